What follows belongs to an exercise in optimizing a design on an open flow for small area, a short achievable clock period and few clock cycles; a production flow would make more cautious choices.
At most, simulation tests tie the RTL to the original design; equivalence was not proved.
Runs are listed by start time; runs that overlapped did not see each other's results, and the first one shown may already differ from the original design.
The series may have gaps, and a smaller design here may also do less where the tests do not look.
Function not checked in runs 2 to 7, 9 and 10: the RTL went through the layout flow alone.
No activity file was given, so power comes from the tool's default toggle rates.

==> flow/design.v <==
module microprocessor(
					input [7:0]data_in,
					input Enter,
					input Reset,
					input Clock,
					input testStart,
					input prog_we,
					input [4:0]prog_addr,
					output [7:0]dataOut,
					output Halt,
					output in_wait);
reg [7:0] mem [0:31];
reg [4:0] pc;		 
reg [7:0] ir;		 
reg       iv;		 
reg [7:0] a;
wire [2:0] op = ir[7:5];
wire [4:0] ad = ir[4:0];
wire [7:0] d  = mem[ad];	 
wire [7:0] f  = mem[pc];	 
wire op_ld  = iv & (op == 3'd0);
wire op_st  = iv & (op == 3'd1);
wire op_ari = iv & (op[2:1] == 2'b01);
wire op_in  = iv & (op == 3'd4);
wire op_hlt = iv & (op == 3'd7);
wire taken  = iv & ((op == 3'd5 & a == 8'd0) | (op == 3'd6 & ~a[7]));
wire hold   = op_hlt | (op_in & ~Enter);
wire [7:0] sum = a + (d ^ {8{op[0]}}) + {7'd0, op[0]};
assign dataOut = a;
assign Halt    = op_hlt;
assign in_wait = op_in;
always @(posedge Clock or posedge Reset)
	if (Reset) begin
		pc <= 5'd0;
		iv <= 1'b0;
		a  <= 8'd0;
	end else if (!hold) begin
		iv <= 1'b1;
		pc <= (taken ? ad : pc) + 5'd1;
		if (op_ld)
			a <= d;
		else if (op_ari)
			a <= sum;
		else if (op_in)
			a <= data_in;
	end
always @(posedge Clock)
	if (!hold)
		ir <= taken ? d : ((op_st & ad == pc) ? a : f);
function [7:0] boot;
	input [4:0] n;
	case (n)
	5'd0:  boot = 8'h80; 5'd1:  boot = 8'h3E; 5'd2:  boot = 8'h80; 5'd3:  boot = 8'h3F;
	5'd4:  boot = 8'h1E; 5'd5:  boot = 8'h7F; 5'd6:  boot = 8'hB0; 5'd7:  boot = 8'hCC;
	5'd8:  boot = 8'h1F; 5'd9:  boot = 8'h7E; 5'd10: boot = 8'h3F; 5'd11: boot = 8'hC4;
	5'd12: boot = 8'h1E; 5'd13: boot = 8'h7F; 5'd14: boot = 8'h3E; 5'd15: boot = 8'hC4;
	5'd16: boot = 8'h1E; default: boot = 8'hFF;
	endcase
endfunction
wire [7:0] wd = prog_we ? data_in : a;
integer i;
always @(posedge Clock)
	for (i = 0; i < 32; i = i + 1)
		if ((prog_we & prog_addr == i) | (op_st & ad == i))
			mem[i] <= wd;
		else if (testStart & i < 18)
			mem[i] <= boot(i);
endmodule
==> flow/run.sh <==
#!/bin/bash
# synth_recipe.tcl (not shown) runs the flow's synth.tcl, then flattens the netlist and writes it again
# the make line also repeats each setting of config.mk as NAME=value (left out here)
make -C /OpenROAD-flow-scripts/flow DESIGN_CONFIG=/design/flow/config.mk WORK_HOME=/design/flow/orfs CLKGATE_MAP_FILE= SYNTH_SCRIPT=/design/flow/synth_recipe.tcl finish
==> flow/config.mk <==
export PLATFORM = sky130hd
export DESIGN_NAME = microprocessor
export DESIGN_NICKNAME = microprocessor
export VERILOG_FILES = /design/flow/design.v
export SDC_FILE = /design/flow/constraint.sdc
export NUM_CORES = 4
export LEC_CHECK = 0
export CAP_MARGIN = 20
export CORE_MARGIN = 2
export CORE_UTILIZATION = 40
export SLEW_MARGIN = 20
==> flow/constraint.sdc <==
create_clock -name core_clock -period 7.0 [get_ports {Clock}]
set_input_delay 1.4000 -clock core_clock [delete_from_list [all_inputs] [get_ports {Clock}]]
set_output_delay 1.4000 -clock core_clock [all_outputs]
set_load 0.01 [all_outputs]
==> results.py, run 1 <==
metrics = {
    "cts": {
        "postCtsSetupRepairBufs": 0,
        "cts_made_buffers": 31,
        "clock_sinks": 278,
        "cts_tree": "yes",
        "ctsLongestPathBuffers": 3,
        "insertion_delay_ns": 0.59,
        "clk_pin_slew_ns": 0.06,
        "ctsResizeCount": 0,
        "cts_htree_levels": 1,
        "cts-root-buf": "clkbuf_16",
        "postCtsHoldBufs": 0,
    },
    "floorplan": {
        "die_w_um": 194,
        "core_um2": 35600,
        "initial_utilization_pct": 40.5,
        "die_area_um2": 37600,
        "die-height_um": 194,
        "num_rows": 69,
        "io_pins": 28,
    },
    "setup_path": {
        "cpMostUsedCell": "a21oi_1",
        "cp_data_arrival_time_ns": 5.58,
        "cp.required_ns": 7.50,
        "ff2ff_setup_slack_ns": 1.92,
        "endpoint_kind": "flip-flop",
        "cp_slowest_cell": "edfxtp_1",
        "worst_path_largest_cell_delay_ns": 0.92,
        "crit_fanout": 27,
        "cp_cell_sequence": "or3b_1 -> nor2_1 -> a22oi_1 -> nand4_1 -> nor2_1 -> a21oi_1 -> xor2_1 -> fa_1 -> a21o_1 -> a21oi_1 -> o21bai_1 -> a21oi_1 -> xnor2_1 -> nand2_1 -> a21oi_1 -> a21oi_1 -> o21ai_0",
        "start_kind": "flip-flop",
        "critPathKind": "flip-flop to flip-flop",
    },
    "timing": {
        "setup-tns-final_ns": 0,
        "finalCriticalPeriod_ns": 5.08,
        "fmax_mhz": 197,
        "slew_viol_final": 0,
        "period_share_pct": 72.5,
        "max_slew.worst_pin.slew_ns": 1.16,
        "skew_ns": 0.0252,
        "rsz0062_at_grt": "false",
        "relSlewSlack_pct": 22.5,
        "hold_viol": 0,
        "finalSetupViolCount": 0,
    },
    "job": {
        "max_cap_violations": 0,
    },
    "synthesis": {
        "async_reset_ff_share_pct": 5.04,
        "avgSynthCellArea_um2": 10.9,
        "synth_cell_type_count": 79,
        "netlist_area_um2": 14400,
        "ys_ff_latch": 278,
        "synth_edf_count": 264,
        "syn_inst": 1322,
        "synth_flop_cell": "edfxtp_1",
        "ys_seq_area_share_pct": 57.4,
        "syn-num-nets": 1349,
        "synth-warning-count": 2,
    },
    "power_and_ir_drop": {
        "p_leak_nw": 5.80,
        "irDropWorstVdd_v": 0.000369,
        "p_per_area_nw_per_um2": 441,
        "p_total_mw": 7.37,
    },
    "grt": {
        "grt_antenna_before_repair": 3,
        "track_usage_pct": 41.9,
        "grt_pass1_wl_um": 107000,
        "grt_max_degree": 43,
        "grt_pass1_vias": 12600,
        "grt_overflow": 0,
    },
    "place": {
        "place_area_um2": 15600,
        "port_buffers": 27,
        "place_congestion": 1.10,
        "hpwl_um": 61600,
    },
    "layout": {
        "final_layout_size_suffix_gt1_share_pct": 12.6,
        "finalInstanceArea_um2": 16700,
        "area_growth_pct": 16.0,
        "nets": 1429,
        "final_core_util_pct": 47.0,
    },
    "detailed_routing": {
        "first_pass_iters": 6,
        "wl_per_cell_um": 42.4,
        "drt_iter0_drc": 2182,
        "routed_wl_um": 80000,
        "via_per_inst": 7.03,
        "vias": 13300,
        "drtAntennaViolNets": 0,
        "drc": 0,
    },
    "worst_hold_path": {
        "hp-class": "flip-flop to flip-flop",
    },
    "outcome": {
        "outcome": "finished clean",
    },
}
## worst max-delay path: cells and delay by family, from the launching register on
family                   cells  cell delay (ns)
flip-flops                   1             0.92
adder cells (fa/ha/maj)      1             0.44
AND/OR/NAND/NOR              5             1.53
XOR/XNOR                     2             0.32
AO/OA/AOI/OAI                9             1.75
## state kept, by name, summed over array words and instances, names as in the netlist
signal / count
iv: 1
a: 8
pc: 5
ir: 8
mem: 256
## through the flow
step	cells	setup slack [ns]	hold WS, ns
5_1_grt	1888	1.68	0.672
3_3_place_gp	1830	2.07	0.631
4_1_cts	1887	2.08	0.632
2_1_floorplan	1322	3.42	0.592
6_report	1888	1.92	0.642
3_5_place_dp	1830	2.12	0.617
## cell usage after synthesis (5+ instances only)
cell / instances / area, um2
a21oi_1: 50 / 250
a222oi_1: 5 / 50.1
a22o_1: 11 / 96.3
a22oi_1: 213 / 1600
a32oi_1: 5 / 43.8
and2_1: 5 / 31.3
and3_1: 21 / 131
buf_1: 7 / 26.3
buf_2: 13 / 65.1
clkbuf_1: 30 / 113
dfrtp_1: 14 / 350
edfxtp_1: 264 / 7930
ha_1: 8 / 100
inv_1: 32 / 120
mux2_2: 5 / 56.3
mux2i_1: 21 / 210
nand2_1: 195 / 732
nand2b_1: 27 / 169
nand3_1: 22 / 110
nand3b_1: 8 / 60.1
nand4_1: 21 / 131
nor2_1: 152 / 571
nor2b_1: 7 / 43.8
nor3_1: 17 / 85.1
nor4_1: 17 / 106
o21ai_0: 30 / 150
or2_2: 9 / 56.3
or3_1: 6 / 37.5
xnor2_1: 8 / 70.1
xor2_1: 8 / 70.1
## layer usage
metal,part of all wire [%],wire (um),GRT usage (%)
met1,37,29500,53.3
met2,43,34700,63.2
met3,11,8830,10.1
met4,8.7,6960,28.8
met5,0.015,12,0
## logic make-up (layout without fill, tap and decap cells)
logic type | Yosys count | after routing | share of synthesized area, %
fa+ha+maj | 9 | 9 | 0.833
xor+xnor | 17 | 17 | 1.16
flops | 278 | 278 | 57.4
buf+inv | 88 | 192 | 2.64
mux | 26 | 26 | 1.85
simple gates | 537 | 537 | 17.6
compound gates | 366 | 366 | 18.5
other cells | 1 | 2 | 0.0260
## path summary, 6_finish.rpt
kind                       startpoint    end  cells after the start
max in group asynchronous       Reset  pc[0]                      2
setup reg to reg                ir[2]   a[6]                     17
hold / removal                   a[6]   a[6]                      2
hold reg to reg                  a[6]   a[6]                      2
min in group asynchronous       Reset     iv                      2
setup / recovery                ir[2]   a[6]                     17
## cells in the final DEF (no fill, tap or decap), drive strengths merged, types with 33 or more instances in the layout
cell and count:
a21oi 50, a22oi 213, buf 76, clkbuf 33
edfxtp 264, inv 35, nand2 196, nor2 159
o21ai 34
## cell type report
class                      instances  area [um2]
antenna                            1        2.50
clock buffer                      33         783
clock inverter                    24         308
fill                            3372       18900
inverter                          32         120
multi-input combinational        956        5810
sequential                       278        8280
tap                              461         577
timing repair buffer             103         841
## report_power, final
part / internal (mW) / switching [mW]
clock: 1.04 / 0.723
sequential: 2.01 / 0.323
combinational: 1.12 / 2.15
Testbench counts, summed over its fixed seeds: cycles 48,868.
==> run 2: changes to the inputs <==
--- a/flow/design.v
+++ b/flow/design.v
@@ -19,32 +19,37 @@
 wire [7:0] d  = mem[ad];	 
 wire [7:0] f  = mem[pc];	 
-wire op_ld  = iv & (op == 3'd0);
-wire op_st  = iv & (op == 3'd1);
-wire op_ari = iv & (op[2:1] == 2'b01);
-wire op_in  = iv & (op == 3'd4);
-wire op_hlt = iv & (op == 3'd7);
-wire taken  = iv & ((op == 3'd5 & a == 8'd0) | (op == 3'd6 & ~a[7]));
-wire hold   = op_hlt | (op_in & ~Enter);
+wire op_ld  = (op == 3'd0);
+wire op_st  = (op == 3'd1) & ~Reset;
+wire op_ari = (op[2:1] == 2'b01);
+wire op_in  = (op == 3'd4);
+wire op_hlt = (op == 3'd7);
+wire taken  = (op == 3'd5 & a == 8'd0) | (op == 3'd6 & ~a[7]);
+wire hold   = op_hlt | (op_in & ~(Enter & iv));
 wire [7:0] sum = a + (d ^ {8{op[0]}}) + {7'd0, op[0]};
 assign dataOut = a;
-assign Halt    = op_hlt;
-assign in_wait = op_in;
+assign Halt    = iv & op_hlt;
+assign in_wait = iv & op_in;
 always @(posedge Clock or posedge Reset)
 	if (Reset) begin
-		pc <= 5'd0;
+		pc <= 5'd1;
 		iv <= 1'b0;
 		a  <= 8'd0;
-	end else if (!hold) begin
+	end else begin
 		iv <= 1'b1;
-		pc <= (taken ? ad : pc) + 5'd1;
-		if (op_ld)
-			a <= d;
-		else if (op_ari)
-			a <= sum;
-		else if (op_in)
-			a <= data_in;
+		if (!hold) begin
+			pc <= (taken ? ad : pc) + 5'd1;
+			if (op_ld)
+				a <= d;
+			else if (op_ari)
+				a <= sum;
+			else if (op_in)
+				a <= data_in;
+		end
 	end
+wire [7:0] m0 = (prog_we & prog_addr == 5'd0) ? data_in : (testStart ? 8'h80 : mem[0]);
 always @(posedge Clock)
-	if (!hold)
+	if (Reset)
+		ir <= m0;
+	else if (!hold)
 		ir <= taken ? d : ((op_st & ad == pc) ? a : f);
 function [7:0] boot;
--- a/flow/config.mk
+++ b/flow/config.mk
@@ -9,3 +9,4 @@
 export CORE_MARGIN = 2
 export CORE_UTILIZATION = 40
+export SETUP_SLACK_MARGIN = 4.0
 export SLEW_MARGIN = 20
==> run 2 against run 1 <==
Against the previous run:
- cell area increased by 18%
- synthesized area increased by 4.4%
- still clean
- worst hold slack got worse by 0.063 ns
- critical path depth increased by 3
- non-clock buffer count increased by 120
- global-route usage decreased by 0.79 points
- clock skew decreased by 0.0012 ns
==> results.py, run 2 <==
metrics = {
    "outcome": {
        "outcome": "finished clean",
    },
    "detailed_routing": {
        "vias": 15200,
        "wl_per_cell_um": 37.9,
        "drc": 0,
        "drtAntennaViolNets": 0,
        "routed_wl_um": 80900,
        "first_pass_iters": 9,
        "via_per_inst": 7.10,
        "drt_iter0_drc": 2503,
    },
    "synthesis": {
        "netlist_top_cells_area": "edfxtp_1 (51%), nand3_1 (7.5%), a22oi_1 (4.5%)",
        "synth_flop_cell": "edfxtp_1",
        "synth_top_area_cell": "edfxtp_1",
        "syn_inst": 1485,
        "yosysMostFrequentCell": "edfxtp_1",
        "avgSynthCellArea_um2": 10.1,
        "netlist_area_um2": 15000,
        "synth-warning-count": 2,
        "ys_ff_latch": 278,
        "synth_cell_type_count": 82,
        "ys_top_cells_by_count": "edfxtp_1 (256), nand3_1 (224), nand2_1 (170)",
        "synth_top_area_share_pct": 51.1,
        "async_reset_ff_share_pct": 5.04,
        "ys_seq_area_share_pct": 54.5,
        "syn-num-nets": 1512,
        "synth_edf_count": 256,
    },
    "timing": {
        "finalCriticalPeriod_ns": 4.21,
        "skew_ns": 0.0240,
        "hold_viol": 0,
        "worst_slack_ns": 2.79,
        "finalSetupViolCount": 0,
        "max_slew.worst_pin.slew_ns": 1.03,
        "relSlewSlack_pct": 30.7,
        "slew_viol_final": 0,
        "period_share_pct": 60.1,
        "setup-tns-final_ns": 0,
        "rsz0062_at_grt": "true",
        "fmax_mhz": 238,
    },
    "setup_path": {
        "crit_fanout": 5,
        "worst_path_largest_cell_delay_ns": 0.43,
        "critPathKind": "flip-flop to flip-flop",
        "cpMostUsedCell": "a21oi_1",
        "start_kind": "flip-flop",
        "cp_cell_sequence": "buf_6 -> buf_6 -> buf_12 -> and3_4 -> buf_4 -> and3_4 -> a2111oi_4 -> nand4_1 -> o22a_2 -> mux2_4 -> fa_2 -> a21o_1 -> a21oi_2 -> o21bai_1 -> a21oi_1 -> xnor2_1 -> nand2_1 -> a21oi_1 -> a21oi_1 -> o21ai_1",
        "cp_data_arrival_time_ns": 4.68,
        "cp_slowest_cell": "a2111oi_4",
        "cp.required_ns": 7.47,
        "crit_family": "compound AO/OA/AOI/OAI gates",
        "endpoint_kind": "flip-flop",
        "path_buf_inv": 4,
    },
    "floorplan": {
        "die_w_um": 198,
        "die_area_um2": 39200,
        "initial_utilization_pct": 40.3,
        "num_rows": 71,
        "core_um2": 37300,
        "die-height_um": 198,
        "io_pins": 28,
    },
    "cts": {
        "clk_pin_slew_ns": 0.06,
        "ctsLongestPathBuffers": 3,
        "postCtsHoldBufs": 0,
        "cts_made_buffers": 34,
        "clock_sinks": 278,
        "cts_tree": "yes",
        "cts-root-buf": "clkbuf_16",
        "cts_htree_levels": 2,
        "insertion_delay_ns": 0.56,
    },
    "power_and_ir_drop": {
        "p_per_area_nw_per_um2": 466,
        "irDropWorstVdd_v": 0.000208,
        "p_leak_nw": 6.68,
    },
    "layout": {
        "stdcell_count": 2133,
        "nets": 1663,
        "final_common_cell": "edfxtp_1",
        "largest_reg_flops": 256,
        "regMostFlops": "mem",
        "diodes": 0,
        "area_growth_pct": 30.7,
        "final_layout_size_suffix_gt1_share_pct": 27.5,
        "nFillCells": 3366,
        "finalInstanceArea_um2": 19700,
        "final_cell_mix": "edfxtp_1 (256), nand3_1 (217), nand2_1 (151)",
        "reg_top3": "mem x256, a x8, ir x8",
    },
    "place": {
        "place_congestion": 1.09,
        "dpl.cell_count": 1921,
        "hpwl_um": 54900,
        "dp_slack_ns": 1.85,
        "port_buffers": 27,
        "place_area_um2": 16000,
    },
    "grt": {
        "grt_antenna_before_repair": 0,
        "grt_overflow": 0,
        "track_usage_pct": 41.1,
        "grt_max_degree": 55,
        "grt_pass1_wl_um": 110000,
        "grt_pass1_vias": 14200,
    },
    "job": {
        "max_cap_violations": 0,
    },
    "worst_hold_path": {
        "hp-class": "flip-flop to flip-flop",
    },
}
-- run 2: cell count changes after synthesis, moves of 17 or more --
cell,previous run,this run
a22oi_1,213,91
clkbuf_1,30,75
nand2_1,195,170
nand2b_1,27,10
nand3_1,22,224
nand4_1,21,73
nor2_1,152,116
-- run 2: final cells by class --
class / count / area, um2 / area share, %
timing repair buffer: 223 / 2240 / 11.4
inverter: 23 / 93.8 / 0.477
clock buffer: 39 / 891 / 4.53
tap: 474 / 593 / 3.02
clock inverter: 20 / 219 / 1.11
sequential: 278 / 8210 / 41.8
multi-input combinational: 1075 / 7410 / 37.7
timing repair inverter: 1 / 7.51 / 0.0382
-- run 2: worst min-delay path, stage by stage (launching register included) --
cell and delay, ns:
dfxtp_1 0.35, a21oi_1 0.14, a21oi_1 0.04
-- run 2: worst paths after layout --
check	slack [ns]	startpoint	endpoint	cells after the start
min	0.58	mem[0][4]	mem[0][4]	2
max in group asynchronous	5.22	Reset	pc[4]	2
max reg2reg	2.79	ir[0]	a[6]	20
min reg2reg	0.58	mem[0][4]	mem[0][4]	2
max	2.79	ir[0]	a[6]	20
min in group asynchronous	1.27	Reset	iv	2
-- run 2: routing by layer --
layer	track usage [%]	wire [um]	up-vias	part of all wire (%)
li1	-	-	6028	-
met1	49.4	27800	7331	34
met2	62.5	35000	1337	43
met3	10.7	9330	458	12
met4	33.0	8710	0	11
met5	0	0	-	0
-- run 2: metrics by stage --
step / hold WS, ns / power, mW / util (%)
6_report: 0.579 / 9.17 / 52.7
5_1_grt: 0.601 / 9.41 / 52.7
4_1_cts: 0.575 / 8.51 / 50.3
3_5_place_dp: 0.563 / 5.82 / 43.0
3_3_place_gp: 0.578 / 5.83 / 43.0
2_1_floorplan: 0.510 / 4.52 / -
-- run 2: kinds of logic (layout without fill, tap and decap cells) --
logic type | Yosys count | count (layout) | synth area share (%)
compound gates | 284 | 284 | 13.6
xor+xnor | 18 | 18 | 1.05
fa+ha+maj | 9 | 9 | 0.798
buf+inv | 133 | 306 | 3.79
flops | 278 | 278 | 54.5
mux | 23 | 23 | 1.57
other cells | 1 | 1 | 0.0249
simple gates | 739 | 740 | 24.7
-- run 2: power breakdown --
part / switching, mW / total (mW) / internal [mW]
registers: 0.131 / 2.13 / 2.00
logic: 3.21 / 5.24 / 2.02
clock network: 0.738 / 1.81 / 1.07
-- run 2: repair_timing --
action,in CTS,in global routing
gates resized for setup,194,72
cloned,6,3
setup endpoints to repair,444,221
pin swaps,45,28
hold endpoints to repair,0,0
buffers inserted,78,66
==> run 3: changes to the inputs <==
--- a/flow/config.mk
+++ b/flow/config.mk
@@ -9,4 +9,3 @@
 export CORE_MARGIN = 2
 export CORE_UTILIZATION = 40
-export SETUP_SLACK_MARGIN = 4.0
 export SLEW_MARGIN = 20
==> run 3 against run 2 <==
Against the previous run:
- first-iteration DRC count decreased by 8.2%
- worst hold slack got worse by 0.016 ns
- via count decreased by 6.7%
- setup slack got worse by 1.4 ns
- sequential cell count unchanged
- largest cell class unchanged
- utilization decreased by 7.0 points
- largest power group unchanged
==> results.py, run 3 <==
metrics = {
    "outcome": {
        "outcome": "finished clean",
    },
    "power_and_ir_drop": {
        "p_per_area_nw_per_um2": 447,
        "p_switching_mw": 3.53,
        "irDropWorstVdd_v": 0.000225,
        "internal_power_mw": 4.10,
        "p_leak_nw": 5.66,
        "p_comb_share_pct": 48.4,
        "power.share.sequential_pct": 29.7,
        "pwr-share-clk_pct": 21.9,
        "switching_share_pct": 46.2,
    },
    "detailed_routing": {
        "drc": 0,
        "drtAntennaViolNets": 0,
        "first_pass_iters": 6,
        "routed_wl_um": 78900,
        "wl_per_cell_um": 39.4,
        "via_per_inst": 7.07,
        "drt_iter0_drc": 2297,
        "vias": 14100,
    },
    "timing": {
        "slew_viol_final": 0,
        "setup-tns-final_ns": 0,
        "finalCriticalPeriod_ns": 5.58,
        "max_slew.worst_pin.slew_ns": 1.18,
        "fmax_mhz": 179,
        "rsz0062_at_grt": "false",
        "relSlewSlack_pct": 20.5,
        "skew_ns": 0.0182,
        "period_share_pct": 79.8,
        "finalSetupViolCount": 0,
        "hold_viol": 0,
    },
    "setup_path": {
        "ff2ff_setup_slack_ns": 1.42,
        "cp_data_arrival_time_ns": 6.05,
        "crit_fanout": 25,
        "cp.required_ns": 7.47,
        "r2r-start": "ir[3]",
        "critPathKind": "flip-flop to flip-flop",
        "r2r_cells": 15,
        "critical_path.reg2reg.endpoint": "a[7]",
        "endpoint_kind": "flip-flop",
        "start_kind": "flip-flop",
    },
    "layout": {
        "regMostFlops": "mem",
        "final_common_cell": "edfxtp_1",
        "final_layout_size_suffix_gt1_share_pct": 10.7,
        "nets": 1531,
        "diodes": 0,
        "reg_top3": "mem x256, a x8, ir x8",
        "final_cell_mix": "edfxtp_1 (256), nand3_1 (224), nand2_1 (169)",
        "final_core_util_pct": 45.7,
        "largest_reg_flops": 256,
        "area_growth_pct": 13.4,
    },
    "grt": {
        "grt_antenna_before_repair": 0,
        "grt_pass1_vias": 13400,
        "grt_overflow": 0,
        "grt_pass1_wl_um": 108000,
        "track_usage_pct": 40.3,
        "grt_max_degree": 65,
    },
    "synthesis": {
        "ys_ff_latch": 278,
        "syn-num-nets": 1512,
        "synth_top_area_cell": "edfxtp_1",
        "ys_seq_area_share_pct": 54.5,
        "synth-warning-count": 2,
        "synth_mux_area_share_pct": 1.57,
        "synth_compound_area_share_pct": 13.6,
        "synth_cell_type_count": 82,
        "synth_edf_count": 256,
        "netlist_area_um2": 15000,
        "ys_top_cells_by_count": "edfxtp_1 (256), nand3_1 (224), nand2_1 (170)",
        "synth_fa_ha_area_share_pct": 0.798,
        "synth_top_family_by_area": "simple AND/OR/NAND/NOR gates",
        "synth_top_area_share_pct": 51.1,
        "yosysMostFrequentCell": "edfxtp_1",
        "synth_xor_area_share_pct": 1.05,
        "synth_flop_cell": "edfxtp_1",
        "syn_inst": 1485,
        "synth-simple-area-share_pct": 24.7,
        "avgSynthCellArea_um2": 10.1,
        "netlist_top_cells_area": "edfxtp_1 (51%), nand3_1 (7.5%), a22oi_1 (4.5%)",
        "async_reset_ff_share_pct": 5.04,
    },
    "worst_hold_path": {
        "holdPathEnd": "mem[0][4]",
        "hp-class": "flip-flop to flip-flop",
        "min_from": "mem[0][4]",
        "holdPathStages": 2,
    },
    "cts": {
        "cts_tree": "yes",
        "postCtsSetupRepairBufs": 0,
        "cts-root-buf": "clkbuf_16",
        "clock_sinks": 278,
        "cts_made_buffers": 31,
        "clk_pin_slew_ns": 0.07,
        "ctsLongestPathBuffers": 3,
        "postCtsHoldBufs": 0,
        "ctsResizeCount": 0,
        "insertion_delay_ns": 0.60,
        "cts_htree_levels": 1,
    },
    "floorplan": {
        "core_um2": 37300,
        "die_w_um": 198,
        "io_pins": 28,
        "initial_utilization_pct": 40.3,
        "num_rows": 71,
        "die-height_um": 198,
        "die_area_um2": 39200,
    },
    "place": {
        "place_congestion": 1.02,
        "port_buffers": 27,
        "hpwl_um": 57500,
    },
    "job": {
        "max_cap_violations": 0,
    },
}
run 3: cell counts after synthesis:
Identical to the previous run, type by type.
run 3: cell type report:
| class | instances | area, um2 |
|---|---|---|
| clock buffers | 34 | 787 |
| clock inverters | 21 | 226 |
| inverters | 23 | 86.3 |
| flip-flops and latches | 278 | 8200 |
| multi-input cells | 1074 | 6380 |
| repair buffers | 96 | 788 |
| fillers | 3543 | 20200 |
| well taps | 474 | 593 |
run 3: per-stage QoR:
step / hold WS [ns] / power [mW] / instances / worst slack (ns) / area (um2)
3_3_place_gp: 0.533 / 5.83 / 1945 / 1.67 / 16000
3_5_place_dp: 0.537 / 5.80 / 1945 / 1.71 / 16000
2_1_floorplan: 0.510 / 4.44 / 1485 / 3.36 / 15000
6_report: 0.563 / 7.62 / 2000 / 1.42 / 17100
5_1_grt: 0.569 / 7.89 / 2000 / 1.23 / 17100
4_1_cts: 0.549 / 7.47 / 2000 / 1.68 / 17100
run 3: power groups by stage:
stage / combinational (mW) / sequential [mW] / clock [mW]
after floorplan: 2.34 / 2.10 / 0
after global placement: 3.54 / 2.29 / 0
after global routing: 3.87 / 2.28 / 1.74
final: 3.69 / 2.27 / 1.67
after detailed placement: 3.51 / 2.29 / 0
after CTS: 3.53 / 2.26 / 1.68
run 3: worst max path at each step:
stage / start / to / slack [ns] / depth (start not counted)
detailed placement: ir[3] / a[7] / 1.71 / 15
floorplan: ir[2] / a[6] / 3.36 / 19
finish: ir[3] / a[7] / 1.42 / 15
CTS: ir[3] / a[7] / 1.68 / 15
global placement: ir[3] / a[7] / 1.67 / 15
global route: ir[3] / a[7] / 1.23 / 15
run 3: cell families (layout without fill, tap and decap cells):
logic type / count (synthesis) / in the layout
multiplexers: 23 / 23
flip-flops: 278 / 278
XOR/XNOR: 18 / 18
buffers and inverters: 133 / 174
AND/OR/NAND/NOR: 739 / 739
other: 1 / 1
adder cells (fa/ha/maj): 9 / 9
AO/OA/AOI/OAI: 284 / 284
run 3: critical path: stages (launching register included):
cell and delay [ns]:
edfxtp_1 0.97, nand2b_1 0.43, nor2_1 0.09, buf_4 0.22, a222oi_1 0.60, nand3_1 0.16, nor4_1 0.97, nor2_1 0.27
xor2_1 0.22, ha_1 0.35, a21oi_1 0.23, o21bai_1 0.10, a21oi_1 0.22, o21ai_1 0.10, a21o_1 0.18, a221o_1 0.31
run 3: routing by layer:
metal	share of wire, %	vias up	wire [um]	global-route usage [%]
met4	9.7	0	7650	31.2
met1	37	6974	28800	50.3
met5	0	-	0	0
li1	-	5745	-	-
met3	9.6	327	7560	7.24
met2	44	1094	34900	62.3
==> run 4: changes to the inputs <==
==> flow/design.v (replaced) <==
module microprocessor(
					input [7:0]data_in,
					input Enter,
					input Reset,
					input Clock,
					input testStart,
					input prog_we,
					input [4:0]prog_addr,
					output [7:0]dataOut,
					output Halt,
					output in_wait);
reg [7:0]  mem [0:31];
reg [31:0] pco;		 
reg [2:0]  op;		 
reg [31:0] ado;		 
reg        iv;		 
reg        m0_stale;	 
reg [7:0]  a;
reg [7:0] d;		 
reg [7:0] f;		 
reg       fwd;		 
integer k;
always @(*) begin
	d = 8'd0;
	f = 8'd0;
	fwd = 1'b0;
	for (k = 0; k < 32; k = k + 1) begin
		d = d | (mem[k] & {8{ado[k]}});
		f = f | (mem[k] & {8{pco[k]}});
		fwd = fwd | (ado[k] & pco[k]);
	end
end
wire op_ld  = (op == 3'd0);
wire op_st  = (op == 3'd1);
wire op_ari = (op[2:1] == 2'b01);
wire op_in  = (op == 3'd4);
wire op_hlt = (op == 3'd7);
wire taken  = (op == 3'd5 & a == 8'd0) | (op == 3'd6 & ~a[7]);
wire hold   = op_hlt | (op_in & ~(Enter & iv));
wire run    = ~Reset & ~m0_stale;		 
wire step   = run & ~hold;
wire store  = run & op_st;
wire [7:0] x = a ^ {8{op[0]}};
wire [7:0] g0 = x & d;
wire [7:0] p0 = x ^ d;
wire [7:0] g1, p1, g2, p2, g3;
genvar j;
generate
	for (j = 0; j < 8; j = j + 1) begin : pre
		if (j >= 1) begin
			assign g1[j] = g0[j] | (p0[j] & g0[j-1]);
			assign p1[j] = p0[j] & p0[j-1];
		end else begin
			assign g1[j] = g0[j];
			assign p1[j] = p0[j];
		end
		if (j >= 2) begin
			assign g2[j] = g1[j] | (p1[j] & g1[j-2]);
			assign p2[j] = p1[j] & p1[j-2];
		end else begin
			assign g2[j] = g1[j];
			assign p2[j] = p1[j];
		end
		if (j >= 4)
			assign g3[j] = g2[j] | (p2[j] & g2[j-4]);
		else
			assign g3[j] = g2[j];
	end
endgenerate
wire [7:0] carry = {g3[6:0], 1'b0};
wire [7:0] sum = p0 ^ carry ^ {8{op[0]}};
assign dataOut = a;
assign Halt    = iv & op_hlt;
assign in_wait = iv & op_in;
always @(posedge Clock or posedge Reset)
	if (Reset) begin
		iv <= 1'b0;
		a  <= 8'd0;
	end else begin
		iv <= 1'b1;
		if (step) begin
			if (op_ld)
				a <= d;
			else if (op_ari)
				a <= sum;
			else if (op_in)
				a <= data_in;
		end
	end
wire [7:0] ir_next = ~run ? mem[0] : (taken ? d : (op_st & fwd ? a : f));
always @(posedge Clock) begin
	m0_stale <= Reset & (testStart | (prog_we & prog_addr == 5'd0));
	if (Reset)
		pco <= 32'd2;
	else if (step)
		pco <= taken ? {ado[30:0], ado[31]} : {pco[30:0], pco[31]};
	if (~run | ~hold) begin
		op  <= ir_next[7:5];
		ado <= 32'd1 << ir_next[4:0];
	end
end
function [7:0] boot;
	input [4:0] n;
	case (n)
	5'd0:  boot = 8'h80; 5'd1:  boot = 8'h3E; 5'd2:  boot = 8'h80; 5'd3:  boot = 8'h3F;
	5'd4:  boot = 8'h1E; 5'd5:  boot = 8'h7F; 5'd6:  boot = 8'hB0; 5'd7:  boot = 8'hCC;
	5'd8:  boot = 8'h1F; 5'd9:  boot = 8'h7E; 5'd10: boot = 8'h3F; 5'd11: boot = 8'hC4;
	5'd12: boot = 8'h1E; 5'd13: boot = 8'h7F; 5'd14: boot = 8'h3E; 5'd15: boot = 8'hC4;
	5'd16: boot = 8'h1E; default: boot = 8'hFF;
	endcase
endfunction
wire [7:0] wd = prog_we ? data_in : a;
integer i;
always @(posedge Clock)
	for (i = 0; i < 32; i = i + 1)
		if ((prog_we & prog_addr == i) | (store & ado[i]))
			mem[i] <= wd;
		else if (testStart & i < 18)
			mem[i] <= boot(i);
endmodule
==> run 4 against run 3 <==
Against the previous run:
- sequential power up 22%
- critical path depth down 3
- non-clock buffer count down 7
- highest routed layer unchanged
- largest cell class unchanged
- synthesized cell count down 6.8%
- still clean on timing, DRC and antenna
==> results.py, run 4 <==
metrics = {
    "power_and_ir_drop": {
        "pwr-share-clk_pct": 28.1,
        "p_leak_nw": 5.75,
        "internal_power_mw": 4.28,
        "p_comb_share_pct": 33.1,
        "power.share.sequential_pct": 38.8,
        "switching_share_pct": 39.8,
        "p_switching_mw": 2.83,
        "p_total_mw": 7.12,
        "p_per_area_nw_per_um2": 389,
        "irDropWorstVdd_v": 0.000310,
    },
    "cts": {
        "postCtsHoldBufs": 0,
        "clock_sinks": 333,
        "ctsResizeCount": 0,
        "cts-root-buf": "clkbuf_16",
        "cts_tree": "yes",
        "cts_made_buffers": 38,
        "insertion_delay_ns": 0.58,
        "ctsLongestPathBuffers": 3,
        "postCtsSetupRepairBufs": 0,
        "clk_pin_slew_ns": 0.06,
        "cts_htree_levels": 2,
    },
    "detailed_routing": {
        "vias": 14200,
        "drc": 0,
        "wl_per_cell_um": 40.9,
        "routed_wl_um": 79900,
        "via_per_inst": 7.27,
        "drt_iter0_drc": 3031,
        "first_pass_iters": 9,
        "drtAntennaViolNets": 0,
    },
    "setup_path": {
        "endpoint_kind": "flip-flop",
        "cp.required_ns": 7.46,
        "start_kind": "flip-flop",
        "critPathKind": "flip-flop to flip-flop",
        "crit_fanout": 11,
        "cp_data_arrival_time_ns": 4.60,
        "ff2ff_setup_slack_ns": 2.87,
    },
    "synthesis": {
        "synth_top_area_cell": "edfxtp_1",
        "syn-num-nets": 1409,
        "ys_ff_latch": 333,
        "netlist_top_cells_area": "edfxtp_1 (54%), a22oi_1 (12%), dfxtp_1 (4.1%)",
        "synth_edf_count": 291,
        "ys_seq_area_share_pct": 59.8,
        "async_reset_ff_share_pct": 2.70,
        "synth_cell_type_count": 63,
        "synth_top_area_share_pct": 54.3,
        "netlist_area_um2": 16100,
        "ys_top_cells_by_count": "edfxtp_1 (291), a22oi_1 (260), nand2_1 (128)",
        "synth-warning-count": 2,
        "syn_inst": 1384,
        "yosysMostFrequentCell": "edfxtp_1",
        "synth_flop_cell": "edfxtp_1",
        "avgSynthCellArea_um2": 11.6,
    },
    "worst_hold_path": {
        "hp-class": "flip-flop to flip-flop",
    },
    "grt": {
        "grt_overflow": 0,
        "grt_pass1_wl_um": 108000,
        "track_usage_pct": 38.3,
        "grt_max_degree": 68,
        "grt_pass1_vias": 13300,
        "grt_antenna_before_repair": 1,
    },
    "timing": {
        "relSlewSlack_pct": 16.8,
        "finalCriticalPeriod_ns": 4.13,
        "max_slew.worst_pin.slew_ns": 1.25,
        "hold_viol": 0,
        "period_share_pct": 59.0,
        "setup-tns-final_ns": 0,
        "skew_ns": 0.0306,
        "finalSetupViolCount": 0,
        "slew_viol_final": 0,
        "rsz0062_at_grt": "false",
        "fmax_mhz": 242,
    },
    "outcome": {
        "outcome": "finished clean",
    },
    "floorplan": {
        "core_um2": 39700,
        "die_area_um2": 41900,
        "initial_utilization_pct": 40.5,
        "die_w_um": 205,
        "die-height_um": 205,
        "num_rows": 73,
        "io_pins": 28,
    },
    "layout": {
        "area_growth_pct": 13.4,
        "nets": 1421,
        "reg_top3": "mem x256, ado x32, pco x32",
        "nFillCells": 3637,
        "largest_reg_flops": 256,
        "final_cell_mix": "edfxtp_1 (291), a22oi_1 (260), nand2_1 (128)",
        "final_layout_size_suffix_gt1_share_pct": 11.1,
        "regArea_um2": 9620,
        "regMostFlops": "mem",
        "multi_input_area_um2": 5980,
        "final_common_cell": "edfxtp_1",
    },
    "place": {
        "hpwl_um": 52400,
        "port_buffers": 27,
        "place_congestion": 1.08,
    },
    "job": {
        "max_cap_violations": 0,
    },
}
[run 4: changes by cell type after synthesis, moves of 21 or more]
cell,previous run,this run
nand2_1,170,128
nor4_1,11,37
mux2i_1,18,43
nand3_1,224,45
nor2_1,116,95
dfxtp_1,8,33
a22oi_1,91,260
nand4_1,73,51
and3_1,32,0
a21oi_1,43,9
edfxtp_1,256,291
[run 4: power groups by stage]
stage	Clock (mW)	Sequential (mW)	Combinational (mW)
5_1_grt	2.07	2.74	2.45
4_1_cts	1.99	2.72	2.22
3_3_place_gp	0	2.77	2.21
2_1_floorplan	0	2.49	1.46
3_5_place_dp	0	2.76	2.21
6_report	2.00	2.76	2.35
[run 4: path summary, 6_finish.rpt]
kind / startpoint / to / cells after the start
setup / recovery: ado[26] / a[7] / 12
hold / removal: mem[0][7] / op[2] / 2
setup reg to reg: ado[26] / a[7] / 12
hold reg to reg: mem[0][7] / op[2] / 2
max in group asynchronous: Reset / a[2] / 3
min in group asynchronous: Reset / a[4] / 3
[run 4: cell type report]
| type | count | area share [%] |
|---|---|---|
| antenna | 4 | 0.0548 |
| clock buffer | 44 | 5.50 |
| clock inverter | 22 | 1.08 |
| inverter | 15 | 0.308 |
| multi-input combinational | 919 | 32.8 |
| sequential | 333 | 52.7 |
| tap | 525 | 3.60 |
| timing repair buffer | 89 | 4.03 |
[run 4: worst max-delay path, stage by stage, from the launching register on]
cell,delay [ns]
edfxtp_1,0.83
a22oi_1,0.43
nand4_1,0.15
nor2_1,0.37
nand2_1,0.20
ha_1,0.33
a21o_1,0.17
a21oi_1,0.23
inv_1,0.10
o211a_2,0.29
or4b_4,0.53
a311oi_2,0.29
nor3b_2,0.07
[run 4: layer usage]
metal  vias to the layer above  track usage [%]  wire length, um
met5                         -                0                0
met4                         0             27.3             7100
met3                       423             15.4            12100
met2                      1378             53.0            32500
met1                      6876             48.4            28200
li1                       5512                -                -
[run 4: logic make-up after synthesis]
logic type,Yosys count,synth area share [%]
XOR/XNOR,15,0.816
AO/OA/AOI/OAI,422,19.4
adder cells (fa/ha/maj),8,0.660
other,1,0.0233
flip-flops,333,59.8
buffers and inverters,132,3.60
AND/OR/NAND/NOR,430,13.1
multiplexers,43,2.67
[run 4: per-stage QoR]
| stage | hold slack, ns | setup slack, ns | utilization (%) | instances | instance area, um2 |
|---|---|---|---|---|---|
| 6_report | 0.657 | 2.87 | 46.0 | 1951 | 18300 |
| 5_1_grt | 0.690 | 2.74 | 46.0 | 1947 | 18300 |
| 4_1_cts | 0.649 | 2.90 | 45.9 | 1947 | 18200 |
| 3_5_place_dp | 0.629 | 2.27 | 42.9 | 1881 | 17000 |
| 3_3_place_gp | 0.616 | 2.31 | 42.9 | 1881 | 17000 |
| 2_1_floorplan | 0.547 | 3.58 | - | 1384 | 16100 |
==> run 5: changes to the inputs <==
--- a/flow/config.mk
+++ b/flow/config.mk
@@ -9,3 +9,4 @@
 export CORE_MARGIN = 2
 export CORE_UTILIZATION = 40
+export SETUP_SLACK_MARGIN = 3.0
 export SLEW_MARGIN = 20
==> run 5 against run 4 <==
Against the previous run:
- utilization increased by 0.88 points
- largest power group unchanged
- count of clock-buffer cells in the layout did not move
- final cell count rose by 1.7%
- total power is 1.5% higher
- global-route usage barely moved
- die area did not move
- register-to-register slack gained 0.25 ns
- clock power hardly changed
- non-clock buffer count is 33 higher
- clock skew is 0.0031 ns lower
- critical path depth is 3 lower
- via count up 1.5%
==> results.py, run 5 <==
metrics = {
    "cts": {
        "postCtsHoldBufs": 0,
        "clk_pin_slew_ns": 0.06,
        "insertion_delay_ns": 0.58,
        "ctsLongestPathBuffers": 3,
        "cts_made_buffers": 38,
        "cts_tree": "yes",
        "clock_sinks": 333,
        "cts_htree_levels": 2,
        "cts-root-buf": "clkbuf_16",
    },
    "layout": {
        "final_common_cell": "edfxtp_1",
        "stdcell_count": 1984,
        "final_layout_size_suffix_gt1_share_pct": 13.4,
        "area_growth_pct": 15.6,
        "regArea_um2": 9620,
        "nFillCells": 3606,
        "finalInstanceArea_um2": 18600,
        "largest_reg_flops": 256,
        "nets": 1455,
        "final_cell_mix": "edfxtp_1 (291), a22oi_1 (259), nand2_1 (128)",
        "multi_input_area_um2": 6000,
        "final_core_util_pct": 46.9,
        "regMostFlops": "mem",
        "reg_top3": "mem x256, ado x32, pco x32",
    },
    "synthesis": {
        "synth-warning-count": 2,
        "ys_ff_latch": 333,
        "avgSynthCellArea_um2": 11.6,
        "ys_seq_area_share_pct": 59.8,
        "syn_inst": 1384,
        "synth_cell_type_count": 63,
        "ys_top_cells_by_count": "edfxtp_1 (291), a22oi_1 (260), nand2_1 (128)",
        "synth_top_area_cell": "edfxtp_1",
        "syn-num-nets": 1409,
        "synth_edf_count": 291,
        "netlist_top_cells_area": "edfxtp_1 (54%), a22oi_1 (12%), dfxtp_1 (4.1%)",
        "async_reset_ff_share_pct": 2.70,
        "synth_flop_cell": "edfxtp_1",
        "netlist_area_um2": 16100,
        "yosysMostFrequentCell": "edfxtp_1",
        "synth_top_area_share_pct": 54.3,
    },
    "timing": {
        "setup-tns-final_ns": 0,
        "fmax_mhz": 258,
        "skew_ns": 0.0275,
        "max_slew.worst_pin.slew_ns": 1.28,
        "relSlewSlack_pct": 14.3,
        "rsz0062_at_grt": "false",
        "period_share_pct": 55.4,
        "finalCriticalPeriod_ns": 3.88,
        "finalSetupViolCount": 0,
        "hold_viol": 0,
        "worst_slack_ns": 3.12,
        "timing.hold.ws_ns": 0.649,
        "slew_viol_final": 0,
    },
    "power_and_ir_drop": {
        "p_total_mw": 7.22,
        "irDropWorstVdd_v": 0.000257,
        "p_per_area_nw_per_um2": 388,
        "p_leak_nw": 5.95,
    },
    "setup_path": {
        "critPathKind": "flip-flop to flip-flop",
        "cp_data_arrival_time_ns": 4.34,
        "cp.required_ns": 7.46,
        "crit_fanout": 12,
        "start_kind": "flip-flop",
        "endpoint_kind": "flip-flop",
    },
    "grt": {
        "track_usage_pct": 38.3,
        "grt_overflow": 0,
        "grt_pass1_wl_um": 108000,
        "grt_pass1_vias": 13300,
        "grt_antenna_before_repair": 2,
        "grt_max_degree": 68,
        "grt_use_met3_pct": 15.4,
        "busiest_layer": "met2",
        "met2_usage_pct": 53.0,
        "use_met1_pct": 48.4,
    },
    "place": {
        "dpl.cell_count": 1881,
        "place_congestion": 1.08,
        "hpwl_um": 52400,
        "dp_slack_ns": 2.27,
        "place_area_um2": 17000,
        "port_buffers": 27,
    },
    "floorplan": {
        "initial_utilization_pct": 40.5,
        "die_area_um2": 41900,
        "core_um2": 39700,
        "die-height_um": 205,
        "die_w_um": 205,
        "io_pins": 28,
        "num_rows": 73,
    },
    "detailed_routing": {
        "drt_iter0_drc": 3181,
        "vias": 14400,
        "wl_per_cell_um": 40.5,
        "drc": 0,
        "first_pass_iters": 7,
        "drtAntennaViolNets": 0,
        "via_per_inst": 7.26,
        "routed_wl_um": 80400,
    },
    "outcome": {
        "outcome": "finished clean",
    },
    "job": {
        "max_cap_violations": 0,
    },
    "worst_hold_path": {
        "hp-class": "flip-flop to flip-flop",
    },
}
## run 5: cell counts after synthesis
No cell type changed its count.
## run 5: what timing repair did
| item | 4_1_cts | 5_1_grt |
|---|---|---|
| setup endpoints to repair | 2 | 50 |
| setup buffers | 0 | 33 |
| gates cloned | 0 | 1 |
| pin swaps | 0 | 1 |
| gates resized for setup | 1 | 3 |
## run 5: path summary, 6_finish.rpt
kind	startpoint	to	slack [ns]	depth (start not counted)
hold / removal	mem[0][7]	op[2]	0.65	2
setup reg to reg	ado[0]	a[7]	3.12	9
max in group asynchronous	Reset	a[2]	5.18	3
hold reg to reg	mem[0][7]	op[2]	0.65	2
setup / recovery	ado[0]	a[7]	3.12	9
min in group asynchronous	Reset	a[4]	1.46	3
## run 5: area by class of cell
class	instances	share of cell area [%]
clock buffers	44	5.40
inverters	15	0.302
multi-input cells	920	32.2
clock inverters	22	1.06
repair buffers	122	5.75
diodes	3	0.0403
flip-flops and latches	333	51.7
well taps	525	3.53
## run 5: power breakdown
part / internal, mW / switching (mW) / leakage, nW / total [mW]
registers: 2.37 / 0.256 / 3.00 / 2.62
logic: 0.862 / 1.75 / 2.36 / 2.61
clock network: 1.14 / 0.851 / 0.587 / 1.99
total: 4.37 / 2.85 / 5.95 / 7.22
## run 5: per-layer routing
metal,routed length (um),share of wire [%]
met1,27900,35
met2,32300,40
met3,12600,16
met4,7600,9.5
met5,0,0
## run 5: cell families after synthesis
group	after synthesis	synth area share, %
AOI/OAI and AO/OA	422	19.4
xor gates and xnor gates	15	0.816
adders and majority gates	8	0.660
buffers and inverters	132	3.60
DFF	333	59.8
muxes	43	2.67
other	1	0.0233
and+or+nand+nor	430	13.1
## run 5: critical path, stage by stage (launching register included)
cell and delay [ns]:
edfxtp_1 0.78, a22o_1 0.38, a221oi_1 0.24, nand3_1 0.12
or4_1 0.66, ha_1 0.44, a31o_2 0.26, or4b_4 0.50
a311oi_2 0.29, nor3b_2 0.07
==> run 6: changes to the inputs <==
--- a/flow/design.v
+++ b/flow/design.v
@@ -13,4 +13,5 @@
 reg [31:0] pco;		 
 reg [2:0]  op;		 
+reg        f_ld, f_st, f_ari, f_in, f_hlt, f_jz, f_jp;	 
 reg [31:0] ado;		 
 reg        iv;		 
@@ -31,14 +32,8 @@
 	end
 end
-wire op_ld  = (op == 3'd0);
-wire op_st  = (op == 3'd1);
-wire op_ari = (op[2:1] == 2'b01);
-wire op_in  = (op == 3'd4);
-wire op_hlt = (op == 3'd7);
-wire taken  = (op == 3'd5 & a == 8'd0) | (op == 3'd6 & ~a[7]);
-wire hold   = op_hlt | (op_in & ~(Enter & iv));
+wire taken  = (f_jz & a == 8'd0) | (f_jp & ~a[7]);
+wire hold   = f_hlt | (f_in & ~(Enter & iv));
 wire run    = ~Reset & ~m0_stale;		 
 wire step   = run & ~hold;
-wire store  = run & op_st;
 wire [7:0] x = a ^ {8{op[0]}};
 wire [7:0] g0 = x & d;
@@ -71,6 +66,6 @@
 wire [7:0] sum = p0 ^ carry ^ {8{op[0]}};
 assign dataOut = a;
-assign Halt    = iv & op_hlt;
-assign in_wait = iv & op_in;
+assign Halt    = iv & f_hlt;
+assign in_wait = iv & f_in;
 always @(posedge Clock or posedge Reset)
 	if (Reset) begin
@@ -80,13 +75,13 @@
 		iv <= 1'b1;
 		if (step) begin
-			if (op_ld)
+			if (f_ld)
 				a <= d;
-			else if (op_ari)
+			else if (f_ari)
 				a <= sum;
-			else if (op_in)
+			else if (f_in)
 				a <= data_in;
 		end
 	end
-wire [7:0] ir_next = ~run ? mem[0] : (taken ? d : (op_st & fwd ? a : f));
+wire [7:0] ir_next = ~run ? mem[0] : (taken ? d : (f_st & fwd ? a : f));
 always @(posedge Clock) begin
 	m0_stale <= Reset & (testStart | (prog_we & prog_addr == 5'd0));
@@ -97,4 +92,11 @@
 	if (~run | ~hold) begin
 		op  <= ir_next[7:5];
+		f_ld  <= ir_next[7:5] == 3'd0;
+		f_st  <= ir_next[7:5] == 3'd1;
+		f_ari <= ir_next[7:6] == 2'b01;
+		f_in  <= ir_next[7:5] == 3'd4;
+		f_jz  <= ir_next[7:5] == 3'd5;
+		f_jp  <= ir_next[7:5] == 3'd6;
+		f_hlt <= ir_next[7:5] == 3'd7;
 		ado <= 32'd1 << ir_next[4:0];
 	end
@@ -114,5 +116,5 @@
 always @(posedge Clock)
 	for (i = 0; i < 32; i = i + 1)
-		if ((prog_we & prog_addr == i) | (store & ado[i]))
+		if ((prog_we & prog_addr == i) | (f_st & ado[i] & run))
 			mem[i] <= wd;
 		else if (testStart & i < 18)
--- a/flow/config.mk
+++ b/flow/config.mk
@@ -9,4 +9,4 @@
 export CORE_MARGIN = 2
 export CORE_UTILIZATION = 40
-export SETUP_SLACK_MARGIN = 3.0
+export SETUP_SLACK_MARGIN = 3.5
 export SLEW_MARGIN = 20
==> run 6 against run 5 <==
Against the previous run:
- final cell count is 1.5% lower
- die area down 1.1%
- clock skew is 0.013 ns lower
- synthesized cell count decreased by 2.7%
- sequential share of layout area up 0.75 points
==> results.py, run 6 <==
metrics = {
    "synthesis": {
        "synth-warning-count": 2,
        "ys_top_cells_by_count": "edfxtp_1 (296), a22oi_1 (285), nor2_1 (114)",
        "syn-num-nets": 1371,
        "synth_top_area_cell": "edfxtp_1",
        "synth_top_area_share_pct": 55.8,
        "yosysMostFrequentCell": "edfxtp_1",
        "ys_seq_area_share_pct": 61.4,
        "synth_edf_count": 296,
        "async_reset_ff_share_pct": 2.66,
        "syn_inst": 1346,
        "ys_ff_latch": 338,
        "avgSynthCellArea_um2": 11.8,
        "synth_flop_cell": "edfxtp_1",
        "netlist_area_um2": 15900,
        "netlist_top_cells_area": "edfxtp_1 (56%), a22oi_1 (13%), dfxtp_1 (4.1%)",
        "synth_cell_type_count": 51,
    },
    "layout": {
        "stdcell_count": 1955,
        "final_layout_size_suffix_gt1_share_pct": 14.6,
        "reg_top3": "mem x256, ado x32, pco x32",
        "final_cell_mix": "edfxtp_1 (296), a22oi_1 (278), nand2_1 (113)",
        "regArea_um2": 9770,
        "multi_input_area_um2": 5790,
        "final_common_cell": "edfxtp_1",
        "regMostFlops": "mem",
        "nets": 1424,
        "nFillCells": 3532,
        "finalInstanceArea_um2": 18600,
        "final_core_util_pct": 47.1,
        "largest_reg_flops": 256,
        "area_growth_pct": 17.1,
    },
    "timing": {
        "rsz0062_at_grt": "true",
        "finalCriticalPeriod_ns": 3.59,
        "setup-tns-final_ns": 0,
        "worst_slack_ns": 3.41,
        "hold_viol": 0,
        "period_share_pct": 51.3,
        "fmax_mhz": 278,
        "max_slew.worst_pin.slew_ns": 1.16,
        "skew_ns": 0.0141,
        "finalSetupViolCount": 0,
        "relSlewSlack_pct": 21.7,
        "slew_viol_final": 0,
        "timing.hold.ws_ns": 0.657,
    },
    "detailed_routing": {
        "first_pass_iters": 7,
        "vias": 14000,
        "wl_per_cell_um": 40.8,
        "drtAntennaViolNets": 0,
        "drt_iter0_drc": 2706,
        "via_per_inst": 7.17,
        "routed_wl_um": 79700,
        "drc": 0,
    },
    "setup_path": {
        "cp.required_ns": 7.30,
        "cp_cell_sequence": "a22oi_1 -> nand4_1 -> nor4_1 -> a21oi_1 -> a222oi_1 -> buf_4 -> nand2b_1 -> nor2_1",
        "cp_slowest_cell": "nor4_1",
        "crit_fanout": 11,
        "endpoint_kind": "flip-flop",
        "cp_data_arrival_time_ns": 3.89,
        "critPathKind": "flip-flop to flip-flop",
        "crit_family": "simple AND/OR/NAND/NOR gates",
        "worst_path_largest_cell_delay_ns": 0.73,
        "path_buf_inv": 1,
        "start_kind": "flip-flop",
    },
    "floorplan": {
        "num_rows": 73,
        "core_um2": 39500,
        "die_w_um": 204,
        "die_area_um2": 41400,
        "io_pins": 28,
        "die-height_um": 204,
        "initial_utilization_pct": 40.3,
    },
    "outcome": {
        "outcome": "finished clean",
    },
    "grt": {
        "met2_usage_pct": 53.7,
        "busiest_layer": "met2",
        "track_usage_pct": 38.7,
        "grt_max_degree": 63,
        "grt_overflow": 0,
        "grt_pass1_wl_um": 108000,
        "grt_use_met3_pct": 18.0,
        "grt_antenna_before_repair": 1,
        "use_met1_pct": 48.5,
        "grt_pass1_vias": 13100,
    },
    "cts": {
        "postCtsHoldBufs": 0,
        "cts-root-buf": "clkbuf_16",
        "cts_htree_levels": 2,
        "clk_pin_slew_ns": 0.06,
        "insertion_delay_ns": 0.57,
        "ctsLongestPathBuffers": 3,
        "cts_made_buffers": 38,
        "cts_tree": "yes",
        "clock_sinks": 338,
    },
    "place": {
        "place_area_um2": 16800,
        "dpl.cell_count": 1847,
        "place_congestion": 1.09,
        "dp_slack_ns": 2.36,
        "port_buffers": 27,
        "hpwl_um": 53600,
    },
    "power_and_ir_drop": {
        "p_total_mw": 8.06,
        "p_per_area_nw_per_um2": 432,
        "irDropWorstVdd_v": 0.000242,
        "p_leak_nw": 5.89,
    },
    "job": {
        "max_cap_violations": 0,
    },
    "worst_hold_path": {
        "hp-class": "flip-flop to flip-flop",
    },
}
run 6: cell types whose count changed in the layout (fill, tap and decap cells not counted), sizes merged, moves of 11 or more:
cell / previous run / this run
a22o: 31 / 18
a22oi: 264 / 287
nand2: 128 / 113
nand3: 45 / 34
nand4: 52 / 69
nor2: 96 / 114
nor4: 37 / 14
run 6: tightest hold or removal path, delay by kind of cell (launching register included):
family	cells	cell delay, ns
DFF	1	0.48
AOI/OAI and AO/OA	1	0.06
and+or+nand+nor	1	0.08
run 6: layer usage:
metal | wire length (um) | vias up
li1 | - | 5407
met1 | 28300 | 6825
met2 | 31800 | 1372
met3 | 12800 | 419
met4 | 6710 | 4
met5 | 118 | -
run 6: timing repair:
| action | 4_1_cts | 5_1_grt |
|---|---|---|
| gates resized for setup | 12 | 45 |
| pin swaps | 6 | 7 |
| setup endpoints to repair | 296 | 115 |
| setup buffers | 33 | 4 |
run 6: where the power goes:
part           total, mW  internal, mW  switching [mW]  leakage (nW)
logic               3.17          1.09            2.08          2.23
registers           2.87          2.50           0.370          3.07
clock network       2.02          1.15           0.869         0.590
run 6: logic make-up (layout without fill, tap and decap cells):
kind of cell             after synthesis  after routing  synth area share (%)
buffers and inverters                126            209                  3.52
other                                  1              2                0.0236
XOR/XNOR                              18             18                 0.990
AND/OR/NAND/NOR                      414            414                  12.5
multiplexers                          44             44                  2.78
flip-flops                           338            338                  61.4
adder cells (fa/ha/maj)                7              7                 0.597
AO/OA/AOI/OAI                        398            398                  18.2
run 6: area by class of cell:
type | count | area share (%)
tap | 525 | 3.52
multi-input combinational | 882 | 31.1
sequential | 338 | 52.4
clock inverter | 24 | 1.03
timing repair buffer | 121 | 5.96
inverter | 18 | 0.362
clock buffer | 46 | 5.60
antenna | 1 | 0.0134
run 6: worst paths after layout:
path                       slack (ns)  endpoint   start  depth (start not counted)
max                              3.41   ado[27]  pco[3]                          8
min                              0.66      a[5]    a[5]                          2
max reg2reg                      3.41   ado[27]  pco[3]                          8
min reg2reg                      0.66      a[5]    a[5]                          2
max in group asynchronous        5.35        iv   Reset                          2
min in group asynchronous        1.35      a[3]   Reset                          2
==> run 7: changes to the inputs <==
--- a/flow/config.mk
+++ b/flow/config.mk
@@ -9,4 +9,4 @@
 export CORE_MARGIN = 2
 export CORE_UTILIZATION = 40
-export SETUP_SLACK_MARGIN = 3.5
+export SETUP_SLACK_MARGIN = 4.5
 export SLEW_MARGIN = 20
==> run 7 against run 6 <==
Against the previous run:
- clock skew grew 0.013 ns
- total power grew 16%
- via count grew 7.3%
- highest routed layer unchanged
- setup slack gained 0.034 ns
- still clean
- register-to-register slack gained 0.03 ns
- sequential cell count is the same
- combinational power grew 37%
- critical endpoint is now a[7]
- largest cell class unchanged
==> results.py, run 7 <==
metrics = {
    "layout": {
        "final_layout_size_suffix_gt1_share_pct": 31.6,
        "stdcell_count": 2096,
        "reg_top3": "mem x256, ado x32, pco x32",
        "finalInstanceArea_um2": 21100,
        "nets": 1564,
        "area_growth_pct": 32.8,
        "regMostFlops": "mem",
        "multi_input_area_um2": 6730,
        "final_common_cell": "edfxtp_1",
        "nFillCells": 3293,
        "final_cell_mix": "edfxtp_1 (296), a22oi_1 (247), buf_4 (144)",
        "largest_reg_flops": 256,
        "regArea_um2": 9790,
    },
    "setup_path": {
        "cp_slowest_cell": "or4_4",
        "cp_data_arrival_time_ns": 4.04,
        "start_kind": "flip-flop",
        "worst_path_largest_cell_delay_ns": 0.63,
        "path_buf_inv": 1,
        "endpoint_kind": "flip-flop",
        "cp_cell_sequence": "buf_6 -> a22oi_2 -> nand4_1 -> or4_4 -> ha_4 -> a21o_1 -> a21o_1 -> nor2b_4 -> o311a_1 -> or3_1 -> a311oi_1",
        "cpMostUsedCell": "a21o_1",
        "crit_family": "simple AND/OR/NAND/NOR gates",
        "crit_fanout": 12,
        "cp.required_ns": 7.48,
        "critPathKind": "flip-flop to flip-flop",
    },
    "place": {
        "dpl.cell_count": 1858,
        "port_buffers": 27,
        "hpwl_um": 58400,
        "place_area_um2": 17500,
        "place_congestion": 1.07,
    },
    "grt": {
        "grt_pass1_vias": 13900,
        "track_usage_pct": 44.0,
        "grt_overflow": 0,
        "grt_max_degree": 63,
        "grt_antenna_before_repair": 4,
        "grt_pass1_wl_um": 121000,
    },
    "job": {
        "max_cap_violations": 0,
    },
    "cts": {
        "clk_pin_slew_ns": 0.06,
        "cts_tree": "yes",
        "postCtsHoldBufs": 0,
        "clock_sinks": 338,
        "cts-root-buf": "clkbuf_16",
        "cts_htree_levels": 2,
        "cts_made_buffers": 40,
        "insertion_delay_ns": 0.59,
        "ctsLongestPathBuffers": 3,
    },
    "synthesis": {
        "async_reset_ff_share_pct": 2.66,
        "ys_ff_latch": 338,
        "ys_top_cells_by_count": "edfxtp_1 (296), a22oi_1 (285), nor2_1 (114)",
        "synth-warning-count": 2,
        "synth_top_area_cell": "edfxtp_1",
        "ys_seq_area_share_pct": 61.4,
        "netlist_top_cells_area": "edfxtp_1 (56%), a22oi_1 (13%), dfxtp_1 (4.1%)",
        "syn_inst": 1346,
        "syn-num-nets": 1371,
        "yosysMostFrequentCell": "edfxtp_1",
        "synth_flop_cell": "edfxtp_1",
        "netlist_area_um2": 15900,
        "avgSynthCellArea_um2": 11.8,
        "synth_edf_count": 296,
        "synth_cell_type_count": 51,
        "synth_top_area_share_pct": 55.8,
    },
    "detailed_routing": {
        "vias": 15000,
        "drc": 0,
        "routed_wl_um": 91300,
        "wl_per_cell_um": 43.6,
        "drtAntennaViolNets": 0,
        "first_pass_iters": 9,
        "via_per_inst": 7.18,
        "drt_iter0_drc": 3120,
    },
    "timing": {
        "setup-tns-final_ns": 0,
        "max_slew.worst_pin.slew_ns": 1.05,
        "slew_viol_final": 0,
        "finalCriticalPeriod_ns": 3.56,
        "period_share_pct": 50.8,
        "relSlewSlack_pct": 29.3,
        "fmax_mhz": 281,
        "hold_viol": 0,
        "finalSetupViolCount": 0,
        "skew_ns": 0.0273,
        "rsz0062_at_grt": "true",
    },
    "outcome": {
        "outcome": "finished clean",
    },
    "power_and_ir_drop": {
        "p_leak_nw": 7.14,
        "irDropWorstVdd_v": 0.000306,
        "p_per_area_nw_per_um2": 441,
    },
    "floorplan": {
        "num_rows": 73,
        "initial_utilization_pct": 40.3,
        "die_area_um2": 41400,
        "die_w_um": 204,
        "io_pins": 28,
        "die-height_um": 204,
        "core_um2": 39500,
    },
    "worst_hold_path": {
        "hp-class": "flip-flop to flip-flop",
    },
}
## run 7: cell counts after synthesis
Identical to the previous run, type by type.
## run 7: where the power goes
group,switching (mW),internal [mW],total [mW]
logic,2.63,1.70,4.33
clock network,0.909,1.22,2.13
registers,0.353,2.50,2.86
total,3.89,5.43,9.32
## run 7: layer usage
layer  wire length, um  part of all wire (%)  global-route usage, %
met5                18                 0.020                  0.357
met4              7840                   8.6                   30.3
met3             15100                    17                   17.8
met2             36200                    40                   60.0
met1             32100                    35                   56.8
## run 7: kinds of logic after synthesis
kind of cell,share of synthesized area (%)
other,0.0236
adder cells (fa/ha/maj),0.597
buffers and inverters,3.52
XOR/XNOR,0.990
flip-flops,61.4
AND/OR/NAND/NOR,12.5
AO/OA/AOI/OAI,18.2
multiplexers,2.78
## run 7: per-stage QoR
step / hold slack [ns] / setup WS [ns] / power [mW] / util (%)
after floorplan: 0.585 / 3.96 / 4.49 / -
after global placement: 0.646 / 2.97 / 5.82 / 44.3
after detailed placement: 0.674 / 2.96 / 5.81 / 44.3
after CTS: 0.695 / 3.58 / 8.80 / 52.6
after global routing: 0.728 / 3.45 / 9.42 / 53.4
final: 0.709 / 3.44 / 9.32 / 53.5
## run 7: cell type report
| cell class | count | area share, % |
|---|---|---|
| inverters | 18 | 0.456 |
| clock buffers | 44 | 4.91 |
| multi-input cells | 887 | 31.8 |
| diodes | 3 | 0.0355 |
| clock inverters | 27 | 1.21 |
| well taps | 525 | 3.11 |
| repair buffers | 254 | 12.2 |
| flip-flops and latches | 338 | 46.3 |
## run 7: final timing paths
| check | from | end | slack (ns) | cells after the start |
|---|---|---|---|---|
| setup / recovery | ado[6] | a[7] | 3.44 | 11 |
| hold / removal | pco[3] | pco[3] | 0.71 | 3 |
| setup reg to reg | ado[6] | a[7] | 3.44 | 11 |
| min in group asynchronous | Reset | a[7] | 0.84 | 2 |
| max in group asynchronous | Reset | iv | 5.41 | 3 |
| hold reg to reg | pco[3] | pco[3] | 0.71 | 3 |
## run 7: worst register-to-register path: stages, from the launching register on
cell,delay (ns)
edfxtp_1,0.38
buf_6,0.19
a22oi_2,0.20
nand4_1,0.29
or4_4,0.63
ha_4,0.28
a21o_1,0.17
a21o_1,0.21
nor2b_4,0.16
o311a_1,0.35
or3_1,0.34
a311oi_1,0.26
## run 7: what timing repair did
action                     in CTS  in global routing
resized for setup             235                 47
setup endpoints to repair     619                243
pin swaps                      56                 19
cloned                          5                  1
buffers inserted              144                 14
==> run 8: changes to the inputs <==
--- a/flow/design.v
+++ b/flow/design.v
@@ -18,4 +18,6 @@
 reg        m0_stale;	 
 reg [7:0]  a;
+reg [7:0]  a_o;		 
+reg        halt_o, wait_o;	 
 reg [7:0] d;		 
 reg [7:0] f;		 
@@ -65,23 +67,34 @@
 wire [7:0] carry = {g3[6:0], 1'b0};
 wire [7:0] sum = p0 ^ carry ^ {8{op[0]}};
-assign dataOut = a;
-assign Halt    = iv & f_hlt;
-assign in_wait = iv & f_in;
+assign dataOut = a_o;
+assign Halt    = halt_o;
+assign in_wait = wait_o;
+wire [7:0] a_next = f_ld ? d : (f_ari ? sum : data_in);
+wire       a_load = step & (f_ld | f_ari | f_in);
+wire [7:0] ir_next = ~run ? mem[0] : (taken ? d : (f_st & fwd ? a : f));
+wire       ir_load = ~run | ~hold;
 always @(posedge Clock or posedge Reset)
 	if (Reset) begin
-		iv <= 1'b0;
-		a  <= 8'd0;
+		iv     <= 1'b0;
+		a_o    <= 8'd0;
+		halt_o <= 1'b0;
+		wait_o <= 1'b0;
 	end else begin
 		iv <= 1'b1;
-		if (step) begin
-			if (f_ld)
-				a <= d;
-			else if (f_ari)
-				a <= sum;
-			else if (f_in)
-				a <= data_in;
+		if (a_load)
+			a_o <= a_next;
+		if (ir_load) begin
+			halt_o <= ir_next[7:5] == 3'd7;
+			wait_o <= ir_next[7:5] == 3'd4;
+		end else begin
+			halt_o <= f_hlt;
+			wait_o <= f_in;
 		end
 	end
-wire [7:0] ir_next = ~run ? mem[0] : (taken ? d : (f_st & fwd ? a : f));
+always @(posedge Clock)
+	if (Reset)
+		a <= 8'd0;
+	else if (a_load)
+		a <= a_next;
 always @(posedge Clock) begin
 	m0_stale <= Reset & (testStart | (prog_we & prog_addr == 5'd0));
@@ -90,5 +103,5 @@
 	else if (step)
 		pco <= taken ? {ado[30:0], ado[31]} : {pco[30:0], pco[31]};
-	if (~run | ~hold) begin
+	if (ir_load) begin
 		op  <= ir_next[7:5];
 		f_ld  <= ir_next[7:5] == 3'd0;
--- a/flow/config.mk
+++ b/flow/config.mk
@@ -8,5 +8,7 @@
 export CAP_MARGIN = 20
 export CORE_MARGIN = 2
-export CORE_UTILIZATION = 40
-export SETUP_SLACK_MARGIN = 4.5
+export CORE_UTILIZATION = 45
+export CTS_CLUSTER_DIAMETER = 100
+export CTS_CLUSTER_SIZE = 20
+export SETUP_SLACK_MARGIN = 4.0
 export SLEW_MARGIN = 20
==> run 8 against run 7 <==
Against the previous run:
- still clean on timing, DRC and antenna
- non-clock buffer count shrank 81
- via count shrank 0.15%
- global-route usage grew 1.5 points
- critical path type unchanged
- largest power group unchanged
==> results.py, run 8 <==
metrics = {
    "cts": {
        "ctsLongestPathBuffers": 3,
        "clk_pin_slew_ns": 0.10,
        "clock_sinks": 348,
        "cts_htree_levels": 1,
        "cts_tree": "yes",
        "postCtsHoldBufs": 0,
        "cts-root-buf": "clkbuf_16",
        "cts_made_buffers": 21,
        "insertion_delay_ns": 0.57,
    },
    "grt": {
        "grt_overflow": 0,
        "track_usage_pct": 45.5,
        "grt_antenna_before_repair": 2,
        "grt_pass1_vias": 13800,
        "grt_max_degree": 64,
        "grt_pass1_wl_um": 117000,
    },
    "synthesis": {
        "syn_inst": 1416,
        "syn-num-nets": 1441,
        "ys_top_cells_by_count": "edfxtp_1 (294), a22oi_1 (210), nor2_1 (141)",
        "netlist_top_cells_area": "edfxtp_1 (54%), a22oi_1 (9.6%), dfxtp_1 (5.2%)",
        "async_reset_ff_share_pct": 3.16,
        "synth_edf_count": 294,
        "ys_ff_latch": 348,
        "netlist_area_um2": 16500,
        "avgSynthCellArea_um2": 11.6,
        "synth-warning-count": 2,
        "ys_seq_area_share_pct": 60.5,
        "yosysMostFrequentCell": "edfxtp_1",
        "synth_top_area_share_pct": 53.6,
        "synth_top_area_cell": "edfxtp_1",
        "synth_cell_type_count": 59,
        "synth_flop_cell": "edfxtp_1",
    },
    "power_and_ir_drop": {
        "power.share.sequential_pct": 34.5,
        "p_leak_nw": 6.45,
        "internal_power_mw": 4.66,
        "p_switching_mw": 3.61,
        "p_per_area_nw_per_um2": 416,
        "p_comb_share_pct": 49.5,
        "switching_share_pct": 43.7,
        "irDropWorstVdd_v": 0.000222,
        "p_total_mw": 8.28,
        "pwr-share-clk_pct": 16.0,
    },
    "timing": {
        "slew_viol_final": 0,
        "finalSetupViolCount": 0,
        "max_slew.worst_pin.slew_ns": 1.16,
        "relSlewSlack_pct": 22.1,
        "period_share_pct": 48.3,
        "finalCriticalPeriod_ns": 3.38,
        "worst_slack_ns": 3.62,
        "fmax_mhz": 296,
        "skew_ns": 0.0248,
        "hold_viol": 0,
        "setup-tns-final_ns": 0,
        "rsz0062_at_grt": "true",
    },
    "detailed_routing": {
        "drc": 0,
        "via_per_inst": 7.57,
        "vias": 15000,
        "drtAntennaViolNets": 0,
        "first_pass_iters": 9,
        "routed_wl_um": 87600,
        "wl_per_cell_um": 44.1,
        "drt_iter0_drc": 2897,
    },
    "layout": {
        "final_cell_mix": "edfxtp_1 (294), a22oi_1 (197), nand2_1 (115)",
        "nFillCells": 3072,
        "finalInstanceArea_um2": 19900,
        "final_layout_size_suffix_gt1_share_pct": 23.3,
        "reg_top3": "mem x256, ado x32, pco x32",
        "final_common_cell": "edfxtp_1",
        "regArea_um2": 9970,
        "nets": 1526,
        "largest_reg_flops": 256,
        "regMostFlops": "mem",
        "area_growth_pct": 20.9,
        "multi_input_area_um2": 7040,
    },
    "place": {
        "place_area_um2": 17500,
        "dp_slack_ns": 2.19,
        "hpwl_um": 59100,
        "place_congestion": 1.08,
        "port_buffers": 27,
    },
    "job": {
        "max_cap_violations": 0,
    },
    "outcome": {
        "outcome": "finished clean",
    },
    "floorplan": {
        "core_um2": 36300,
        "die_area_um2": 38200,
        "num_rows": 70,
        "die-height_um": 195,
        "die_w_um": 195,
        "io_pins": 28,
        "initial_utilization_pct": 45.3,
    },
    "setup_path": {
        "endpoint_kind": "flip-flop",
        "cp_data_arrival_time_ns": 3.84,
        "critPathKind": "flip-flop to flip-flop",
        "crit_fanout": 5,
        "cp.required_ns": 7.46,
        "start_kind": "flip-flop",
        "ff2ff_setup_slack_ns": 3.62,
    },
    "worst_hold_path": {
        "hp-class": "flip-flop to flip-flop",
    },
}
[run 8: cell count changes after synthesis, moves of 18 or more]
cell / change
a22oi_1: -75
a221oi_1: +35
a22o_1: +29
clkbuf_1: +29
nor2_1: +27
buf_2: -18
[run 8: timing repair]
item	CTS	global route
pin swaps	36	40
cloned	1	0
resized for setup	151	106
setup buffers	53	25
endpoints found under the setup margin	640	110
[run 8: final timing paths]
kind | start | end | cells after the start
min in group asynchronous | Reset | a_o[4] | 2
max reg2reg | ado[6] | a[6] | 11
max in group asynchronous | Reset | halt_o | 3
max | ado[6] | a[6] | 11
min reg2reg | a_o[3] | a_o[3] | 2
min | a_o[3] | a_o[3] | 2
[run 8: metrics by stage]
stage | hold slack (ns) | cells | util [%]
after floorplan | 0.453 | 1416 | -
after global placement | 0.477 | 1867 | 48.2
after detailed placement | 0.486 | 1867 | 48.2
after CTS | 0.509 | 1958 | 53.0
after global routing | 0.532 | 1984 | 54.8
final | 0.502 | 1984 | 54.8
[run 8: cell families (layout without fill, tap and decap cells)]
family	Yosys count	count (layout)	share of synthesized area, %
and+or+nand+nor	447	447	12.9
AOI/OAI and AO/OA	418	419	19.3
DFF	348	348	60.5
buffers and inverters	131	229	3.06
muxes	45	45	2.75
xor gates and xnor gates	19	19	1.01
adders and majority gates	7	7	0.532
other	1	2	0.0228
[run 8: critical path, stage by stage, from the launching register on]
cell	delay, ns
edfxtp_1	0.43
buf_12	0.18
a22o_1	0.23
a221oi_2	0.30
nand3_2	0.24
or4_4	0.60
ha_4	0.19
or3_4	0.35
a221o_1	0.29
nand2_2	0.09
mux2i_2	0.25
o31ai_1	0.10
[run 8: routing by layer]
layer | global-route usage [%] | share of wire [%]
met5 | 0.511 | 0.013
met4 | 34.7 | 11
met3 | 17.4 | 15
met2 | 63.9 | 40
met1 | 56.5 | 34
[run 8: area by class of cell]
type / count / area share (%)
clock inverters: 2 / 0.170
multi-input cells: 938 / 35.3
well taps: 468 / 2.94
diodes: 1 / 0.0126
repair buffers: 173 / 8.21
inverters: 19 / 0.358
clock buffers: 35 / 2.90
flip-flops and latches: 348 / 50.1
[run 8: power groups by stage]
stage,combinational (mW),clock (mW),sequential (mW)
after detailed placement,2.92,0,2.91
final,4.10,1.33,2.86
after global placement,2.92,0,2.91
after floorplan,1.83,0,2.67
after CTS,3.51,1.32,2.82
after global routing,4.15,1.38,2.86
Testbench counts for the RTL of run 8, summed over its fixed seeds: cycles 48,466.
==> run 9: changes to the inputs <==
==> flow/design.v (replaced) <==
module microprocessor(
					input [7:0]data_in,
					input Enter,
					input Reset,
					input Clock,
					input testStart,
					input prog_we,
					input [4:0]prog_addr,
					output [7:0]dataOut,
					output Halt,
					output in_wait);
reg [7:0]  mem [0:31];
reg [3:0]  pcl;		 
reg [7:0]  pch;		 
reg [2:0]  r_op;
reg [4:0]  r_ad;
reg        r_stale;	 
reg        e_valid;
reg        e_ld, e_st, e_ari, e_sub, e_in, e_jz, e_jp, e_hlt;
reg [31:0] e_ado;	 
reg [3:0]  e_tl;	 
reg [7:0]  e_th;	 
reg [7:0]  e_d;		 
reg        tk;		 
reg [7:0]  a;
reg [7:0]  a_o;		 
reg        z, ng;	 
reg        halt_o, wait_o;
wire taken  = tk;
wire stall  = e_valid & (e_hlt | (e_in & ~Enter));
wire store  = e_valid & e_st;
integer k;
reg [31:0] pco;		 
always @(*)
	for (k = 0; k < 32; k = k + 1)
		pco[k] = pcl[k % 4] & pch[k / 4];
wire [3:0] fl = taken ? e_tl : pcl;		 
wire [7:0] fh = taken ? e_th : pch;
wire       xv   = taken | ~r_stale;		 
wire [2:0] x_op = taken ? e_d[7:5] : r_op;
reg  [31:0] radr;	 
always @(*)
	for (k = 0; k < 32; k = k + 1)
		radr[k] = taken ? (e_d[4:0] == k) : (r_ad == k);
reg [7:0] rd;		 
reg [7:0] f;		 
reg       fwd_r;	 
reg       fwd_f;	 
reg       st_next;	 
always @(*) begin
	rd = 8'd0;
	f = 8'd0;
	fwd_r = 1'b0;
	fwd_f = 1'b0;
	st_next = 1'b0;
	for (k = 0; k < 32; k = k + 1) begin
		rd = rd | (mem[k] & {8{radr[k]}});
		f = f | (mem[k] & {8{fl[k % 4] & fh[k / 4]}});
		fwd_r = fwd_r | (e_ado[k] & radr[k]);
		fwd_f = fwd_f | (e_ado[k] & pco[k]);
		st_next = st_next | (radr[k] & fl[k % 4] & fh[k / 4]);
	end
end
function [7:0] add8;
	input [7:0] x, y;
	reg [7:0] g, p, c;
	integer n;
	begin
		g = x & y;
		p = x ^ y;
		for (n = 1; n < 8; n = n + 1) begin
			g[8-n] = g[8-n] | (p[8-n] & g[7-n]);
			p[8-n] = p[8-n] & p[7-n];
		end
		for (n = 2; n < 8; n = n + 1) begin
			g[9-n] = g[9-n] | (p[9-n] & g[7-n]);
			p[9-n] = p[9-n] & p[7-n];
		end
		for (n = 4; n < 8; n = n + 1)
			g[11-n] = g[11-n] | (p[11-n] & g[7-n]);
		c = {g[6:0], 1'b0};
		add8 = x ^ y ^ c;
	end
endfunction
wire [7:0] sum    = add8(a ^ {8{e_sub}}, e_d) ^ {8{e_sub}};
wire [7:0] a_next = e_ld ? e_d : (e_ari ? sum : data_in);
wire       a_load = e_valid & ~stall & (e_ld | e_ari | e_in);
wire       x_hlt   = xv & (x_op == 3'd7);
wire       x_in    = xv & (x_op == 3'd4);
wire       z_next  = a_load ? (a_next == 8'd0) : z;
wire       ng_next = a_load ? a_next[7] : ng;
wire [7:0] m0 = (prog_we & prog_addr == 5'd0) ? data_in : (testStart ? 8'h80 : mem[0]);
assign dataOut = a_o;
assign Halt    = halt_o;
assign in_wait = wait_o;
always @(posedge Clock or posedge Reset)
	if (Reset) begin
		a_o     <= 8'd0;
		halt_o  <= 1'b0;
		wait_o  <= 1'b0;
		pcl     <= 4'b0010;
		pch     <= 8'b00000001;
		e_valid <= 1'b0;
		r_stale <= 1'b0;
		tk      <= 1'b0;
	end else begin
		if (a_load)
			a_o <= a_next;
		if (!stall) begin
			halt_o  <= x_hlt;
			wait_o  <= x_in;
			e_valid <= xv;
			r_stale <= xv & (x_op == 3'd1) & st_next;
			tk      <= xv & (((x_op == 3'd5) & z_next) | ((x_op == 3'd6) & ~ng_next));
			if (xv) begin
				pcl <= {fl[2:0], fl[3]};
				pch <= fl[3] ? {fh[6:0], fh[7]} : fh;
			end
		end
	end
always @(posedge Clock)
	if (Reset) begin
		a  <= 8'd0;
		z  <= 1'b1;
		ng <= 1'b0;
	end else if (a_load) begin
		a  <= a_next;
		z  <= a_next == 8'd0;
		ng <= a_next[7];
	end
reg [3:0] x_l;
reg [7:0] x_h;
always @(*) begin
	x_l = 4'd0;
	x_h = 8'd0;
	for (k = 0; k < 32; k = k + 1) begin
		x_l[(k + 1) % 4] = x_l[(k + 1) % 4] | radr[k];
		x_h[((k + 1) % 32) / 4] = x_h[((k + 1) % 32) / 4] | radr[k];
	end
end
always @(posedge Clock) begin
	if (!stall) begin
		e_ld    <= xv & (x_op == 3'd0);
		e_st    <= xv & (x_op == 3'd1);
		e_ari   <= xv & (x_op[2:1] == 2'b01);
		e_sub   <= x_op[0];
		e_in    <= x_in;
		e_jz    <= xv & (x_op == 3'd5);
		e_jp    <= xv & (x_op == 3'd6);
		e_hlt   <= x_hlt;
		e_ado   <= radr;
		e_tl    <= x_l;
		e_th    <= x_h;
		e_d     <= (store & fwd_r) ? a : rd;
	end
	if (Reset) begin
		r_op <= m0[7:5];
		r_ad <= m0[4:0];
	end else if (!stall) begin
		if (~taken & r_stale) begin
			r_op <= a[7:5];
			r_ad <= a[4:0];
		end else begin
			r_op <= (store & fwd_f) ? a[7:5] : f[7:5];
			r_ad <= (store & fwd_f) ? a[4:0] : f[4:0];
		end
	end
end
function [7:0] boot;
	input [4:0] n;
	case (n)
	5'd0:  boot = 8'h80; 5'd1:  boot = 8'h3E; 5'd2:  boot = 8'h80; 5'd3:  boot = 8'h3F;
	5'd4:  boot = 8'h1E; 5'd5:  boot = 8'h7F; 5'd6:  boot = 8'hB0; 5'd7:  boot = 8'hCC;
	5'd8:  boot = 8'h1F; 5'd9:  boot = 8'h7E; 5'd10: boot = 8'h3F; 5'd11: boot = 8'hC4;
	5'd12: boot = 8'h1E; 5'd13: boot = 8'h7F; 5'd14: boot = 8'h3E; 5'd15: boot = 8'hC4;
	5'd16: boot = 8'h1E; default: boot = 8'hFF;
	endcase
endfunction
wire [7:0] wd = prog_we ? data_in : a;
integer i;
always @(posedge Clock)
	for (i = 0; i < 32; i = i + 1)
		if ((prog_we & prog_addr == i) | (store & e_ado[i]))
			mem[i] <= wd;
		else if (testStart & i < 18)
			mem[i] <= boot(i);
endmodule
--- a/flow/config.mk
+++ b/flow/config.mk
@@ -11,4 +11,4 @@
 export CTS_CLUSTER_DIAMETER = 100
 export CTS_CLUSTER_SIZE = 20
-export SETUP_SLACK_MARGIN = 4.0
+export SETUP_SLACK_MARGIN = 3.7
 export SLEW_MARGIN = 20
==> run 9 against run 8 <==
Against the previous run:
- synthesized cell count grew 7.2%
- synthesized area is 8.0% higher
- routed wire length is 2.1% higher
- die area is 7.8% higher
==> results.py, run 9 <==
metrics = {
    "synthesis": {
        "synth-warning-count": 2,
        "synth_cell_type_count": 75,
        "synth_top_area_share_pct": 53.0,
        "synth_top_area_cell": "edfxtp_1",
        "avgSynthCellArea_um2": 11.7,
        "synth_mux_area_share_pct": 1.46,
        "synth_edf_count": 314,
        "synth_xor_area_share_pct": 0.886,
        "ys_top_cells_by_count": "edfxtp_1 (314), nand2_1 (170), a22oi_1 (131)",
        "synth_top_family_by_area": "compound AO/OA/AOI/OAI gates",
        "synth-simple-area-share_pct": 12.3,
        "netlist_area_um2": 17800,
        "ys_ff_latch": 357,
        "netlist_top_cells_area": "edfxtp_1 (53%), a22oi_1 (5.5%), a22o_1 (4.6%)",
        "syn_inst": 1518,
        "synth_compound_area_share_pct": 22.4,
        "yosysMostFrequentCell": "edfxtp_1",
        "synth_flop_cell": "edfxtp_1",
        "synth_fa_ha_area_share_pct": 0.534,
        "async_reset_ff_share_pct": 7.00,
        "syn-num-nets": 1543,
        "ys_seq_area_share_pct": 58.5,
    },
    "detailed_routing": {
        "vias": 15900,
        "drc": 0,
        "routed_wl_um": 89400,
        "via_per_inst": 7.64,
        "first_pass_iters": 9,
        "drtAntennaViolNets": 0,
        "wl_per_cell_um": 43.0,
        "drt_iter0_drc": 2833,
    },
    "setup_path": {
        "r2r_cells": 6,
        "r2r-start": "pcl[0]",
        "endpoint_kind": "flip-flop",
        "crit_fanout": 18,
        "cp_data_arrival_time_ns": 3.71,
        "ff2ff_setup_slack_ns": 3.61,
        "critical_path.reg2reg.endpoint": "r_ad[3]",
        "start_kind": "flip-flop",
        "critPathCapture": "r_ad[3]",
        "cp.required_ns": 7.32,
        "critPathKind": "flip-flop to flip-flop",
        "startpoint": "pcl[0]",
    },
    "place": {
        "place_congestion": 1.05,
        "port_buffers": 27,
        "hpwl_um": 64800,
    },
    "cts": {
        "clk_pin_slew_ns": 0.10,
        "insertion_delay_ns": 0.58,
        "cts-root-buf": "clkbuf_16",
        "ctsLongestPathBuffers": 3,
        "clock_sinks": 357,
        "cts_made_buffers": 21,
        "cts_htree_levels": 1,
        "cts_tree": "yes",
        "postCtsHoldBufs": 0,
    },
    "timing": {
        "finalSetupViolCount": 0,
        "setup-tns-final_ns": 0,
        "slew_viol_final": 0,
        "max_slew.worst_pin.slew_ns": 1.04,
        "skew_ns": 0.0238,
        "hold_viol": 0,
        "finalCriticalPeriod_ns": 3.39,
        "fmax_mhz": 295,
        "timing.hold.ws_ns": 0.468,
        "period_share_pct": 48.4,
        "rsz0062_at_grt": "true",
        "relSlewSlack_pct": 30.6,
    },
    "layout": {
        "largest_reg_flops": 256,
        "reg_top3": "mem x256, e_ado x32",
        "final_common_cell": "edfxtp_1",
        "regMostFlops": "mem",
        "final_cell_mix": "edfxtp_1 (314), nand2_1 (170), a22oi_1 (130)",
        "nets": 1567,
        "final_layout_size_suffix_gt1_share_pct": 14.3,
        "area_growth_pct": 12.2,
        "nFillCells": 3446,
    },
    "grt": {
        "grt_max_degree": 55,
        "track_usage_pct": 43.1,
        "grt_pass1_wl_um": 122000,
        "grt_pass1_vias": 14900,
        "grt_antenna_before_repair": 3,
        "grt_overflow": 0,
    },
    "floorplan": {
        "die_area_um2": 41100,
        "io_pins": 28,
        "core_um2": 38800,
        "die_w_um": 203,
        "initial_utilization_pct": 45.8,
        "die-height_um": 203,
        "num_rows": 72,
    },
    "power_and_ir_drop": {
        "p_per_area_nw_per_um2": 545,
        "irDropWorstVdd_v": 0.000257,
        "p_leak_nw": 6.78,
    },
    "outcome": {
        "outcome": "finished clean",
    },
    "job": {
        "max_cap_violations": 0,
    },
    "worst_hold_path": {
        "hp-class": "flip-flop to flip-flop",
    },
}
## run 9: cell types whose count changed in the layout (fill, tap and decap cells not counted), moves of 25 or more
cell      previous run  this run
a21oi_1              8        45
a221oi_1            30        62
a222oi_1             0        25
a22o_1              45        90
a22oi_1            197       130
a32o_1               4        29
nand2_1            115       170
## run 9: cell families after synthesis
family          count (synthesis)
fa+ha+maj                       7
compound gates                498
simple gates                  455
flops                         357
buf+inv                       158
mux                            25
xor+xnor                       18
## run 9: final cells by class
class	count	area, um2	share of cell area (%)
sequential	357	10400	52.2
multi-input combinational	1003	7060	35.4
timing repair buffer	126	1090	5.47
tap	518	648	3.25
clock buffer	36	582	2.92
inverter	33	130	0.652
clock inverter	2	13.8	0.0690
antenna	3	7.51	0.0376
## run 9: what timing repair did
item | CTS | global route
gates resized for setup | 50 | 33
gates cloned | 1 | 1
buffers inserted | 15 | 13
pin swaps | 3 | 11
setup endpoints to repair | 291 | 63
## run 9: where the power goes
part	internal (mW)	total, mW	switching (mW)
logic	1.89	5.37	3.48
registers	3.23	4.20	0.972
clock network	0.573	1.31	0.736
## run 9: how the worst min path moves through the flow
| stage | slack [ns] | endpoint | cells after the start | start |
|---|---|---|---|---|
| floorplan | 0.43 | ng | 2 | ng |
| global placement | 0.44 | ng | 2 | ng |
| detailed placement | 0.45 | halt_o | 2 | halt_o |
| CTS | 0.47 | ng | 2 | ng |
| global route | 0.48 | halt_o | 2 | halt_o |
| finish | 0.47 | halt_o | 2 | halt_o |
## run 9: per-layer routing
layer | routed length [um] | global-route usage (%) | vias up
met2 | 38500 | 64.7 | 1442
li1 | - | - | 6109
met5 | 27 | 0 | -
met4 | 8150 | 30.6 | 4
met1 | 31600 | 54.8 | 7891
met3 | 11200 | 10.5 | 424
## run 9: worst max-delay path, cell delays in order (launching register included)
cell,delay [ns]
dfrtp_1,0.65
a32o_1,0.69
a22o_1,0.39
a221oi_1,0.41
nand4_1,0.20
o41ai_2,0.63
a21oi_1,0.17
## run 9: per-stage QoR
stage	cell area, um2	utilization (%)	std cells	worst slack, ns	power, mW
final	20000	51.4	2078	3.61	10.9
after global routing	19900	51.4	2075	3.59	11.1
after CTS	19700	50.8	2061	3.66	10.3
after detailed placement	18800	48.3	2007	2.48	8.81
after global placement	18800	48.3	2007	2.50	8.83
after floorplan	17800	-	1518	3.73	6.54
==> run 10: changes to the inputs <==
--- a/flow/config.mk
+++ b/flow/config.mk
@@ -11,4 +11,4 @@
 export CTS_CLUSTER_DIAMETER = 100
 export CTS_CLUSTER_SIZE = 20
-export SETUP_SLACK_MARGIN = 3.7
+export SETUP_SLACK_MARGIN = 4.0
 export SLEW_MARGIN = 20
==> run 10 against run 9 <==
Against the previous run:
- still clean
- register-to-register slack improved by 0.09 ns
- clock skew decreased by 0.0066 ns
- first-iteration DRC count is 2.5% lower
- critical endpoint is now e_d[5]
- largest cell class unchanged
- highest routed layer unchanged
==> results.py, run 10 <==
metrics = {
    "layout": {
        "reg_top3": "mem x256, e_ado x32",
        "nets": 1629,
        "area_growth_pct": 19.5,
        "final_cell_mix": "edfxtp_1 (314), nand2_1 (163), buf_4 (121)",
        "regMostFlops": "mem",
        "final_common_cell": "edfxtp_1",
        "largest_reg_flops": 256,
        "final_layout_size_suffix_gt1_share_pct": 23.8,
        "diodes": 0,
    },
    "synthesis": {
        "synth_edf_count": 314,
        "netlist_top_cells_area": "edfxtp_1 (53%), a22oi_1 (5.5%), a22o_1 (4.6%)",
        "ys_top_cells_by_count": "edfxtp_1 (314), nand2_1 (170), a22oi_1 (131)",
        "syn-num-nets": 1543,
        "async_reset_ff_share_pct": 7.00,
        "netlist_area_um2": 17800,
        "yosysMostFrequentCell": "edfxtp_1",
        "synth-warning-count": 2,
        "ys_ff_latch": 357,
        "synth_cell_type_count": 75,
        "ys_seq_area_share_pct": 58.5,
        "synth_top_area_cell": "edfxtp_1",
        "synth_top_area_share_pct": 53.0,
        "syn_inst": 1518,
        "avgSynthCellArea_um2": 11.7,
        "synth_flop_cell": "edfxtp_1",
    },
    "timing": {
        "finalSetupViolCount": 0,
        "setup-tns-final_ns": 0,
        "finalCriticalPeriod_ns": 3.30,
        "slew_viol_final": 0,
        "fmax_mhz": 303,
        "worst_slack_ns": 3.70,
        "period_share_pct": 47.1,
        "hold_viol": 0,
        "rsz0062_at_grt": "true",
        "skew_ns": 0.0171,
        "max_slew.worst_pin.slew_ns": 1.16,
        "relSlewSlack_pct": 22.8,
    },
    "cts": {
        "cts_htree_levels": 1,
        "cts_made_buffers": 22,
        "postCtsHoldBufs": 0,
        "cts_tree": "yes",
        "ctsLongestPathBuffers": 3,
        "clock_sinks": 357,
        "insertion_delay_ns": 0.59,
        "cts-root-buf": "clkbuf_16",
        "clk_pin_slew_ns": 0.09,
    },
    "setup_path": {
        "worst_path_largest_cell_delay_ns": 0.76,
        "cp_slowest_cell": "a222oi_1",
        "cp.required_ns": 7.34,
        "cp_data_arrival_time_ns": 3.64,
        "crit_fanout": 5,
        "critPathKind": "flip-flop to flip-flop",
        "endpoint_kind": "flip-flop",
        "cp_cell_sequence": "buf_6 -> buf_6 -> nand3b_1 -> and2_4 -> inv_4 -> and2_4 -> buf_12 -> a222oi_1 -> nand4_1 -> or3_4 -> mux2_4",
        "start_kind": "flip-flop",
    },
    "outcome": {
        "outcome": "finished clean",
    },
    "job": {
        "max_cap_violations": 0,
    },
    "worst_hold_path": {
        "hp-class": "flip-flop to flip-flop",
    },
    "grt": {
        "grt_max_degree": 56,
        "grt_pass1_vias": 15200,
        "grt_antenna_before_repair": 6,
        "grt_pass1_wl_um": 124000,
        "track_usage_pct": 43.6,
        "grt_overflow": 0,
    },
    "floorplan": {
        "num_rows": 72,
        "die_w_um": 203,
        "initial_utilization_pct": 45.8,
        "core_um2": 38800,
        "die-height_um": 203,
        "io_pins": 28,
        "die_area_um2": 41100,
    },
    "detailed_routing": {
        "via_per_inst": 7.64,
        "routed_wl_um": 91200,
        "drt_iter0_drc": 2762,
        "first_pass_iters": 10,
        "drtAntennaViolNets": 0,
        "wl_per_cell_um": 42.7,
        "drc": 0,
        "vias": 16300,
    },
    "place": {
        "dp_slack_ns": 2.66,
        "place_congestion": 1.11,
        "port_buffers": 27,
        "hpwl_um": 63900,
    },
    "power_and_ir_drop": {
        "p_per_area_nw_per_um2": 553,
        "irDropWorstVdd_v": 0.000244,
        "p_leak_nw": 7.41,
    },
}
[run 10: per-stage QoR]
step | area [um2] | utilization [%] | hold slack [ns] | power [mW] | cells
3_5_place_dp | 18800 | 48.3 | 0.450 | 8.88 | 2002
6_report | 21300 | 54.8 | 0.475 | 11.8 | 2138
5_1_grt | 21300 | 54.8 | 0.493 | 12.0 | 2138
4_1_cts | 20700 | 53.2 | 0.462 | 11.0 | 2101
3_3_place_gp | 18800 | 48.3 | 0.448 | 8.90 | 2002
2_1_floorplan | 17800 | - | 0.433 | 6.55 | 1518
[run 10: path summary, 6_finish.rpt]
path                       start     end  slack [ns]  cells after the start
setup reg to reg              tk  e_d[5]        3.70                     11
min in group asynchronous  Reset  a_o[3]        1.38                      2
setup / recovery              tk  e_d[5]        3.70                     11
max in group asynchronous  Reset  pcl[1]        4.97                      3
hold reg to reg               ng      ng        0.47                      2
hold / removal                ng      ng        0.47                      2
[run 10: repair_timing]
item	CTS	global route
setup endpoints to repair	533	217
buffers inserted	57	34
cloned	2	3
pin swaps	37	34
resized for setup	180	67
[run 10: per-layer routing]
layer,routed length [um],vias to the layer above,track usage (%)
met5,73,-,0
met3,12500,460,13.8
met1,31400,8054,54.1
li1,-,6253,-
met4,8300,10,30.4
met2,38900,1553,64.8
[run 10: kinds of logic after synthesis]
logic type | synth area share [%]
multiplexers | 1.46
buffers and inverters | 3.83
AO/OA/AOI/OAI | 22.4
XOR/XNOR | 0.886
flip-flops | 58.5
AND/OR/NAND/NOR | 12.3
adder cells (fa/ha/maj) | 0.534
[run 10: layout make-up]
type | count | area (um2)
Tap cell | 518 | 648
Clock buffer | 35 | 609
Inverter | 33 | 143
Clock inverter | 5 | 46.3
Sequential cell | 357 | 10400
Timing Repair Buffer | 186 | 1730
Fill cell | 3252 | 17600
Multi-Input combinational cell | 1004 | 7670
[run 10: critical path: cells and delay by family (launching register included)]
| kind | cells | cell delay (ns) |
|---|---|---|
| AOI/OAI and AO/OA | 1 | 0.76 |
| buffers and inverters | 4 | 0.46 |
| muxes | 1 | 0.27 |
| and+or+nand+nor | 5 | 1.10 |
| DFF | 1 | 0.46 |
[run 10: report_power, final]
group	leakage, nW	switching (mW)	total, mW	internal, mW
Combinational	3.72	3.87	6.19	2.32
Clock	0.317	0.767	1.38	0.611
Sequential	3.38	0.961	4.19	3.23
==> run 11: changes to the inputs <==
==> flow/design.v (replaced) <==
module microprocessor(
					input [7:0]data_in,
					input Enter,
					input Reset,
					input Clock,
					input testStart,
					input prog_we,
					input [4:0]prog_addr,
					output [7:0]dataOut,
					output Halt,
					output in_wait);
reg [7:0]  mem [0:31];
reg [31:0] pco;		 
reg [2:0]  op;		 
reg        f_ld, f_st, f_ari, f_in, f_hlt, f_jz, f_jp;	 
reg [31:0] ado;		 
reg        iv;		 
reg        m0_stale;	 
reg [7:0]  a;
reg        halt_o, wait_o;	 
reg [7:0] d;		 
reg [7:0] f;		 
reg       fwd;		 
integer k;
always @(*) begin
	d = 8'd0;
	f = 8'd0;
	fwd = 1'b0;
	for (k = 0; k < 32; k = k + 1) begin
		d = d | (mem[k] & {8{ado[k]}});
		f = f | (mem[k] & {8{pco[k]}});
		fwd = fwd | (ado[k] & pco[k]);
	end
end
wire taken  = (f_jz & a == 8'd0) | (f_jp & ~a[7]);
wire hold   = f_hlt | (f_in & ~(Enter & iv));
wire run    = ~Reset & ~m0_stale;		 
wire step   = run & ~hold;
wire [7:0] x = a ^ {8{op[0]}};
wire [7:0] g0 = x & d;
wire [7:0] p0 = x ^ d;
wire [7:0] g1, p1, g2, p2, g3;
genvar j;
generate
	for (j = 0; j < 8; j = j + 1) begin : pre
		if (j >= 1) begin
			assign g1[j] = g0[j] | (p0[j] & g0[j-1]);
			assign p1[j] = p0[j] & p0[j-1];
		end else begin
			assign g1[j] = g0[j];
			assign p1[j] = p0[j];
		end
		if (j >= 2) begin
			assign g2[j] = g1[j] | (p1[j] & g1[j-2]);
			assign p2[j] = p1[j] & p1[j-2];
		end else begin
			assign g2[j] = g1[j];
			assign p2[j] = p1[j];
		end
		if (j >= 4)
			assign g3[j] = g2[j] | (p2[j] & g2[j-4]);
		else
			assign g3[j] = g2[j];
	end
endgenerate
wire [7:0] carry = {g3[6:0], 1'b0};
wire [7:0] sum = p0 ^ carry ^ {8{op[0]}};
assign dataOut = a;
assign Halt    = halt_o;
assign in_wait = wait_o;
wire [7:0] a_next = f_ld ? d : (f_ari ? sum : data_in);
wire       a_load = step & (f_ld | f_ari | f_in);
wire [7:0] ir_next = ~run ? mem[0] : (taken ? d : (f_st & fwd ? a : f));
wire       ir_load = ~run | ~hold;
always @(posedge Clock or posedge Reset)
	if (Reset) begin
		iv     <= 1'b0;
		halt_o <= 1'b0;
		wait_o <= 1'b0;
	end else begin
		iv <= 1'b1;
		if (ir_load) begin
			halt_o <= ir_next[7:5] == 3'd7;
			wait_o <= ir_next[7:5] == 3'd4;
		end else begin
			halt_o <= f_hlt;
			wait_o <= f_in;
		end
	end
always @(posedge Clock)
	if (Reset)
		a <= 8'd0;
	else if (a_load)
		a <= a_next;
always @(posedge Clock) begin
	m0_stale <= Reset & (testStart | (prog_we & prog_addr == 5'd0));
	if (Reset)
		pco <= 32'd2;
	else if (step)
		pco <= taken ? {ado[30:0], ado[31]} : {pco[30:0], pco[31]};
	if (ir_load) begin
		op  <= ir_next[7:5];
		f_ld  <= ir_next[7:5] == 3'd0;
		f_st  <= ir_next[7:5] == 3'd1;
		f_ari <= ir_next[7:6] == 2'b01;
		f_in  <= ir_next[7:5] == 3'd4;
		f_jz  <= ir_next[7:5] == 3'd5;
		f_jp  <= ir_next[7:5] == 3'd6;
		f_hlt <= ir_next[7:5] == 3'd7;
		ado <= 32'd1 << ir_next[4:0];
	end
end
function [7:0] boot;
	input [4:0] n;
	case (n)
	5'd0:  boot = 8'h80; 5'd1:  boot = 8'h3E; 5'd2:  boot = 8'h80; 5'd3:  boot = 8'h3F;
	5'd4:  boot = 8'h1E; 5'd5:  boot = 8'h7F; 5'd6:  boot = 8'hB0; 5'd7:  boot = 8'hCC;
	5'd8:  boot = 8'h1F; 5'd9:  boot = 8'h7E; 5'd10: boot = 8'h3F; 5'd11: boot = 8'hC4;
	5'd12: boot = 8'h1E; 5'd13: boot = 8'h7F; 5'd14: boot = 8'h3E; 5'd15: boot = 8'hC4;
	5'd16: boot = 8'h1E; default: boot = 8'hFF;
	endcase
endfunction
wire [7:0] wd = prog_we ? data_in : a;
integer i;
always @(posedge Clock)
	for (i = 0; i < 32; i = i + 1)
		if ((prog_we & prog_addr == i) | (f_st & ado[i] & run))
			mem[i] <= wd;
		else if (testStart & i < 18)
			mem[i] <= boot(i);
endmodule
==> run 11 against run 10 <==
Against the previous run:
- maximum frequency up 1.3%
- die area is 8.3% lower
- sequential cell count decreased by 17
- cell area shrank 5.3%
- clock power down 7%
- still clean on timing, DRC and antenna
- sequential power down 36%
- final cell count decreased by 8.0%
- routed wire length decreased by 6.7%
- global-route usage grew 0.73 points
- critical path depth down 2
==> results.py, run 11 <==
metrics = {
    "setup_path": {
        "cp_slowest_cell": "or4_4",
        "endpoint_kind": "flip-flop",
        "cp_cell_sequence": "buf_4 -> a22oi_2 -> nand4_1 -> or4_4 -> ha_1 -> xnor2_1 -> nor4b_1 -> mux2i_1 -> o21ai_0",
        "ff2ff_setup_slack_ns": 3.75,
        "crit_family": "simple AND/OR/NAND/NOR gates",
        "worst_path_largest_cell_delay_ns": 0.62,
        "critical_path.reg2reg.endpoint": "a[6]",
        "start_kind": "flip-flop",
        "r2r_cells": 9,
        "path_buf_inv": 1,
        "crit_fanout": 12,
        "cp.required_ns": 7.49,
        "critPathKind": "flip-flop to flip-flop",
        "cp_data_arrival_time_ns": 3.74,
        "r2r-start": "ado[4]",
    },
    "cts": {
        "cts_made_buffers": 20,
        "clock_sinks": 340,
        "clk_pin_slew_ns": 0.09,
        "cts-root-buf": "clkbuf_16",
        "ctsLongestPathBuffers": 3,
        "cts_tree": "yes",
        "cts_htree_levels": 1,
        "postCtsHoldBufs": 0,
        "insertion_delay_ns": 0.57,
    },
    "layout": {
        "final_layout_size_suffix_gt1_share_pct": 25.8,
        "reg_top3": "mem x256, ado x32, pco x32",
        "final_common_cell": "edfxtp_1",
        "final_core_util_pct": 56.6,
        "regMostFlops": "mem",
        "largest_reg_flops": 256,
        "area_growth_pct": 23.7,
        "stdcell_count": 1968,
        "final_cell_mix": "edfxtp_1 (294), a22oi_1 (212), buf_4 (131)",
        "nFillCells": 2936,
        "nets": 1517,
    },
    "synthesis": {
        "async_reset_ff_share_pct": 0.882,
        "netlist_area_um2": 16300,
        "ys_ff_latch": 340,
        "syn-num-nets": 1396,
        "synth_cell_type_count": 65,
        "synth_edf_count": 294,
        "ys_seq_area_share_pct": 59.9,
        "yosysMostFrequentCell": "edfxtp_1",
        "synth_top_area_cell": "edfxtp_1",
        "syn_inst": 1371,
        "avgSynthCellArea_um2": 11.9,
        "synth_top_area_share_pct": 54.2,
        "netlist_top_cells_area": "edfxtp_1 (54%), a22oi_1 (10%), dfxtp_1 (5.3%)",
        "synth_flop_cell": "edfxtp_1",
        "synth-warning-count": 2,
        "ys_top_cells_by_count": "edfxtp_1 (294), a22oi_1 (223), nand2_1 (112)",
    },
    "power_and_ir_drop": {
        "p_leak_nw": 6.59,
        "irDropWorstVdd_v": 0.000474,
        "p_per_area_nw_per_um2": 423,
    },
    "timing": {
        "period_share_pct": 46.5,
        "slew_viol_final": 0,
        "fmax_mhz": 308,
        "finalSetupViolCount": 0,
        "finalCriticalPeriod_ns": 3.25,
        "max_slew.worst_pin.slew_ns": 1.07,
        "skew_ns": 0.0149,
        "setup-tns-final_ns": 0,
        "rsz0062_at_grt": "true",
        "hold_viol": 0,
        "relSlewSlack_pct": 28.4,
    },
    "detailed_routing": {
        "wl_per_cell_um": 43.2,
        "drc": 0,
        "via_per_inst": 7.45,
        "first_pass_iters": 9,
        "drtAntennaViolNets": 0,
        "routed_wl_um": 85100,
        "drt_iter0_drc": 3230,
        "vias": 14700,
    },
    "grt": {
        "grt_overflow": 0,
        "grt_pass1_vias": 13700,
        "grt_pass1_wl_um": 114000,
        "track_usage_pct": 44.3,
        "grt_antenna_before_repair": 2,
        "grt_max_degree": 63,
    },
    "worst_hold_path": {
        "holdPathEnd": "f_hlt",
        "min_from": "f_hlt",
        "hp-class": "flip-flop to flip-flop",
        "holdPathStages": 1,
    },
    "floorplan": {
        "die-height_um": 194,
        "die_w_um": 194,
        "core_um2": 35600,
        "num_rows": 69,
        "initial_utilization_pct": 45.8,
        "die_area_um2": 37700,
        "io_pins": 28,
    },
    "job": {
        "max_cap_violations": 0,
    },
    "place": {
        "hpwl_um": 54600,
        "port_buffers": 27,
        "place_congestion": 1.04,
        "dpl.cell_count": 1818,
    },
    "outcome": {
        "outcome": "finished clean",
    },
}
-- run 11: cell count changes in the layout (fill, tap and decap cells not counted), sizes merged, moves of 27 or more --
cell | before | now
a22oi | 131 | 223
nand2 | 171 | 113
a21oi | 52 | 15
mux2i | 18 | 45
a221oi | 68 | 32
buf | 158 | 187
a22o | 94 | 41
-- run 11: area by class of cell --
| cell class | count | area, um2 | area share (%) |
|---|---|---|---|
| timing repair buffer | 216 | 2260 | 11.2 |
| clock buffer | 36 | 582 | 2.89 |
| timing repair inverter | 1 | 7.51 | 0.0373 |
| inverter | 15 | 63.8 | 0.317 |
| multi-input combinational | 898 | 6870 | 34.1 |
| sequential | 340 | 9780 | 48.5 |
| tap | 461 | 577 | 2.86 |
| antenna | 1 | 2.50 | 0.0124 |
-- run 11: cells by family after synthesis --
group	count (synthesis)	synth area share (%)
other	1	0.0230
AOI/OAI and AO/OA	403	19.1
DFF	340	59.9
xor gates and xnor gates	18	0.968
buffers and inverters	133	3.39
adders and majority gates	8	0.599
muxes	46	2.83
and+or+nand+nor	422	13.1
-- run 11: through the flow --
step	cell area [um2]	setup WS (ns)	total power [mW]	hold slack, ns
6_report	20100	3.75	8.51	0.517
5_1_grt	20100	3.70	8.66	0.558
4_1_cts	19700	3.80	8.05	0.513
3_5_place_dp	17400	2.52	5.95	0.492
3_3_place_gp	17400	2.58	5.96	0.506
2_1_floorplan	16500	3.86	4.59	0.458
-- run 11: worst max-delay path by stage --
stage,startpoint,end,depth (start not counted),slack [ns]
finish,ado[4],a[6],9,3.75
global route,ado[16],a[5],12,3.70
CTS,ado[1],a[5],11,3.80
detailed placement,prog_we,mem[1][1],5,2.52
global placement,prog_we,mem[19][7],3,2.58
floorplan,prog_addr[0],mem[17][0],5,3.86
-- run 11: per-layer routing --
metal / GRT usage, % / share of wire [%] / vias to the layer above
li1: - / - / 5654
met5: 0 / 0.047 / -
met3: 16.9 / 16 / 389
met4: 27.6 / 8.2 / 2
met2: 63.2 / 41 / 1461
met1: 56.8 / 34 / 7153
-- run 11: timing repair --
item,CTS,global route
pin swaps,58,40
gates resized for setup,174,46
cloned,6,0
setup endpoints to repair,607,248
setup buffers,82,25
-- run 11: report_power, final --
| part | switching [mW] | internal (mW) |
|---|---|---|
| combinational | 2.76 | 1.77 |
| clock | 0.711 | 0.566 |
| sequential | 0.224 | 2.48 |
| total | 3.69 | 4.82 |
Testbench counts for the RTL of run 11, summed over its fixed seeds: cycles 48,466.
==> run 12: changes to the inputs <==
--- a/flow/config.mk
+++ b/flow/config.mk
@@ -8,7 +8,7 @@
 export CAP_MARGIN = 20
 export CORE_MARGIN = 2
-export CORE_UTILIZATION = 45
+export CORE_UTILIZATION = 50
 export CTS_CLUSTER_DIAMETER = 100
 export CTS_CLUSTER_SIZE = 20
-export SETUP_SLACK_MARGIN = 4.0
+export SETUP_SLACK_MARGIN = 4.2
 export SLEW_MARGIN = 20
==> run 12 against run 11 <==
Against the previous run:
- combinational power is essentially flat
- highest routed layer unchanged
- largest cell class unchanged
- still clean on timing, DRC and antenna
- first-iteration DRC count grew 11%
- count of clock-buffer cells in the layout shrank 1
- utilization grew 7.1 points
- via count grew 4.4%
- non-clock buffer count grew 12
- largest power group unchanged
- die area shrank 9.8%
==> results.py, run 12 <==
metrics = {
    "grt": {
        "grt_antenna_before_repair": 1,
        "grt_pass1_vias": 13900,
        "track_usage_pct": 48.4,
        "grt_max_degree": 44,
        "grt_overflow": 0,
        "grt_pass1_wl_um": 111000,
    },
    "cts": {
        "clk_pin_slew_ns": 0.09,
        "clock_sinks": 340,
        "postCtsHoldBufs": 0,
        "ctsLongestPathBuffers": 3,
        "cts-root-buf": "clkbuf_16",
        "cts_made_buffers": 20,
        "cts_htree_levels": 1,
        "cts_tree": "yes",
        "insertion_delay_ns": 0.57,
    },
    "place": {
        "dpl.cell_count": 1773,
        "port_buffers": 27,
        "hpwl_um": 52600,
        "place_congestion": 1.06,
    },
    "layout": {
        "nets": 1534,
        "area_growth_pct": 26.3,
        "final_common_cell": "edfxtp_1",
        "nFillCells": 2485,
        "largest_reg_flops": 256,
        "stdcell_count": 1969,
        "reg_top3": "mem x256, ado x32, pco x32",
        "regMostFlops": "mem",
        "final_cell_mix": "edfxtp_1 (294), a22oi_1 (202), buf_4 (144)",
        "final_layout_size_suffix_gt1_share_pct": 30.3,
        "regArea_um2": 9800,
        "multi_input_area_um2": 7310,
    },
    "synthesis": {
        "synth-warning-count": 2,
        "syn_inst": 1371,
        "synth_cell_type_count": 65,
        "syn-num-nets": 1396,
        "ys_seq_area_share_pct": 59.9,
        "async_reset_ff_share_pct": 0.882,
        "netlist_top_cells_area": "edfxtp_1 (54%), a22oi_1 (10%), dfxtp_1 (5.3%)",
        "synth_flop_cell": "edfxtp_1",
        "ys_ff_latch": 340,
        "synth_top_area_cell": "edfxtp_1",
        "synth_top_area_share_pct": 54.2,
        "ys_top_cells_by_count": "edfxtp_1 (294), a22oi_1 (223), nand2_1 (112)",
        "avgSynthCellArea_um2": 11.9,
        "yosysMostFrequentCell": "edfxtp_1",
        "synth_edf_count": 294,
        "netlist_area_um2": 16300,
    },
    "timing": {
        "max_slew.worst_pin.slew_ns": 0.858,
        "skew_ns": 0.0280,
        "period_share_pct": 46.7,
        "timing.hold.ws_ns": 0.583,
        "finalCriticalPeriod_ns": 3.27,
        "hold_viol": 0,
        "relSlewSlack_pct": 42.8,
        "slew_viol_final": 0,
        "finalSetupViolCount": 0,
        "fmax_mhz": 306,
        "setup-tns-final_ns": 0,
        "rsz0062_at_grt": "true",
    },
    "power_and_ir_drop": {
        "p_leak_nw": 6.70,
        "p_per_area_nw_per_um2": 419,
        "irDropWorstVdd_v": 0.000393,
    },
    "detailed_routing": {
        "drtAntennaViolNets": 0,
        "routed_wl_um": 83700,
        "drt_iter0_drc": 3595,
        "drc": 0,
        "first_pass_iters": 8,
        "vias": 15300,
        "via_per_inst": 7.78,
        "wl_per_cell_um": 42.5,
    },
    "setup_path": {
        "cp_data_arrival_time_ns": 3.69,
        "cp.required_ns": 7.42,
        "start_kind": "flip-flop",
        "critPathKind": "flip-flop to flip-flop",
        "endpoint_kind": "flip-flop",
        "crit_fanout": 4,
    },
    "floorplan": {
        "die_area_um2": 34000,
        "initial_utilization_pct": 50.4,
        "num_rows": 66,
        "core_um2": 32300,
        "die_w_um": 184,
        "die-height_um": 184,
        "io_pins": 28,
    },
    "outcome": {
        "outcome": "finished clean",
    },
    "worst_hold_path": {
        "hp-class": "flip-flop to flip-flop",
    },
    "job": {
        "max_cap_violations": 0,
    },
}
## run 12: cell counts after synthesis
No cell type changed its count.
## run 12: logic make-up after synthesis
family                     synth area share (%)
adders and majority gates                 0.599
AOI/OAI and AO/OA                          19.1
xor gates and xnor gates                  0.968
other                                    0.0230
muxes                                      2.83
and+or+nand+nor                            13.1
DFF                                        59.9
buffers and inverters                      3.39
## run 12: repair_timing
item	in CTS	in global routing
pin swaps	64	40
gates resized for setup	214	54
setup endpoints to repair	642	239
setup buffers	112	37
gates cloned	6	1
hold endpoints to repair	0	0
## run 12: final cells by class
| type | instances | share of cell area (%) |
|---|---|---|
| Inverter | 15 | 0.389 |
| Timing Repair Buffer | 228 | 10.9 |
| Timing Repair inverter | 2 | 0.0730 |
| Multi-Input combinational cell | 902 | 35.5 |
| Tap cell | 442 | 2.69 |
| Clock buffer | 35 | 2.71 |
| Sequential cell | 340 | 47.6 |
| Clock inverter | 1 | 0.0791 |
| Antenna cell | 4 | 0.0486 |
## run 12: per-stage QoR
stage | utilization (%) | area, um2 | power [mW] | setup WS [ns]
4_1_cts | 61.8 | 20000 | 7.93 | 3.81
3_5_place_dp | 54.3 | 17500 | 5.94 | 2.73
3_3_place_gp | 54.3 | 17500 | 5.93 | 2.81
5_1_grt | 63.7 | 20600 | 8.68 | 3.67
2_1_floorplan | - | 16900 | 4.70 | 3.89
6_report | 63.7 | 20600 | 8.62 | 3.73
## run 12: worst paths after layout
check,from,end,slack [ns],cells past startpoint
setup / recovery,ado[8],a[5],3.73,10
hold / removal,f_in,wait_o,0.58,2
setup reg to reg,ado[8],a[5],3.73,10
hold reg to reg,f_in,wait_o,0.58,2
max in group asynchronous,Reset,halt_o,5.49,2
min in group asynchronous,Reset,wait_o,1.17,2
## run 12: where the power goes
part / switching [mW] / internal, mW
Sequential: 0.355 / 2.48
Combinational: 2.74 / 1.79
Clock: 0.707 / 0.548
## run 12: worst max-delay path, stage by stage (launching register included)
cell and delay [ns]:
edfxtp_1 0.40, buf_4 0.18, a22oi_2 0.30, nand4_1 0.36
or4_4 0.62, ha_4 0.20, o2111a_1 0.26, o31ai_2 0.21
a21oi_1 0.12, o41ai_2 0.35, a2111oi_2 0.12
## run 12: per-layer routing
metal / vias up / routed length (um) / share of wire [%] / track usage (%)
li1: 5710 / - / - / -
met1: 7295 / 27800 / 33 / 59.6
met2: 1738 / 33000 / 39 / 66.8
met3: 561 / 14000 / 17 / 22.1
met4: 6 / 8600 / 10 / 34.8
met5: - / 199 / 0.24 / 0.148
==> run 13: changes to the inputs <==
--- a/flow/design.v
+++ b/flow/design.v
@@ -11,5 +11,6 @@
 					output in_wait);
 reg [7:0]  mem [0:31];
-reg [31:0] pco;		 
+reg [3:0]  pcl;		 
+reg [7:0]  pch;		 
 reg [2:0]  op;		 
 reg        f_ld, f_st, f_ari, f_in, f_hlt, f_jz, f_jp;	 
@@ -29,6 +30,6 @@
 	for (k = 0; k < 32; k = k + 1) begin
 		d = d | (mem[k] & {8{ado[k]}});
-		f = f | (mem[k] & {8{pco[k]}});
-		fwd = fwd | (ado[k] & pco[k]);
+		f = f | (mem[k] & {8{pcl[k % 4] & pch[k / 4]}});
+		fwd = fwd | (ado[k] & pcl[k % 4] & pch[k / 4]);
 	end
 end
@@ -93,10 +94,25 @@
 	else if (a_load)
 		a <= a_next;
+reg [3:0] tl;
+reg [7:0] th;
+always @(*) begin
+	tl = 4'd0;
+	th = 8'd0;
+	for (k = 0; k < 32; k = k + 1) begin
+		tl[k % 4] = tl[k % 4] | ado[k];
+		th[k / 4] = th[k / 4] | ado[k];
+	end
+end
+wire [3:0] bl = taken ? tl : pcl;	 
+wire [7:0] bh = taken ? th : pch;
 always @(posedge Clock) begin
 	m0_stale <= Reset & (testStart | (prog_we & prog_addr == 5'd0));
-	if (Reset)
-		pco <= 32'd2;
-	else if (step)
-		pco <= taken ? {ado[30:0], ado[31]} : {pco[30:0], pco[31]};
+	if (Reset) begin
+		pcl <= 4'b0010;
+		pch <= 8'b00000001;
+	end else if (step) begin
+		pcl <= {bl[2:0], bl[3]};
+		pch <= bl[3] ? {bh[6:0], bh[7]} : bh;
+	end
 	if (ir_load) begin
 		op  <= ir_next[7:5];
--- a/flow/config.mk
+++ b/flow/config.mk
@@ -8,7 +8,7 @@
 export CAP_MARGIN = 20
 export CORE_MARGIN = 2
-export CORE_UTILIZATION = 50
+export CORE_UTILIZATION = 45
 export CTS_CLUSTER_DIAMETER = 100
 export CTS_CLUSTER_SIZE = 20
-export SETUP_SLACK_MARGIN = 4.2
+export SETUP_SLACK_MARGIN = 4.0
 export SLEW_MARGIN = 20
==> run 13 against run 12 <==
Against the previous run:
- worst hold slack got worse by 0.020 ns
- non-clock buffer count fell by 64
- utilization fell by 9.3 points
- critical path depth rose by 1
- setup slack improved by 0.15 ns
- critical path type unchanged
- largest cell class unchanged
==> results.py, run 13 <==
metrics = {
    "outcome": {
        "outcome": "finished clean",
    },
    "cts": {
        "cts-root-buf": "clkbuf_16",
        "cts_htree_levels": 1,
        "ctsLongestPathBuffers": 3,
        "insertion_delay_ns": 0.56,
        "clk_pin_slew_ns": 0.09,
        "cts_made_buffers": 19,
        "postCtsHoldBufs": 0,
        "clock_sinks": 320,
        "cts_tree": "yes",
    },
    "layout": {
        "final_layout_size_suffix_gt1_share_pct": 21.8,
        "regMostFlops": "mem",
        "reg_top3": "mem x256, ado x32",
        "nets": 1491,
        "largest_reg_flops": 256,
        "stdcell_count": 1937,
        "final_cell_mix": "edfxtp_1 (294), a22oi_1 (215), nand2_1 (129)",
        "area_growth_pct": 18.5,
        "final_common_cell": "edfxtp_1",
    },
    "floorplan": {
        "io_pins": 28,
        "die_area_um2": 36800,
        "die-height_um": 192,
        "initial_utilization_pct": 45.9,
        "core_um2": 34600,
        "num_rows": 68,
        "die_w_um": 192,
    },
    "detailed_routing": {
        "via_per_inst": 7.54,
        "wl_per_cell_um": 39.9,
        "vias": 14600,
        "first_pass_iters": 10,
        "drtAntennaViolNets": 0,
        "drc": 0,
        "drt_iter0_drc": 3271,
        "routed_wl_um": 77200,
    },
    "timing": {
        "finalSetupViolCount": 0,
        "period_share_pct": 44.5,
        "finalCriticalPeriod_ns": 3.12,
        "skew_ns": 0.0275,
        "hold_viol": 0,
        "fmax_mhz": 321,
        "slew_viol_final": 0,
        "relSlewSlack_pct": 30.1,
        "worst_slack_ns": 3.88,
        "setup-tns-final_ns": 0,
        "max_slew.worst_pin.slew_ns": 1.05,
        "rsz0062_at_grt": "true",
    },
    "setup_path": {
        "cp_cell_sequence": "buf_4 -> a22oi_1 -> nand4_1 -> or4_4 -> ha_4 -> and2_4 -> a32o_2 -> or3_4 -> a21oi_2 -> xnor2_1 -> a21oi_1",
        "worst_path_largest_cell_delay_ns": 0.62,
        "endpoint_kind": "flip-flop",
        "path_buf_inv": 1,
        "crit_family": "simple AND/OR/NAND/NOR gates",
        "start_kind": "flip-flop",
        "critPathKind": "flip-flop to flip-flop",
        "ff2ff_setup_slack_ns": 3.88,
        "cp.required_ns": 7.44,
        "cp_data_arrival_time_ns": 3.56,
        "crit_fanout": 12,
        "cp_slowest_cell": "or4_4",
    },
    "grt": {
        "grt_antenna_before_repair": 4,
        "grt_overflow": 0,
        "grt_pass1_vias": 13700,
        "grt_max_degree": 42,
        "track_usage_pct": 42.7,
        "grt_pass1_wl_um": 108000,
    },
    "power_and_ir_drop": {
        "irDropWorstVdd_v": 0.000309,
        "p_per_area_nw_per_um2": 413,
        "p_leak_nw": 5.99,
    },
    "synthesis": {
        "ys_ff_latch": 320,
        "synth_cell_type_count": 81,
        "synth-warning-count": 2,
        "synth_edf_count": 294,
        "avgSynthCellArea_um2": 11.5,
        "synth_top_area_share_pct": 55.6,
        "synth_flop_cell": "edfxtp_1",
        "netlist_top_cells_area": "edfxtp_1 (56%), a22oi_1 (11%), nand2_1 (3.1%)",
        "yosysMostFrequentCell": "edfxtp_1",
        "ys_seq_area_share_pct": 58.9,
        "syn-num-nets": 1411,
        "netlist_area_um2": 15900,
        "async_reset_ff_share_pct": 0.938,
        "synth_top_area_cell": "edfxtp_1",
        "ys_top_cells_by_count": "edfxtp_1 (294), a22oi_1 (228), nand2_1 (133)",
        "syn_inst": 1386,
    },
    "place": {
        "dpl.cell_count": 1821,
        "hpwl_um": 50300,
        "dp_slack_ns": 2.33,
        "port_buffers": 27,
        "place_congestion": 1.03,
    },
    "job": {
        "max_cap_violations": 0,
    },
    "worst_hold_path": {
        "hp-class": "flip-flop to flip-flop",
    },
}
[run 13: cell types whose count changed in the layout (fill, tap and decap cells not counted), sizes merged, moves of 20 or more]
| cell | before | now |
|---|---|---|
| a222oi | 0 | 22 |
| buf | 202 | 138 |
| mux2i | 45 | 17 |
| a221oi | 32 | 7 |
| nand2 | 114 | 136 |
| dfxtp | 43 | 23 |
| nor2 | 102 | 124 |
| inv | 8 | 28 |
[run 13: per-layer routing]
layer,global-route usage [%],routed length [um],share of wire [%]
met1,56.5,27300,35
met2,57.4,29700,38
met3,17.5,12700,16
met4,27.5,7500,9.7
met5,0,44,0.057
[run 13: final timing paths]
kind	startpoint	to	depth (start not counted)
worst max register to register	ado[28]	a[5]	11
worst max-delay path	ado[28]	a[5]	11
worst min register to register	f_in	wait_o	2
worst min-delay path	f_in	wait_o	2
max in group asynchronous	Reset	halt_o	3
min in group asynchronous	Reset	iv	3
[run 13: worst reg2reg max path, stage by stage (launching register included)]
cell      delay (ns)
edfxtp_1        0.37
buf_4           0.25
a22oi_1         0.24
nand4_1         0.14
or4_4           0.62
ha_4            0.28
and2_4          0.15
a32o_2          0.28
or3_4           0.33
a21oi_2         0.14
xnor2_1         0.13
a21oi_1         0.08
[run 13: cell families after synthesis]
logic type / share of synthesized area [%]
adder cells (fa/ha/maj): 0.614
AND/OR/NAND/NOR: 13.2
multiplexers: 1.64
XOR/XNOR: 0.992
buffers and inverters: 3.80
flip-flops: 58.9
other: 0.0236
AO/OA/AOI/OAI: 20.8
[run 13: power breakdown]
group	total [mW]	internal (mW)	switching (mW)
clock	1.17	0.520	0.654
sequential	2.56	2.34	0.219
combinational	4.04	1.44	2.61
[run 13: repair_timing]
action                                  CTS  global route
pin swaps                                46            22
endpoints found under the setup margin  473           123
cloned                                    2             0
buffers inserted                         51            26
gates resized for setup                 105            43
[run 13: cell type report]
class	instances	area (um2)
sequential	320	9380
inverter	31	136
tap	455	569
clock inverter	1	8.76
antenna	3	7.51
timing repair buffer	164	1520
multi-input combinational	930	6680
fill	2911	15800
clock buffer	33	528
[run 13: metrics by stage]
step / instance area, um2 / total power, mW / utilization (%) / hold WS [ns]
after floorplan: 16300 / 4.59 / - / 0.461
after global placement: 17000 / 5.86 / 49.2 / 0.481
after detailed placement: 17000 / 5.86 / 49.2 / 0.497
after CTS: 18400 / 7.32 / 53.2 / 0.557
after global routing: 18800 / 7.95 / 54.4 / 0.595
final: 18800 / 7.78 / 54.4 / 0.563
Testbench counts for the RTL of run 13, summed over its fixed seeds: cycles 48,466.
==> run 14: changes to the inputs <==
--- a/flow/config.mk
+++ b/flow/config.mk
@@ -11,4 +11,4 @@
 export CTS_CLUSTER_DIAMETER = 100
 export CTS_CLUSTER_SIZE = 20
-export SETUP_SLACK_MARGIN = 4.0
+export SETUP_SLACK_MARGIN = 3.9
 export SLEW_MARGIN = 20
==> run 14 against run 13 <==
Against the previous run:
- first-iteration DRC count is 6.7% higher
- worst hold slack worse by 0.058 ns
- sequential share of layout area is 0.83 points higher
- critical endpoint is now a[7]
- utilization is 0.89 points lower
- register-to-register slack worse by 0.12 ns
- still clean
- synthesized cell count stayed put
==> results.py, run 14 <==
metrics = {
    "cts": {
        "cts-root-buf": "clkbuf_16",
        "cts_tree": "yes",
        "cts_htree_levels": 1,
        "ctsLongestPathBuffers": 3,
        "postCtsHoldBufs": 0,
        "clk_pin_slew_ns": 0.08,
        "clock_sinks": 320,
        "insertion_delay_ns": 0.56,
        "cts_made_buffers": 20,
    },
    "synthesis": {
        "syn-num-nets": 1411,
        "ys_seq_area_share_pct": 58.9,
        "synth_top_area_share_pct": 55.6,
        "synth-warning-count": 2,
        "async_reset_ff_share_pct": 0.938,
        "netlist_area_um2": 15900,
        "ys_ff_latch": 320,
        "ys_top_cells_by_count": "edfxtp_1 (294), a22oi_1 (228), nand2_1 (133)",
        "synth_top_area_cell": "edfxtp_1",
        "synth_edf_count": 294,
        "netlist_top_cells_area": "edfxtp_1 (56%), a22oi_1 (11%), nand2_1 (3.1%)",
        "syn_inst": 1386,
        "synth_cell_type_count": 81,
        "yosysMostFrequentCell": "edfxtp_1",
        "avgSynthCellArea_um2": 11.5,
        "synth_flop_cell": "edfxtp_1",
    },
    "worst_hold_path": {
        "hp-class": "flip-flop to flip-flop",
    },
    "timing": {
        "rsz0062_at_grt": "true",
        "finalCriticalPeriod_ns": 3.24,
        "slew_viol_final": 0,
        "timing.hold.ws_ns": 0.505,
        "period_share_pct": 46.3,
        "hold_viol": 0,
        "finalSetupViolCount": 0,
        "skew_ns": 0.0274,
        "setup-tns-final_ns": 0,
        "worst_slack_ns": 3.76,
        "max_slew.worst_pin.slew_ns": 0.833,
        "fmax_mhz": 308,
        "relSlewSlack_pct": 43.4,
    },
    "grt": {
        "grt_max_degree": 42,
        "grt_antenna_before_repair": 2,
        "grt_overflow": 0,
        "grt_pass1_vias": 13500,
        "track_usage_pct": 43.3,
        "grt_pass1_wl_um": 108000,
    },
    "setup_path": {
        "critPathKind": "flip-flop to flip-flop",
        "start_kind": "flip-flop",
        "cp_data_arrival_time_ns": 3.71,
        "endpoint_kind": "flip-flop",
        "crit_fanout": 5,
        "cp.required_ns": 7.46,
    },
    "detailed_routing": {
        "first_pass_iters": 12,
        "vias": 14700,
        "wl_met1_um": 27000,
        "wl_per_cell_um": 41.3,
        "drtAntennaViolNets": 0,
        "wl_met3_um": 14000,
        "via_per_inst": 7.65,
        "routed_wl_um": 79400,
        "drt_iter0_drc": 3490,
        "wl_met2_um": 30500,
        "drc": 0,
        "top_layer_used": "met5",
    },
    "place": {
        "port_buffers": 27,
        "dp_slack_ns": 1.92,
        "place_congestion": 1.04,
        "hpwl_um": 51600,
        "dpl.cell_count": 1820,
        "place_area_um2": 16800,
    },
    "layout": {
        "largest_reg_flops": 256,
        "finalInstanceArea_um2": 18500,
        "area_growth_pct": 16.6,
        "final_core_util_pct": 53.5,
        "final_layout_size_suffix_gt1_share_pct": 20.3,
        "regMostFlops": "mem",
        "reg_top3": "mem x256, ado x32",
        "final_common_cell": "edfxtp_1",
        "stdcell_count": 1922,
        "final_cell_mix": "edfxtp_1 (294), a22oi_1 (222), nand2_1 (130)",
        "nets": 1484,
    },
    "floorplan": {
        "num_rows": 68,
        "io_pins": 28,
        "core_um2": 34600,
        "die-height_um": 192,
        "initial_utilization_pct": 45.9,
        "die_w_um": 192,
        "die_area_um2": 36800,
    },
    "power_and_ir_drop": {
        "p_per_area_nw_per_um2": 421,
        "p_leak_nw": 5.89,
        "irDropWorstVdd_v": 0.000284,
        "p_total_mw": 7.80,
    },
    "outcome": {
        "outcome": "finished clean",
    },
    "job": {
        "max_cap_violations": 0,
    },
}
## run 14: cell counts after synthesis
No cell type changed its count.
## run 14: cell type report
type | instances | area [um2]
antenna | 1 | 2.50
clock buffer | 26 | 523
clock inverter | 3 | 41.3
fill | 2971 | 16100
inverter | 31 | 133
multi-input combinational | 928 | 6500
sequential | 320 | 9380
tap | 455 | 569
timing repair buffer | 158 | 1370
## run 14: cells by family after synthesis
| group | count (synthesis) | synth area share, % |
|---|---|---|
| fa+ha+maj | 8 | 0.614 |
| buf+inv | 138 | 3.80 |
| other cells | 1 | 0.0236 |
| xor+xnor | 18 | 0.992 |
| flops | 320 | 58.9 |
| simple gates | 442 | 13.2 |
| mux | 25 | 1.64 |
| compound gates | 434 | 20.8 |
## run 14: power breakdown
part	internal (mW)	switching (mW)	total, mW
combinational	1.39	2.62	4.01
clock	0.536	0.670	1.21
sequential	2.34	0.241	2.59
## run 14: worst paths after layout
check / start / end / slack [ns] / cells past startpoint
hold reg to reg: f_hlt / f_hlt / 0.51 / 1
setup / recovery: ado[9] / a[7] / 3.76 / 12
max in group asynchronous: Reset / wait_o / 5.60 / 2
hold / removal: f_hlt / f_hlt / 0.51 / 1
setup reg to reg: ado[9] / a[7] / 3.76 / 12
min in group asynchronous: Reset / halt_o / 0.99 / 2
## run 14: worst max-delay path, cell delays in order (launching register included)
cell and delay (ns):
edfxtp_1 0.42, buf_12 0.17, a22o_1 0.26, a221oi_2 0.22
nand3_1 0.13, or4_4 0.55, ha_4 0.29, and2_4 0.16
nand2_2 0.06, a22oi_2 0.25, nor3_2 0.08, or4_1 0.39
a31oi_1 0.17
## run 14: timing repair
action,CTS,global route
buffers inserted,51,21
gates resized for setup,78,58
endpoints found under the setup margin,569,278
pin swaps,18,32
## run 14: routing by layer
metal,global-route usage (%),vias up
met4,29.6,6
met5,3.16,-
met3,20.6,496
li1,-,5615
met2,58.7,1562
met1,53.8,7024
==> run 15: changes to the inputs <==
--- a/flow/config.mk
+++ b/flow/config.mk
@@ -11,4 +11,4 @@
 export CTS_CLUSTER_DIAMETER = 100
 export CTS_CLUSTER_SIZE = 20
-export SETUP_SLACK_MARGIN = 3.9
+export SETUP_SLACK_MARGIN = 3.8
 export SLEW_MARGIN = 20
==> run 15 against run 14 <==
Against the previous run:
- largest cell class unchanged
- synthesized cell count unchanged
- sequential cell count unchanged
- sequential power about the same
==> results.py, run 15 <==
metrics = {
    "place": {
        "port_buffers": 27,
        "hpwl_um": 51700,
        "place_congestion": 1.05,
        "place_area_um2": 16700,
    },
    "synthesis": {
        "synth-warning-count": 2,
        "syn-num-nets": 1411,
        "synth_flop_cell": "edfxtp_1",
        "synth_mux_area_share_pct": 1.64,
        "synth_compound_area_share_pct": 20.8,
        "ys_ff_latch": 320,
        "synth-simple-area-share_pct": 13.2,
        "synth_top_area_cell": "edfxtp_1",
        "synth_top_area_share_pct": 55.6,
        "ys_top_cells_by_count": "edfxtp_1 (294), a22oi_1 (228), nand2_1 (133)",
        "netlist_area_um2": 15900,
        "syn_inst": 1386,
        "ys_seq_area_share_pct": 58.9,
        "avgSynthCellArea_um2": 11.5,
        "yosysMostFrequentCell": "edfxtp_1",
        "synth_top_family_by_area": "compound AO/OA/AOI/OAI gates",
        "synth_fa_ha_area_share_pct": 0.614,
        "synth_xor_area_share_pct": 0.992,
        "async_reset_ff_share_pct": 0.938,
        "synth_edf_count": 294,
        "netlist_top_cells_area": "edfxtp_1 (56%), a22oi_1 (11%), nand2_1 (3.1%)",
        "synth_cell_type_count": 81,
    },
    "layout": {
        "final_cell_mix": "edfxtp_1 (294), a22oi_1 (224), nand2_1 (131)",
        "reg_top3": "mem x256, ado x32",
        "largest_reg_flops": 256,
        "final_layout_size_suffix_gt1_share_pct": 19.0,
        "area_growth_pct": 16.2,
        "finalInstanceArea_um2": 18500,
        "nFillCells": 3078,
        "regMostFlops": "mem",
        "final_common_cell": "edfxtp_1",
        "nets": 1484,
    },
    "cts": {
        "ctsLongestPathBuffers": 3,
        "cts_htree_levels": 1,
        "cts_made_buffers": 20,
        "cts_tree": "yes",
        "clk_pin_slew_ns": 0.09,
        "postCtsHoldBufs": 0,
        "cts-root-buf": "clkbuf_16",
        "clock_sinks": 320,
        "insertion_delay_ns": 0.56,
    },
    "timing": {
        "fmax_mhz": 304,
        "finalSetupViolCount": 0,
        "slew_viol_final": 0,
        "max_slew.worst_pin.slew_ns": 1.08,
        "relSlewSlack_pct": 26.3,
        "hold_viol": 0,
        "period_share_pct": 47.0,
        "setup-tns-final_ns": 0,
        "skew_ns": 0.0271,
        "rsz0062_at_grt": "true",
        "finalCriticalPeriod_ns": 3.29,
    },
    "grt": {
        "track_usage_pct": 42.6,
        "grt_overflow": 0,
        "grt_pass1_wl_um": 107000,
        "grt_max_degree": 44,
        "grt_antenna_before_repair": 4,
        "grt_pass1_vias": 13200,
    },
    "floorplan": {
        "num_rows": 68,
        "core_um2": 34600,
        "die_w_um": 192,
        "die-height_um": 192,
        "die_area_um2": 36800,
        "initial_utilization_pct": 45.9,
        "io_pins": 28,
    },
    "setup_path": {
        "endpoint_kind": "flip-flop",
        "cp_data_arrival_time_ns": 3.72,
        "start_kind": "flip-flop",
        "startpoint": "ado[9]",
        "cp.required_ns": 7.43,
        "critPathKind": "flip-flop to flip-flop",
        "crit_fanout": 5,
        "r2r-start": "ado[9]",
    },
    "worst_hold_path": {
        "min_from": "f_hlt",
        "hp-class": "flip-flop to flip-flop",
    },
    "detailed_routing": {
        "vias": 14600,
        "drc": 0,
        "drtAntennaViolNets": 0,
        "via_per_inst": 7.58,
        "wl_per_cell_um": 40.8,
        "first_pass_iters": 20,
        "routed_wl_um": 78700,
        "drt_iter0_drc": 3317,
    },
    "power_and_ir_drop": {
        "p_leak_nw": 5.88,
        "irDropWorstVdd_v": 0.000317,
        "p_per_area_nw_per_um2": 423,
    },
    "outcome": {
        "outcome": "finished clean",
    },
    "job": {
        "max_cap_violations": 0,
    },
}
[run 15: cell counts after synthesis]
Identical to the previous run, type by type.
[run 15: cells by family (layout without fill, tap and decap cells)]
kind of cell	Yosys count	in the layout
AOI/OAI and AO/OA	434	434
xor gates and xnor gates	18	18
adders and majority gates	8	8
buffers and inverters	138	225
DFF	320	320
muxes	25	25
other	1	3
and+or+nand+nor	442	442
[run 15: critical path: stages (launching register included)]
cell      delay, ns
edfxtp_1       0.39
buf_6          0.17
buf_12         0.13
buf_4          0.17
a22oi_1        0.21
nand4_1        0.13
nor4_2         0.28
buf_4          0.21
inv_1          0.06
ha_1           0.20
or3_1          0.42
a221oi_1       0.48
or4_1          0.23
nand3_1        0.08
[run 15: power by group]
| part | switching (mW) | internal (mW) |
|---|---|---|
| registers | 0.231 | 2.34 |
| logic | 2.62 | 1.39 |
| clock network | 0.680 | 0.551 |
| total | 3.53 | 4.28 |
[run 15: worst paths after layout]
kind | depth (start not counted) | slack, ns | end
worst min-delay path | 1 | 0.51 | f_hlt
min in group asynchronous | 2 | 1.08 | iv
worst max register to register | 13 | 3.71 | a[6]
max in group asynchronous | 2 | 5.47 | wait_o
worst min register to register | 1 | 0.51 | f_hlt
worst max-delay path | 13 | 3.71 | a[6]
[run 15: layer usage]
layer	vias up	track usage [%]	share of wire, %
met3	395	18.1	16
li1	5634	-	-
met2	1502	58.1	39
met4	6	23.3	8.1
met1	7100	56.6	36
met5	-	1.51	0.18
[run 15: cell type report]
class | instances | area [um2] | share of cell area [%]
Antenna cell | 2 | 5.00 | 0.0271
Clock buffer | 33 | 549 | 2.97
Clock inverter | 3 | 38.8 | 0.210
Inverter | 31 | 124 | 0.671
Multi-Input combinational cell | 928 | 6420 | 34.8
Sequential cell | 320 | 9370 | 50.7
Tap cell | 455 | 569 | 3.08
Timing Repair Buffer | 158 | 1390 | 7.54
[run 15: metrics by stage]
stage	setup WS [ns]	util (%)	hold WS (ns)	total power, mW	std cells
6_report	3.71	53.3	0.510	7.81	1930
5_1_grt	3.61	53.3	0.544	7.92	1928
4_1_cts	3.51	52.5	0.510	7.34	1916
3_5_place_dp	2.11	48.3	0.490	5.84	1809
3_3_place_gp	2.22	48.3	0.474	5.86	1809
2_1_floorplan	3.73	-	0.461	4.57	1386
[run 15: what timing repair did]
| item | 4_1_cts | 5_1_grt |
|---|---|---|
| gates resized for setup | 65 | 40 |
| pin swaps | 16 | 19 |
| endpoints found under the setup margin | 562 | 212 |
| endpoints found under the hold margin | 0 | 0 |
| buffers inserted | 71 | 12 |

-- static timing again, ports no longer ideal --
The flow's constraints put no driver on any port. The routed layouts listed below were extracted and timed again, unchanged, in two steps.
Step 1 sets driving cells, clkbuf_16 on the clock port and buf_2 on the other inputs (assumed; they add their load-dependent delay and slew).
Step 2, shift: input delay + t, output delay - t, t = (earliest + latest rising clock arrival at the registers) / 2. This alone moves slack from input paths to output paths.
Three values: ideal ports, drivers, drivers and shift; two values: the first two.
| run | shift t [ns] | setup WS [ns] | worst setup path after step 2 | clock arrival spread, ns | worst data-port slew with drivers (ns) |
|---|---|---|---|---|---|
| run 1 | 0.642 | 1.925 / 1.925 / 1.925 | register to register | 0.039 / 0.038 | 0.04 |
| run 2 | 0.600 | 2.793 / 2.793 / 2.793 | register to register | 0.026 / 0.026 | 0.03 |
| run 3 | 0.646 | 1.417 / 1.417 / 1.417 | register to register | 0.018 / 0.018 | 0.03 |
| run 4 | 0.619 | 2.867 / 2.867 / 2.411 | input to register | 0.031 / 0.030 | 0.04 |
| run 5 | 0.617 | 3.121 / 3.121 / 2.572 | input to register | 0.029 / 0.029 | 0.04 |
| run 6 | 0.619 | 3.408 / 3.408 / 2.941 | input to register | 0.014 / 0.015 | 0.03 |
| run 7 | 0.638 | 3.442 / 3.442 / 3.442 | register to register | 0.027 / 0.028 | 0.05 |
| run 8 | 0.617 | 3.622 / 3.622 / 3.338 | input to register | 0.031 / 0.031 | 0.03 |
| run 9 | 0.625 | 3.610 / 3.610 / 3.102 | input to register | 0.028 / 0.027 | 0.04 |
| run 10 | 0.643 | 3.705 / 3.705 / 3.353 | input to register | 0.020 / 0.019 | 0.04 |
| run 11 | 0.616 | 3.748 / 3.748 / 3.347 | input to register | 0.020 / 0.020 | 0.04 |
| run 12 | 0.610 | 3.731 / 3.731 / 3.387 | input to register | 0.034 / 0.034 | 0.03 |
| run 13 | 0.602 | 3.882 / 3.882 / 3.416 | input to register | 0.028 / 0.028 | 0.06 |
| run 14 | 0.605 | 3.757 / 3.757 / 3.262 | input to register | 0.031 / 0.031 | 0.04 |
| run 15 | 0.601 | 3.711 / 3.711 / 3.182 | input to register | 0.037 / 0.036 | 0.04 |
After both steps setup and hold are still met in every run listed. The setup slack of run 5, which loses most, moves by 0.000 ns with the drivers and by -0.549 ns with both steps.
